Background: an optimization exercise with open tools, aiming at small area. Do not read the settings as production practice. In this exercise RTL edits were held to simulation tests only and were not proved equivalent to the original. Runs are listed by start time; runs that overlapped did not see each other's results, and the first one shown may already differ from the original design. Not every run is shown, and edits may drop behaviour that the tests do not exercise. No activity file was given, so power comes from the tool's default toggle rates. The clock port is modelled as an ideal driver; clocking choices that lean on that would not hold on a real chip.

[design.v]
module axi4_straddle_convertor #
(
    parameter integer AXI_TUSER_L        = 161,
    parameter integer BUFFER_SIZE        = 4
)
(
    input wire                                  ACLK,
    input wire                                  ARESETN,
    input wire [AXI_TUSER_L-1:0]               S_AXIS_TUSER,
    input wire [511:0]                         S_AXIS_TDATA,
    input wire [15:0]                          S_AXIS_TKEEP,
    input wire                                 S_AXIS_TLAST,
    input wire                                 S_AXIS_TVALID,
    output wire                                S_AXIS_TREADY,
    output wire [AXI_TUSER_L-1:0]              M_AXIS_TUSER,
    output wire [511:0]                        M_AXIS_TDATA,
    output wire [15:0]                         M_AXIS_TKEEP,
    output wire                                M_AXIS_TLAST,
    output wire                                M_AXIS_TVALID,
    input wire                                 M_AXIS_TREADY,
    output reg [1:0]                                error_invalid_state
);
reg [511:0] data0_reg [0:BUFFER_SIZE-1];
reg [15:0]  keep0_reg [0:BUFFER_SIZE-1];
reg [511:0] data1_reg [0:BUFFER_SIZE-1];
reg [15:0]  keep1_reg [0:BUFFER_SIZE-1];
reg [$clog2(BUFFER_SIZE)-1:0] write_ptr0, read_ptr0;
reg [$clog2(BUFFER_SIZE)-1:0] write_ptr1, read_ptr1;
reg [1:0] buffer0_lanes_valid;
reg [1:0] buffer1_lanes_valid;
reg illegal_sop_encountered;
reg illegal_eop_encountered;
reg buffer1_full, buffer1_empty;
reg buffer0_full, buffer0_empty;
reg [1:0] tlp_active;
reg [1:0] tlp_active_next;
reg [1:0] tlp_active_current;
reg old_tlp;
reg old_tlp_current;
reg [BUFFER_SIZE-1:0] buffer0_eop;
reg [BUFFER_SIZE-1:0] buffer1_eop;
reg reading_from_buffer0;   
reg output_is_sop;   
reg [3:0] byte_lane_tracker;
reg [3:0] byte_lane_tracker_next;
reg [3:0] byte_lane_tracker_current;
reg [3:0] is_eop_delayed;
reg [15:0] keep0_masked;
reg [15:0] keep1_masked;
reg [15:0] mask0, mask1;
wire [3:0]  is_sop;
wire [3:0]  is_eop;
wire [1:0]  is_sop0_ptr, is_sop1_ptr;
wire [3:0]  is_eop0_ptr, is_eop1_ptr;
wire discontinue;
assign is_sop = (AXI_TUSER_L == 161) ? S_AXIS_TUSER[67:64] : 4'b0001;
assign is_eop = (AXI_TUSER_L == 161) ? S_AXIS_TUSER[79:76] : 4'b0001;
assign is_sop0_ptr = (AXI_TUSER_L == 161) ? S_AXIS_TUSER[69:68] : 2'b00;
assign is_sop1_ptr = (AXI_TUSER_L == 161) ? S_AXIS_TUSER[71:70] : 2'b00;
assign is_eop0_ptr = (AXI_TUSER_L == 161) ? S_AXIS_TUSER[83:80] : 2'b00;
assign is_eop1_ptr = (AXI_TUSER_L == 161) ? S_AXIS_TUSER[87:84] : 2'b00;
assign discontinue = (AXI_TUSER_L == 161) ? S_AXIS_TUSER[96] : 1'b0;
assign S_AXIS_TREADY = !buffer0_full && !buffer1_full;
wire [$clog2(BUFFER_SIZE)-1:0] next_write_ptr0 = (write_ptr0 == BUFFER_SIZE - 1) ? 0 : write_ptr0 + 1;
wire [$clog2(BUFFER_SIZE)-1:0] next_write_ptr1 = (write_ptr1 == BUFFER_SIZE - 1) ? 0 : write_ptr1 + 1;
wire [$clog2(BUFFER_SIZE)-1:0] next_next_write_ptr0 = (next_write_ptr0 == BUFFER_SIZE - 1) ? 0 : next_write_ptr0 + 1;
wire [$clog2(BUFFER_SIZE)-1:0] next_next_write_ptr1 = (next_write_ptr1 == BUFFER_SIZE - 1) ? 0 : next_write_ptr1 + 1;
wire buffer0_would_be_full = (next_write_ptr0 == read_ptr0);
wire buffer1_would_be_full = (next_write_ptr1 == read_ptr1);
wire buffer0_next_would_be_full = (next_next_write_ptr0 == read_ptr0);
wire buffer1_next_would_be_full = (next_next_write_ptr1 == read_ptr1);
reg buffer0_lane0_filled;
reg buffer1_lane0_filled;
wire buffer0_has_data = (write_ptr0 != read_ptr0);
wire buffer1_has_data = (write_ptr1 != read_ptr1);
wire actual_read_from_buffer0 = buffer0_has_data && (!buffer1_has_data || reading_from_buffer0);
assign M_AXIS_TVALID = buffer0_has_data || buffer1_has_data;
assign M_AXIS_TDATA = actual_read_from_buffer0 ? data0_reg[read_ptr0] : data1_reg[read_ptr1];
assign M_AXIS_TKEEP = actual_read_from_buffer0 ? keep0_reg[read_ptr0] : keep1_reg[read_ptr1];
assign M_AXIS_TLAST = actual_read_from_buffer0 ? buffer0_eop[read_ptr0] : buffer1_eop[read_ptr1];
reg [3:0] output_eop_ptr;
reg [AXI_TUSER_L-1:0] output_tuser;
always @(*) begin
    output_eop_ptr = 4'b0000;
    if (M_AXIS_TKEEP[15]) output_eop_ptr = 4'd15;
    else if (M_AXIS_TKEEP[14]) output_eop_ptr = 4'd14;
    else if (M_AXIS_TKEEP[13]) output_eop_ptr = 4'd13;
    else if (M_AXIS_TKEEP[12]) output_eop_ptr = 4'd12;
    else if (M_AXIS_TKEEP[11]) output_eop_ptr = 4'd11;
    else if (M_AXIS_TKEEP[10]) output_eop_ptr = 4'd10;
    else if (M_AXIS_TKEEP[9]) output_eop_ptr = 4'd9;
    else if (M_AXIS_TKEEP[8]) output_eop_ptr = 4'd8;
    else if (M_AXIS_TKEEP[7]) output_eop_ptr = 4'd7;
    else if (M_AXIS_TKEEP[6]) output_eop_ptr = 4'd6;
    else if (M_AXIS_TKEEP[5]) output_eop_ptr = 4'd5;
    else if (M_AXIS_TKEEP[4]) output_eop_ptr = 4'd4;
    else if (M_AXIS_TKEEP[3]) output_eop_ptr = 4'd3;
    else if (M_AXIS_TKEEP[2]) output_eop_ptr = 4'd2;
    else if (M_AXIS_TKEEP[1]) output_eop_ptr = 4'd1;
    else output_eop_ptr = 4'd0;
    if (AXI_TUSER_L == 161) begin
        output_tuser = {161{1'b0}};
        output_tuser[64] = output_is_sop;   
        output_tuser[76] = M_AXIS_TLAST;    
        output_tuser[83:80] = output_eop_ptr;   
    end else begin
        output_tuser = {AXI_TUSER_L{1'b0}};
    end
end
assign M_AXIS_TUSER = output_tuser&{AXI_TUSER_L{M_AXIS_TVALID}};
always @(*) begin
    keep0_masked = S_AXIS_TKEEP;
    keep1_masked = S_AXIS_TKEEP;
    mask0 = S_AXIS_TKEEP & ((16'h1 << (is_eop0_ptr + 1)) - 1);
    mask1 = S_AXIS_TKEEP & ((16'h1 << (is_eop1_ptr + 1)) - 1);
    if (S_AXIS_TVALID && S_AXIS_TREADY) begin
        if (tlp_active_current[0] && !tlp_active_next[0]) begin
            keep0_masked = (is_eop[0]&&(!old_tlp_current)) ? mask0 : mask1;
        end
        if (tlp_active_current[1] && !tlp_active_next[1]) begin
            keep1_masked = (is_eop[1]&&old_tlp_current) ? mask0 : mask1;
        end
    end
end
always @(*) begin
    tlp_active_next            = tlp_active;
    tlp_active_current         = tlp_active;
    byte_lane_tracker_current  = byte_lane_tracker;
    byte_lane_tracker_next     = byte_lane_tracker;
    old_tlp_current            = old_tlp;
    illegal_sop_encountered    = 1'b0;
    illegal_eop_encountered    = 1'b0;
    if (S_AXIS_TVALID && S_AXIS_TREADY) begin
        casez ({is_sop[1:0],tlp_active})
            4'b11??:begin
                tlp_active_current        = 2'b11;
                byte_lane_tracker_current = 4'b1001;
                old_tlp_current           = 1'b0;
            end
            4'b0100:begin
                tlp_active_current        = 2'b01;  
                byte_lane_tracker_current = (is_sop0_ptr == 2'b00) ? 4'b0011 : 4'b0010;
                old_tlp_current           = 1'b0;
            end
            4'b0101:begin
                tlp_active_current        = 2'b11;  
                byte_lane_tracker_current = (is_sop0_ptr == 2'b00) ? 4'b0110 : 4'b1001;
                old_tlp_current           = 1'b0;
            end
            4'b0110:begin
                tlp_active_current        = 2'b11;  
                byte_lane_tracker_current = (is_sop0_ptr == 2'b00) ? 4'b1001 : 4'b0110;
                old_tlp_current           = 1'b1;
            end
            4'b00??:begin
                tlp_active_current        = tlp_active;
                byte_lane_tracker_current = byte_lane_tracker;
                old_tlp_current           = old_tlp;
            end
            default:begin
                tlp_active_current        = tlp_active;
                byte_lane_tracker_current = byte_lane_tracker;
                old_tlp_current           = old_tlp;
                illegal_sop_encountered   = 1'b1;
            end
        endcase
        casez ({is_eop[1:0],tlp_active_current})
            4'b1111:begin
                tlp_active_next           = 2'b00;
                byte_lane_tracker_next    = 4'b0000;
            end
            4'b0111:begin
                tlp_active_next           = (!old_tlp_current)? 2'b10 : 2'b01;  
                byte_lane_tracker_next    = (!old_tlp_current)? 4'b1100 : 4'b0011;
            end
            4'b0101:begin
                tlp_active_next           = 2'b00;  
                byte_lane_tracker_next    = 4'b0000;  
            end
            4'b0110:begin
                tlp_active_next           = 2'b00;  
                byte_lane_tracker_next    = 4'b0000;
            end
            4'b00??:begin
                tlp_active_next           = tlp_active_current;
                byte_lane_tracker_next    = byte_lane_tracker_current;
            end
            default:begin
                tlp_active_next           = tlp_active_current;
                byte_lane_tracker_next    = byte_lane_tracker_current;
                illegal_eop_encountered   = 1'b1;
            end
        endcase 
    end
end
always @(posedge ACLK) begin
    if (!ARESETN) begin
        write_ptr0 <= 0;
        read_ptr0  <= 0;
        write_ptr1 <= 0;
        read_ptr1  <= 0;
        buffer0_lanes_valid <= 2'b00;
        buffer1_lanes_valid <= 2'b00;
        tlp_active        <= 2'b00;
        byte_lane_tracker <= 4'b0000;
        is_eop_delayed    <= 4'b0000;
        buffer0_full      <= 0;
        buffer0_empty     <= 1;
        buffer1_full      <= 0;
        buffer1_empty     <= 1;
        old_tlp           <= 0;
        buffer0_eop <= {BUFFER_SIZE{1'b0}};
        buffer1_eop <= {BUFFER_SIZE{1'b0}};
        buffer0_lane0_filled <= 0;
        buffer1_lane0_filled <= 0;
        reading_from_buffer0 <= 1;   
        output_is_sop <= 1;   
        error_invalid_state  <= 2'b00;
    end else begin
        is_eop_delayed <= (S_AXIS_TVALID)? is_eop : 4'b1111;
        old_tlp        <= old_tlp_current;
        tlp_active        <= S_AXIS_TREADY? tlp_active_next : tlp_active_current;
        byte_lane_tracker <= S_AXIS_TREADY? byte_lane_tracker_next : byte_lane_tracker_current;
        if (S_AXIS_TVALID && S_AXIS_TREADY) begin
            error_invalid_state <= error_invalid_state |{illegal_sop_encountered, illegal_eop_encountered};
        end
        if (S_AXIS_TVALID && S_AXIS_TREADY) begin
            if (tlp_active_current[0]) begin
                case (byte_lane_tracker_current[1:0])
                    2'b01: begin  
                        if (!buffer0_lane0_filled) begin
                            buffer0_lane0_filled <= 1;
                            data0_reg[write_ptr0][255:0] <= S_AXIS_TDATA[255:0];
                            keep0_reg[write_ptr0][7:0] <= keep0_masked[7:0];
                        keep0_reg[write_ptr0][15:8] <= 8'h00;
                        end else begin
                            buffer0_lane0_filled <= 0;
                            data0_reg[write_ptr0][511:256] <= S_AXIS_TDATA[255:0];
                            keep0_reg[write_ptr0][15:8] <= keep0_masked[7:0];
                        end
                    end
                    2'b10: begin  
                        if (!buffer0_lane0_filled) begin
                            buffer0_lane0_filled <= 1;
                            data0_reg[write_ptr0][255:0] <= S_AXIS_TDATA[511:256];
                            keep0_reg[write_ptr0][7:0] <= keep0_masked[15:8];
                        keep0_reg[write_ptr0][15:8] <= 8'h00;
                        end else begin
                            buffer0_lane0_filled <= 0;
                            data0_reg[write_ptr0][511:256] <= S_AXIS_TDATA[511:256];
                            keep0_reg[write_ptr0][15:8] <= keep0_masked[15:8];
                        end
                    end
                    2'b11: begin  
                        if (!buffer0_lane0_filled) begin
                            buffer0_lane0_filled <= 0;
                            data0_reg[write_ptr0][255:0] <= S_AXIS_TDATA[255:0];
                            data0_reg[write_ptr0][511:256] <= S_AXIS_TDATA[511:256];
                            keep0_reg[write_ptr0][7:0] <= keep0_masked[7:0];
                            keep0_reg[write_ptr0][15:8] <= keep0_masked[15:8];
                        end else begin
                            buffer0_lane0_filled <= 1;
                            data0_reg[write_ptr0][511:256] <= S_AXIS_TDATA[255:0];
                            data0_reg[next_write_ptr0][255:0] <= S_AXIS_TDATA[511:256];
                            keep0_reg[write_ptr0][15:8] <= keep0_masked[7:0];
                            keep0_reg[next_write_ptr0][7:0] <= keep0_masked[15:8];
                            keep0_reg[next_write_ptr0][15:8] <= 8'h00;
                        end
                    end
                    default: begin  
                        buffer0_lane0_filled <= buffer0_lane0_filled;
                    end
                endcase
                if (tlp_active_current[0] && !tlp_active_next[0]) begin
                    if (byte_lane_tracker_current[1] && buffer0_lane0_filled && byte_lane_tracker_current[0]) begin
                        buffer0_eop[next_write_ptr0] <= 1'b1;
                    end else begin
                        buffer0_eop[write_ptr0] <= 1'b1;
                    end
                end else begin
                    buffer0_eop[write_ptr0] <= 1'b0;
                end
                if (tlp_active_current[0] && !tlp_active_next[0]) begin
                    write_ptr0 <= next_write_ptr0;
                    buffer0_lane0_filled <= 0;
                end else begin
                    casez({buffer0_lane0_filled, byte_lane_tracker_current[1:0]})
                        3'b11?: write_ptr0 <= next_write_ptr0;
                        3'b1?1: write_ptr0 <= next_write_ptr0;
                        3'b?11: write_ptr0 <= next_write_ptr0;
                        default: write_ptr0 <= write_ptr0;
                    endcase
                end
            end
            if (tlp_active_current[1]) begin
                case (byte_lane_tracker_current[3:2])
                    2'b01: begin  
                        if (!buffer1_lane0_filled) begin
                            buffer1_lane0_filled <= 1;
                            data1_reg[write_ptr1][255:0] <= S_AXIS_TDATA[255:0];
                            keep1_reg[write_ptr1][7:0] <= keep1_masked[7:0];
                        keep1_reg[write_ptr1][15:8] <= 8'h00;
                        end else begin
                            buffer1_lane0_filled <= 0;
                            data1_reg[write_ptr1][511:256] <= S_AXIS_TDATA[255:0];
                            keep1_reg[write_ptr1][15:8] <= keep1_masked[7:0];
                        end
                    end
                    2'b10: begin  
                        if (!buffer1_lane0_filled) begin
                            buffer1_lane0_filled <= 1;
                            data1_reg[write_ptr1][255:0] <= S_AXIS_TDATA[511:256];
                            keep1_reg[write_ptr1][7:0] <= keep1_masked[15:8];
                        keep1_reg[write_ptr1][15:8] <= 8'h00;
                        end else begin
                            buffer1_lane0_filled <= 0;
                            data1_reg[write_ptr1][511:256] <= S_AXIS_TDATA[511:256];
                            keep1_reg[write_ptr1][15:8] <= keep1_masked[15:8];
                        end
                    end
                    2'b11: begin  
                        if (!buffer1_lane0_filled) begin
                            buffer1_lane0_filled <= 0;
                            data1_reg[write_ptr1][255:0] <= S_AXIS_TDATA[255:0];
                            data1_reg[write_ptr1][511:256] <= S_AXIS_TDATA[511:256];
                            keep1_reg[write_ptr1][7:0] <= keep1_masked[7:0];
                            keep1_reg[write_ptr1][15:8] <= keep1_masked[15:8];
                        end else begin
                            buffer1_lane0_filled <= 1;
                            data1_reg[write_ptr1][511:256] <= S_AXIS_TDATA[255:0];
                            data1_reg[next_write_ptr1][255:0] <= S_AXIS_TDATA[511:256];
                            keep1_reg[write_ptr1][15:8] <= keep1_masked[7:0];
                            keep1_reg[next_write_ptr1][7:0] <= keep1_masked[15:8];
                            keep1_reg[next_write_ptr1][15:8] <= 8'h00;
                        end
                    end
                    default: begin  
                        buffer1_lane0_filled <= buffer1_lane0_filled;
                    end
                endcase
                if (tlp_active_current[1] && !tlp_active_next[1]) begin
                    if (byte_lane_tracker_current[3] && buffer1_lane0_filled && byte_lane_tracker_current[2]) begin
                        buffer1_eop[next_write_ptr1] <= 1'b1;
                    end else begin
                        buffer1_eop[write_ptr1] <= 1'b1;
                    end
                end else begin
                    buffer1_eop[write_ptr1] <= 1'b0;
                end
                if (tlp_active_current[1] && !tlp_active_next[1]) begin
                    write_ptr1 <= next_write_ptr1;
                    buffer1_lane0_filled <= 0;
                end else begin
                    casez({buffer1_lane0_filled, byte_lane_tracker_current[3:2]})
                        3'b11?: write_ptr1 <= next_write_ptr1;
                        3'b1?1: write_ptr1 <= next_write_ptr1;
                        3'b?11: write_ptr1 <= next_write_ptr1;
                        default: write_ptr1 <= write_ptr1;
                    endcase
                end
            end
        end
        if (M_AXIS_TVALID && M_AXIS_TREADY) begin
            if (actual_read_from_buffer0) begin
                read_ptr0 <= read_ptr0 + 1;
                if (buffer0_eop[read_ptr0] && buffer1_has_data) begin
                    reading_from_buffer0 <= 0;
                end
                if (buffer0_eop[read_ptr0]) begin
                    output_is_sop <= 1;
                end else begin
                    output_is_sop <= 0;
                end
            end else begin
                read_ptr1 <= read_ptr1 + 1;
                if (buffer1_eop[read_ptr1] && buffer0_has_data) begin
                    reading_from_buffer0 <= 1;
                end
                if (buffer1_eop[read_ptr1]) begin
                    output_is_sop <= 1;
                end else begin
                    output_is_sop <= 0;
                end
            end
        end
        buffer0_empty <= (write_ptr0 == read_ptr0) && (buffer0_lanes_valid == 2'b00);
        buffer0_full  <= buffer0_would_be_full || (buffer0_lane0_filled && buffer0_next_would_be_full);
        buffer1_empty <= (write_ptr1 == read_ptr1) && (buffer1_lanes_valid == 2'b00);
        buffer1_full  <= buffer1_would_be_full || (buffer1_lane0_filled && buffer1_next_would_be_full);
    end
end
endmodule
[run.sh]
#!/bin/bash
# synth_recipe.tcl (not shown) runs the flow's synth.tcl, then flattens the netlist and writes it again
# the make line also repeats each setting of config.mk as NAME=value (left out here)
make -C /OpenROAD-flow-scripts/flow DESIGN_CONFIG=/design/flow/config.mk WORK_HOME=/design/flow/orfs CLKGATE_MAP_FILE= SYNTH_SCRIPT=/design/flow/synth_recipe.tcl finish
[config.mk]
export PLATFORM = sky130hd
export DESIGN_NAME = axi4_straddle_convertor
export DESIGN_NICKNAME = axi4_straddle_convertor
export VERILOG_FILES = /design/flow/design.v
export SDC_FILE = /design/flow/constraint.sdc
export NUM_CORES = 8
export LEC_CHECK = 0
export CAP_MARGIN = 20
export CORE_MARGIN = 2
export CORE_UTILIZATION = 40
export SLEW_MARGIN = 20
[constraint.sdc]
create_clock -name core_clock -period 6.0 [get_ports {ACLK}]
set_input_delay 1.2000 -clock core_clock [delete_from_list [all_inputs] [get_ports {ACLK}]]
set_output_delay 1.2000 -clock core_clock [all_outputs]
set_load 0.01 [all_outputs]
==> results of run 1 <==
-- power by group through the flow --
stage | combinational, µW | sequential (µW) | clock [µW]
2_1_floorplan | 14000 | 33900 | 0
3_3_place_gp | 27800 | 34100 | 0
3_5_place_dp | 27800 | 34100 | 0
4_1_cts | 27900 | 33400 | 28400
5_1_grt | 28900 | 33500 | 29500
6_report | 27600 | 33400 | 27900
-- cell type report --
class | instances | area, µm²
diodes | 39 | 97.59
clock buffers | 529 | 11630
clock inverters | 293 | 3012
fillers | 42530 | 263500
inverters | 21 | 78.83
multi-input cells | 6598 | 66430
flip-flops and latches | 4259 | 126900
well taps | 6655 | 8327
repair buffers | 1632 | 18040
-- routing by layer --
layer  up-vias  track usage (%)  part of all wire [%]
met1     59445            30.93                    41
li1      47710                -                     -
met3       881            3.506                   5.7
met2      3890            39.64                    50
met4        32            7.462                   3.4
met5         -                0                 0.030
-- critical path: cells and delay by family, from the launching register on --
| family | cells | cell delay (ps) |
|---|---|---|
| flip-flops | 1 | 560 |
| XOR/XNOR | 1 | 210 |
| buffers and inverters | 3 | 1200 |
| AND/OR/NAND/NOR | 4 | 1440 |
-- worst min path at each step --
| stage | slack, ps | endpoint |
|---|---|---|
| floorplan | 430 | output_is_sop$_SDFFE_PN1P_ |
| global placement | 450 | buffer1_eop[3]$_SDFFE_PN0P_ |
| detailed placement | 460 | buffer1_eop[2]$_SDFFE_PN0P_ |
| CTS | 470 | buffer1_eop[2]$_SDFFE_PN0P_ |
| global route | 490 | buffer1_eop[3]$_SDFFE_PN0P_ |
| finish | 480 | buffer1_eop[2]$_SDFFE_PN0P_ |
-- cells in the final DEF, fill, tap and decap left out, types with 93 or more instances in the layout --
cell,netlist,routed
mux2_2,1632,1632
buf_12,0,246
mux2_1,175,175
buf_4,410,302
clkinv_2,0,95
o21ai_0,93,93
clkbuf_16,0,453
conb_1,2,157
mux2_4,525,525
edfxtp_1,4160,4160
mux4_2,1058,1058
dfxtp_1,99,95
nand2_1,2396,2381
clkinv_1,0,103
clkdlybuf4s50_1,0,1084
-- cells by family after synthesis --
group,count (synthesis),share of synthesized area (%)
DFF,4259,63.40
and+or+nand+nor,2624,5.149
other,2,0.003752
muxes,3480,26.46
AOI/OAI and AO/OA,300,0.9633
buffers and inverters,1412,3.814
xor gates and xnor gates,13,0.05689
adders and majority gates,24,0.1500
-- through the flow --
stage / hold WS [ps] / util, % / instances
6_report: 476.7 / 47.09 / 20026
4_1_cts: 474.8 / 47.07 / 19987
2_1_floorplan: 431.6 / - / 12269
3_3_place_gp: 447.7 / 44.13 / 19165
5_1_grt: 494.8 / 47.08 / 20011
3_5_place_dp: 461.2 / 44.13 / 19165
==> reports/summary.txt, run 1 <==
Outcome - no timing/DRC/antenna violations
Worst-path fanout max - 38
Setup TNS - 0 ps
F_max - 174.1 MHz
Postcts setup bufs - 0
Post-synth EDFFs - 4160
Crit share post-route - 95.74%
CORE AREA - 498100 µm²
Hold-fix buffers at CTS - 0
Worst R2R Setup Slack - 1640 ps
Power density cells - 379.2 nW/µm²
Layout net count - 13680
IO buf count - 1084
Area Overhead vs Synth - 17.18%
Hold Fails Final Rpt - 0
Crit path arrival time - 4540 ps
Top cells by area, synth - edfxtp_1 (62%), mux4_2 (12%), mux2_2 (9.2%), nand2_1 (4.5%), mux2_4 (3.9%)
Die X - 711.4 µm
Hold Crit Class - reg -> reg
Synth Area per Inst - 16.52 µm²
CTS tree - done
Max Root-Sink Buffers - 4
Clk pwr share - 31.4%
Final instance area - 234500 µm²
Register area share after synthesis - 63.40%
RePlAce Congestion - 0.8344
RSZ-0062 raised after global routing - false
IO Pins - 1388
Top-area cell type share of the netlist area - 62.41%
Hold wc startpoint - buffer1_eop[2]$_SDFFE_PN0P_
Skew-Pair Late Insertion Delay - 1070 ps
Worst R2R Path Depth - 10
Syn. warnings - 1
CP Capture Point - M_AXIS_TDATA[335]
CTS root buffer - clkbuf_16
Slew HR - 24.26%
Comb power frac - 31.0%
Peak supply drop - 521.5 µV
Detailed Place HPWL - 401200 µm
Initial antenna violation count - 109
Power, Total - 88930 µW
Antenna Nets Post-Route - 0
Switching share of power - 31.48%
Overall die area - 506100 µm²
Flops & latches, synth - 4259
Synth area leader - edfxtp_1
Cell mode on critical path - nand2_1
Placed Area - 219800 µm²
Endpoints failing setup - 0
Fin worst setup slack - 255.4 ps
Resize count post-CTS - 0
Gr usage total - 23.36%
WS Path Type - reg -> out
Worst path cell trace - xor2_1 > nand2b_1 > and2_4 > buf_12 > buf_4 > nand2_1 > nand2_1 > clkdlybuf4s50_1
CP startpoint - write_ptr0[0]$_SDFFE_PN0P_
Largest net degree at the start of global routing - 115
Post-synth top flop - edfxtp_1
Sink Count - 4259
Psw - 28000 µW
Reg clk slew, reported paths - 60 ps
Site row count - 259
Initial drt markers - 9951
Die height - 711.4 µm
Setup WS pre-CTS - 417.6 ps
DR WL/cell - 30.20 µm
GRT Residual Overflow - 0
Worst R2R Start - tlp_active[0]$_SDFF_PN0_
DRC Markers - 0
Pleak - 0.07999 µW
Critical path's slowest cell - and2_4
Sequential share of power - 37.6%
Most frequent cell after synthesis - edfxtp_1
DRT Pass-1 Iters - 6
Final WL - 604800 µm
Worst flop-to-flop path endpoint - data0_reg[3][121]$_DFFE_PP_
Slew Limit Fails - 0
Final clock skew - 98.84 ps
Synth cell count leaders - edfxtp_1 (4160), nand2_1 (2396), mux2_2 (1632), mux4_2 (1058), clkbuf_1 (577)
Distinct cell type count after synthesis - 86
First-pass GRT wire length - 862100 µm
Worst-margin pin slew - 1133 ps
Slowest stage delay, CP - 730 ps
DR vias - 111958
WHS Path Cells - 2
Async set-reset flop share out of synthesis - 0%
CTS Buf Count - 450
Critical Path Sink Type - output pin
Ratio of cells with drive above 1 in the final layout - 33.54%
Post-Syn Area - 200200 µm²
Synthesized instance count - 12114
Post-layout minimum cycle time - 5745 ps
Initial core utilization - 40.19%
H-tree Lvls - 5
CP required - 4800 ps
Via density per instance - 5.591
Vias in the first global route - 113401
Max cap viols - 0
CP Launch Type - register
Cell internal pwr - 60930 µW
==> run 2: changes to the inputs <==
==> design.v (replaced) <==
module axi4_straddle_convertor #
(
    parameter integer AXI_TUSER_L        = 161,
    parameter integer BUFFER_SIZE        = 4
)
(
    input wire                                  ACLK,
    input wire                                  ARESETN,
    input wire [AXI_TUSER_L-1:0]               S_AXIS_TUSER,
    input wire [511:0]                         S_AXIS_TDATA,
    input wire [15:0]                          S_AXIS_TKEEP,
    input wire                                 S_AXIS_TLAST,
    input wire                                 S_AXIS_TVALID,
    output wire                                S_AXIS_TREADY,
    output wire [AXI_TUSER_L-1:0]              M_AXIS_TUSER,
    output wire [511:0]                        M_AXIS_TDATA,
    output wire [15:0]                         M_AXIS_TKEEP,
    output wire                                M_AXIS_TLAST,
    output wire                                M_AXIS_TVALID,
    input wire                                 M_AXIS_TREADY,
    output reg [1:0]                           error_invalid_state
);
wire [3:0] is_sop      = S_AXIS_TUSER[67:64];
wire [3:0] is_eop      = S_AXIS_TUSER[79:76];
wire [1:0] is_sop0_ptr = S_AXIS_TUSER[69:68];
wire [3:0] is_eop0_ptr = S_AXIS_TUSER[83:80];
wire [3:0] is_eop1_ptr = S_AXIS_TUSER[87:84];
reg [1:0] write_ptr0, read_ptr0;
reg [1:0] write_ptr1, read_ptr1;
reg       lane0_filled0, lane0_filled1;
reg       buffer0_full, buffer1_full;
reg [1:0] tlp_active;
reg [3:0] byte_lane_tracker;
reg       old_tlp;
reg [3:0] buffer0_eop, buffer1_eop;
reg       reading_from_buffer0;
reg       output_is_sop;
assign S_AXIS_TREADY = !buffer0_full && !buffer1_full;
wire s_fire = S_AXIS_TVALID && S_AXIS_TREADY;
reg [1:0] tlp_cur, tlp_nxt;
reg [3:0] blt_cur, blt_nxt;
reg       old_cur;
reg       illegal_sop, illegal_eop;
always @(*) begin
    tlp_cur = tlp_active;
    blt_cur = byte_lane_tracker;
    old_cur = old_tlp;
    illegal_sop = 1'b0;
    casez ({is_sop[1:0], tlp_active})
        4'b11??: begin tlp_cur = 2'b11; blt_cur = 4'b1001; old_cur = 1'b0; end
        4'b0100: begin tlp_cur = 2'b01; blt_cur = (is_sop0_ptr == 2'b00) ? 4'b0011 : 4'b0010; old_cur = 1'b0; end
        4'b0101: begin tlp_cur = 2'b11; blt_cur = (is_sop0_ptr == 2'b00) ? 4'b0110 : 4'b1001; old_cur = 1'b0; end
        4'b0110: begin tlp_cur = 2'b11; blt_cur = (is_sop0_ptr == 2'b00) ? 4'b1001 : 4'b0110; old_cur = 1'b1; end
        4'b00??: ;
        default: illegal_sop = 1'b1;
    endcase
    tlp_nxt = tlp_cur;
    blt_nxt = blt_cur;
    illegal_eop = 1'b0;
    casez ({is_eop[1:0], tlp_cur})
        4'b1111: begin tlp_nxt = 2'b00; blt_nxt = 4'b0000; end
        4'b0111: begin tlp_nxt = old_cur ? 2'b01 : 2'b10; blt_nxt = old_cur ? 4'b0011 : 4'b1100; end
        4'b0101: begin tlp_nxt = 2'b00; blt_nxt = 4'b0000; end
        4'b0110: begin tlp_nxt = 2'b00; blt_nxt = 4'b0000; end
        4'b00??: ;
        default: illegal_eop = 1'b1;
    endcase
end
wire [15:0] mask0 = S_AXIS_TKEEP & ((32'h1 << ({28'd0, is_eop0_ptr} + 32'd1)) - 32'd1);
wire [15:0] mask1 = S_AXIS_TKEEP & ((32'h1 << ({28'd0, is_eop1_ptr} + 32'd1)) - 32'd1);
wire end0 = tlp_cur[0] && !tlp_nxt[0];
wire end1 = tlp_cur[1] && !tlp_nxt[1];
wire [15:0] km0 = end0 ? ((is_eop[0] && !old_cur) ? mask0 : mask1) : S_AXIS_TKEEP;
wire [15:0] km1 = end1 ? ((is_eop[1] &&  old_cur) ? mask0 : mask1) : S_AXIS_TKEEP;
wire       act0 = s_fire && tlp_cur[0];
wire       act1 = s_fire && tlp_cur[1];
wire [1:0] l0 = blt_cur[1:0];
wire [1:0] l1 = blt_cur[3:2];
wire [1:0] nwp0 = write_ptr0 + 2'd1;
wire [1:0] nwp1 = write_ptr1 + 2'd1;
wire wlo0  = act0 && !lane0_filled0 && (l0 != 2'b00);
wire whi0  = act0 && ((l0 == 2'b11) || (lane0_filled0 && l0 != 2'b00));
wire wlon0 = act0 && lane0_filled0 && (l0 == 2'b11);
wire wlo1  = act1 && !lane0_filled1 && (l1 != 2'b00);
wire whi1  = act1 && ((l1 == 2'b11) || (lane0_filled1 && l1 != 2'b00));
wire wlon1 = act1 && lane0_filled1 && (l1 == 2'b11);
wire slo0 = (l0 == 2'b10) || (l0 == 2'b11 && lane0_filled0);
wire shi0 = (l0 == 2'b10) || (l0 == 2'b11 && !lane0_filled0);
wire slo1 = (l1 == 2'b10) || (l1 == 2'b11 && lane0_filled1);
wire shi1 = (l1 == 2'b10) || (l1 == 2'b11 && !lane0_filled1);
wire [255:0] din_lo0, din_hi0, din_lo1, din_hi1;
genvar b;
generate
for (b = 0; b < 256; b = b + 1) begin : g_din
    straddle_muxi u_lo0 (.s(slo0), .a(S_AXIS_TDATA[b]), .b(S_AXIS_TDATA[256+b]), .y(din_lo0[b]));
    straddle_muxi u_hi0 (.s(shi0), .a(S_AXIS_TDATA[b]), .b(S_AXIS_TDATA[256+b]), .y(din_hi0[b]));
    straddle_muxi u_lo1 (.s(slo1), .a(S_AXIS_TDATA[b]), .b(S_AXIS_TDATA[256+b]), .y(din_lo1[b]));
    straddle_muxi u_hi1 (.s(shi1), .a(S_AXIS_TDATA[b]), .b(S_AXIS_TDATA[256+b]), .y(din_hi1[b]));
end
endgenerate
wire [7:0]   kin_lo0 = slo0 ? km0[15:8] : km0[7:0];
wire [7:0]   kin_hi0 = shi0 ? km0[15:8] : km0[7:0];
wire [7:0]   kin_lo1 = slo1 ? km1[15:8] : km1[7:0];
wire [7:0]   kin_hi1 = shi1 ? km1[15:8] : km1[7:0];
reg [255:0] d0_lo [0:3];
reg [255:0] d0_hi [0:3];
reg [255:0] d1_lo [0:3];
reg [255:0] d1_hi [0:3];
reg [7:0]   k0_lo [0:3];
reg [7:0]   k0_hi [0:3];
reg [7:0]   k1_lo [0:3];
reg [7:0]   k1_hi [0:3];
genvar e;
generate
for (e = 0; e < 4; e = e + 1) begin : g_ent
    wire lo_we0 = (wlo0 && write_ptr0 == e) || (wlon0 && nwp0 == e);
    wire hi_we0 = whi0 && write_ptr0 == e;
    wire lo_we1 = (wlo1 && write_ptr1 == e) || (wlon1 && nwp1 == e);
    wire hi_we1 = whi1 && write_ptr1 == e;
    always @(posedge ACLK) begin
        if (lo_we0) begin d0_lo[e] <= din_lo0; k0_lo[e] <= kin_lo0; end
        if (hi_we0) d0_hi[e] <= din_hi0;
        if (lo_we0 || hi_we0) k0_hi[e] <= hi_we0 ? kin_hi0 : 8'h00;
        if (lo_we1) begin d1_lo[e] <= din_lo1; k1_lo[e] <= kin_lo1; end
        if (hi_we1) d1_hi[e] <= din_hi1;
        if (lo_we1 || hi_we1) k1_hi[e] <= hi_we1 ? kin_hi1 : 8'h00;
    end
end
endgenerate
wire has0 = (write_ptr0 != read_ptr0);
wire has1 = (write_ptr1 != read_ptr1);
wire rd0  = has0 && (!has1 || reading_from_buffer0);
assign M_AXIS_TVALID = has0 || has1;
wire [3:0] sel0 = {4{rd0}}  & (4'b0001 << read_ptr0);
wire [3:0] sel1 = {4{!rd0}} & (4'b0001 << read_ptr1);
wire [3:0] nsel0 = ~sel0;
wire [3:0] nsel1 = ~sel1;
wire [511:0] q0 [0:3];
wire [511:0] q1 [0:3];
genvar q;
generate
for (q = 0; q < 4; q = q + 1) begin : g_q
    assign q0[q] = {d0_hi[q], d0_lo[q]};
    assign q1[q] = {d1_hi[q], d1_lo[q]};
end
for (b = 0; b < 512; b = b + 1) begin : g_out
    straddle_out8 u_o (.ns({nsel1, nsel0}),
                       .q({q1[3][b], q1[2][b], q1[1][b], q1[0][b], q0[3][b], q0[2][b], q0[1][b], q0[0][b]}),
                       .y(M_AXIS_TDATA[b]));
end
endgenerate
reg [15:0]  tkeep;
integer i;
always @(*) begin
    tkeep = 16'd0;
    for (i = 0; i < 4; i = i + 1)
        tkeep = tkeep | ({16{sel0[i]}} & {k0_hi[i], k0_lo[i]})
                      | ({16{sel1[i]}} & {k1_hi[i], k1_lo[i]});
end
wire eop0_rd = buffer0_eop[read_ptr0];
wire eop1_rd = buffer1_eop[read_ptr1];
assign M_AXIS_TKEEP = tkeep;
assign M_AXIS_TLAST = rd0 ? eop0_rd : eop1_rd;
reg [3:0] out_eop_ptr;
integer j;
always @(*) begin
    out_eop_ptr = 4'd0;
    for (j = 1; j < 16; j = j + 1)
        if (tkeep[j]) out_eop_ptr = j[3:0];
end
assign M_AXIS_TUSER = {{(AXI_TUSER_L-84){1'b0}}, out_eop_ptr, 3'b000, M_AXIS_TLAST,
                       11'd0, output_is_sop, 64'd0};
wire m_fire = M_AXIS_TVALID && M_AXIS_TREADY;
always @(posedge ACLK) begin
    if (!ARESETN) begin
        write_ptr0 <= 2'd0;
        read_ptr0  <= 2'd0;
        write_ptr1 <= 2'd0;
        read_ptr1  <= 2'd0;
        tlp_active <= 2'b00;
        byte_lane_tracker <= 4'b0000;
        buffer0_full <= 1'b0;
        buffer1_full <= 1'b0;
        old_tlp <= 1'b0;
        buffer0_eop <= 4'b0000;
        buffer1_eop <= 4'b0000;
        lane0_filled0 <= 1'b0;
        lane0_filled1 <= 1'b0;
        reading_from_buffer0 <= 1'b1;
        output_is_sop <= 1'b1;
        error_invalid_state <= 2'b00;
    end else begin
        if (s_fire) begin
            tlp_active <= tlp_nxt;
            byte_lane_tracker <= blt_nxt;
            old_tlp <= old_cur;
            error_invalid_state <= error_invalid_state | {illegal_sop, illegal_eop};
        end
        if (act0) begin
            if (end0) begin
                if (wlon0) buffer0_eop[nwp0] <= 1'b1;
                else       buffer0_eop[write_ptr0] <= 1'b1;
            end else begin
                buffer0_eop[write_ptr0] <= 1'b0;
            end
            if (end0 || (lane0_filled0 && l0 != 2'b00) || l0 == 2'b11)
                write_ptr0 <= nwp0;
            if (end0)
                lane0_filled0 <= 1'b0;
            else if (l0 == 2'b01 || l0 == 2'b10)
                lane0_filled0 <= !lane0_filled0;
        end
        if (act1) begin
            if (end1) begin
                if (wlon1) buffer1_eop[nwp1] <= 1'b1;
                else       buffer1_eop[write_ptr1] <= 1'b1;
            end else begin
                buffer1_eop[write_ptr1] <= 1'b0;
            end
            if (end1 || (lane0_filled1 && l1 != 2'b00) || l1 == 2'b11)
                write_ptr1 <= nwp1;
            if (end1)
                lane0_filled1 <= 1'b0;
            else if (l1 == 2'b01 || l1 == 2'b10)
                lane0_filled1 <= !lane0_filled1;
        end
        if (m_fire) begin
            if (rd0) begin
                read_ptr0 <= read_ptr0 + 2'd1;
                if (eop0_rd && has1) reading_from_buffer0 <= 1'b0;
                output_is_sop <= eop0_rd;
            end else begin
                read_ptr1 <= read_ptr1 + 2'd1;
                if (eop1_rd && has0) reading_from_buffer0 <= 1'b1;
                output_is_sop <= eop1_rd;
            end
        end
        buffer0_full <= (nwp0 == read_ptr0) || (lane0_filled0 && (nwp0 + 2'd1 == read_ptr0));
        buffer1_full <= (nwp1 == read_ptr1) || (lane0_filled1 && (nwp1 + 2'd1 == read_ptr1));
    end
end
endmodule
module straddle_muxi (input wire s, input wire a, input wire b, output wire y);
assign y = ~(s ? b : a);
endmodule
module straddle_out8 (input wire [7:0] ns, input wire [7:0] q, output wire y);
assign y = ~&(ns | q);
endmodule
--- a/config.mk
+++ b/config.mk
@@ -11 +11,3 @@
 export SLEW_MARGIN = 20
+export SYNTH_HIERARCHICAL = 1
+export SYNTH_MINIMUM_KEEP_SIZE = 0
==> run 2 against run 1 <==
  * Still clean
  * Final cell count down 18%
  * Power down 4.5%
  * Non-clock buffer count up 23
  * Setup slack worse by 140 ps
  * Hold slack better by 6.9 ps
  * Count of clock-buffer cells in the layout down 7
  * Synthesized cell count down 28%
  * Sequential power up 4%
  * Sequential cell count down 4
==> reports/summary.txt, run 2 <==
Outcome - no timing/DRC/antenna violations
Peak supply drop - 452.4 µV
Final clock skew - 60.01 ps
H-tree Lvls - 5
Critical Path Sink Type - output pin
Setup TNS - 0 ps
Slew Limit Fails - 0
Syn. warnings - 15
Post-layout minimum cycle time - 5885 ps
Max cap viols - 0
Via density per instance - 6.146
Flops & latches, synth - 4255
Placed Area - 184100 µm²
Final instance area - 198000 µm²
IO Pins - 1388
F_max - 169.9 MHz
Crit path arrival time - 4690 ps
Top-area cell type share of the netlist area - 79.15%
CP required - 4800 ps
WS Path Type - reg -> out
DR vias - 100877
DRT Pass-1 Iters - 8
Synth Area per Inst - 18.38 µm²
Gr usage total - 26.82%
CTS Buf Count - 426
Most frequent cell after synthesis - edfxtp_1
Top cells by area, synth - edfxtp_1 (79%), o22ai_1 (8.0%), mux2i_1 (6.8%), or4_1 (2.4%), buf_4 (0.75%)
Final WL - 565100 µm
CP Launch Type - register
Hold Crit Class - reg -> reg
Reg clk slew, reported paths - 60 ps
Vias in the first global route - 99955
Initial drt markers - 10985
CP top delay family - buffers and inverters
CORE AREA - 399100 µm²
Die height - 637.0 µm
Post-synth EDFFs - 4224
Crit share post-route - 98.08%
Sink Count - 4255
Power density cells - 428.8 nW/µm²
Worst-margin pin slew - 1063 ps
Most common cell after layout, fill and taps aside - edfxtp_1
Post-Syn Area - 160300 µm²
Filler cells - 32432
Max Root-Sink Buffers - 4
Most frequent cells in the layout - edfxtp_1 (4224), o22ai_1 (2050), mux2i_1 (1081)
Site row count - 232
Distinct cell type count after synthesis - 82
Ratio of cells with drive above 1 in the final layout - 11.22%
Antenna Nets Post-Route - 0
Skew-Pair Late Insertion Delay - 1000 ps
IO buf count - 1084
Worst-path fanout max - 23
Endpoints failing setup - 0
GRT Residual Overflow - 0
Post-synth top flop - edfxtp_1
Synth area leader - edfxtp_1
Synthesized instance count - 8720
DRC Markers - 0
Slew HR - 28.66%
CTS tree - done
Initial antenna violation count - 127
Synth cell count leaders - edfxtp_1 (4224), o22ai_1 (2050), mux2i_1 (1081), or4_1 (512), buf_4 (160)
Worst path cell trace - xnor2_4 > nand2_1 > a21boi_4 > buf_12 > nand2_8 > buf_16 > buf_4 > o22ai_1 > or4_1 > clkdlybuf4s50_1
Worst R2R Setup Slack - 2050 ps
Critical path's slowest cell - or4_1
Crit path buf inv count - 4
CTS root buffer - clkbuf_16
Async set-reset flop share out of synthesis - 0%
Initial core utilization - 40.15%
Die X - 637.0 µm
Hold Fails Final Rpt - 0
RePlAce Congestion - 0.8446
Overall die area - 405700 µm²
Hold-fix buffers at CTS - 0
Register area share after synthesis - 79.54%
Largest net degree at the start of global routing - 95
Layout net count - 11482
First-pass GRT wire length - 779200 µm
DR WL/cell - 34.43 µm
Pleak - 0.06459 µW
Area Overhead vs Synth - 23.54%
Detailed Place HPWL - 352200 µm
RSZ-0062 raised after global routing - false
Slowest stage delay, CP - 670 ps
run 2: changes by cell type in the layout (fill, tap and decap cells not counted), sizes merged, moves of 36 or more:
| cell | change |
|---|---|
| nand2 | -2316 |
| mux2 | -2305 |
| o22ai | +2049 |
| mux4 | -1056 |
| mux2i | +992 |
| or4 | +512 |
| dfxtp | -68 |
| edfxtp | +64 |
| nor2 | +52 |
| a21oi | -43 |
| a22oi | +42 |
| o21ai | -36 |
run 2: tightest hold or removal path, stage by stage, from the launching register on:
cell     delay, ps
dfxtp_1        330
nor2_1          50
nor2_1          70
run 2: kinds of logic (layout without fill, tap and decap cells):
group,after synthesis,after routing,share of synthesized area [%]
XOR/XNOR,10,10,0.06402
AND/OR/NAND/NOR,786,790,3.194
AO/OA/AOI/OAI,2273,2274,8.975
buffers and inverters,251,2474,0.9900
flip-flops,4255,4255,79.54
multiplexers,1111,1111,6.988
adder cells (fa/ha/maj),32,32,0.2498
other,2,202,0.004686
run 2: power by group:
part           switching (µW)  internal, µW
clock                   11200         14500
combinational           15000          9370
sequential                212         34600
run 2: worst paths after layout:
kind | endpoint | depth (start not counted) | from
min reg2reg | error_invalid_state[1]$_SDFFE_PN0P_ | 2 | error_invalid_state[1]$_SDFFE_PN0P_
min | error_invalid_state[1]$_SDFFE_PN0P_ | 2 | error_invalid_state[1]$_SDFFE_PN0P_
max reg2reg | d1_hi[1][146]$_DFFE_PP_ | 9 | tlp_active[0]$_SDFFE_PN0P_
max | M_AXIS_TDATA[184] | 10 | read_ptr0[1]$_SDFFE_PN0P_
run 2: modules after synthesis, one instance, submodules excluded:
module | flip-flops and latches | cell area, µm² | cells inside
straddle_muxi | 0 | 10.01 | 1
straddle_out8 | 0 | 32.53 | 5
axi4_straddle_convertor | 4255 | 133400 | 5136
run 2: metal layers:
layer	part of all wire, %	up-vias	GRT usage (%)
met5	0.10	-	0
met4	5.3	88	12.94
met3	8.8	1146	5.231
met2	47	5882	43.02
met1	39	52222	35.12
li1	-	41539	-
run 2: final cells by class:
type	count	area, µm²	share of cell area, %
timing repair buffer	1655	18100	9.141
clock buffer	522	11130	5.620
sequential	4255	127500	64.38
tap	5265	6588	3.327
inverter	44	242.7	0.1226
clock inverter	253	2237	1.130
multi-input combinational	4374	32120	16.22
antenna	45	112.6	0.05688
run 2: timing repair:
| action | 4_1_cts | 5_1_grt |
|---|---|---|
| resized for setup | 15 | 7 |
| hold endpoints to repair | 0 | 0 |
| setup endpoints to repair | 402 | 56 |
| pin swaps | 3 | 1 |
| setup buffers | 16 | 7 |
| gates cloned | 4 | 1 |
run 2: through the flow:
step / cells / total power [µW] / hold slack (ps) / setup WS (ps) / util, %
floorplan: 8875 / 45030 / 446.3 / -1670 / -
global placement: 15565 / 59220 / 458.7 / 619.7 / 46.12
detailed placement: 15565 / 59340 / 477.0 / 685.6 / 46.12
CTS: 16360 / 85120 / 492.7 / -8.948 / 49.55
global route: 16403 / 87040 / 524.0 / 17.15 / 49.60
finish: 16413 / 84900 / 483.5 / 114.9 / 49.61
==> run 3: changes to the inputs <==
--- a/design.v
+++ b/design.v
@@ -68,4 +68,10 @@
 end
-wire [15:0] mask0 = S_AXIS_TKEEP & ((32'h1 << ({28'd0, is_eop0_ptr} + 32'd1)) - 32'd1);
-wire [15:0] mask1 = S_AXIS_TKEEP & ((32'h1 << ({28'd0, is_eop1_ptr} + 32'd1)) - 32'd1);
+reg [15:0] mask0, mask1;
+integer m;
+always @(*) begin
+    for (m = 0; m < 16; m = m + 1) begin
+        mask0[m] = S_AXIS_TKEEP[m] && (m <= is_eop0_ptr);
+        mask1[m] = S_AXIS_TKEEP[m] && (m <= is_eop1_ptr);
+    end
+end
 wire end0 = tlp_cur[0] && !tlp_nxt[0];
@@ -100,6 +106,6 @@
 endgenerate
-wire [7:0]   kin_lo0 = slo0 ? km0[15:8] : km0[7:0];
-wire [7:0]   kin_hi0 = shi0 ? km0[15:8] : km0[7:0];
-wire [7:0]   kin_lo1 = slo1 ? km1[15:8] : km1[7:0];
-wire [7:0]   kin_hi1 = shi1 ? km1[15:8] : km1[7:0];
+wire [7:0]   kin_lo0 = ~(slo0 ? km0[15:8] : km0[7:0]);
+wire [7:0]   kin_hi0 = ~(shi0 ? km0[15:8] : km0[7:0]);
+wire [7:0]   kin_lo1 = ~(slo1 ? km1[15:8] : km1[7:0]);
+wire [7:0]   kin_hi1 = ~(shi1 ? km1[15:8] : km1[7:0]);
 reg [255:0] d0_lo [0:3];
@@ -122,6 +128,6 @@
         if (hi_we0) d0_hi[e] <= din_hi0;
-        if (lo_we0 || hi_we0) k0_hi[e] <= hi_we0 ? kin_hi0 : 8'h00;
+        if (lo_we0 || hi_we0) k0_hi[e] <= hi_we0 ? kin_hi0 : 8'hff;
         if (lo_we1) begin d1_lo[e] <= din_lo1; k1_lo[e] <= kin_lo1; end
         if (hi_we1) d1_hi[e] <= din_hi1;
-        if (lo_we1 || hi_we1) k1_hi[e] <= hi_we1 ? kin_hi1 : 8'h00;
+        if (lo_we1 || hi_we1) k1_hi[e] <= hi_we1 ? kin_hi1 : 8'hff;
     end
@@ -133,6 +139,7 @@
 assign M_AXIS_TVALID = has0 || has1;
-wire [3:0] sel0 = {4{rd0}}  & (4'b0001 << read_ptr0);
-wire [3:0] sel1 = {4{!rd0}} & (4'b0001 << read_ptr1);
-wire [3:0] nsel0 = ~sel0;
-wire [3:0] nsel1 = ~sel1;
+reg  [7:0] nsel_q;
+wire [3:0] nsel0 = nsel_q[3:0];
+wire [3:0] nsel1 = nsel_q[7:4];
+wire [3:0] sel0  = ~nsel0;
+wire [3:0] sel1  = ~nsel1;
 wire [511:0] q0 [0:3];
@@ -151,14 +158,22 @@
 endgenerate
-reg [15:0]  tkeep;
-integer i;
-always @(*) begin
-    tkeep = 16'd0;
-    for (i = 0; i < 4; i = i + 1)
-        tkeep = tkeep | ({16{sel0[i]}} & {k0_hi[i], k0_lo[i]})
-                      | ({16{sel1[i]}} & {k1_hi[i], k1_lo[i]});
-end
-wire eop0_rd = buffer0_eop[read_ptr0];
-wire eop1_rd = buffer1_eop[read_ptr1];
+wire [15:0] tkeep;
+generate
+for (b = 0; b < 16; b = b + 1) begin : g_kout
+    if (b < 8) begin : g_l
+        straddle_out8 u_o (.ns({nsel1, nsel0}),
+                           .q({k1_lo[3][b], k1_lo[2][b], k1_lo[1][b], k1_lo[0][b],
+                               k0_lo[3][b], k0_lo[2][b], k0_lo[1][b], k0_lo[0][b]}),
+                           .y(tkeep[b]));
+    end else begin : g_h
+        straddle_out8 u_o (.ns({nsel1, nsel0}),
+                           .q({k1_hi[3][b-8], k1_hi[2][b-8], k1_hi[1][b-8], k1_hi[0][b-8],
+                               k0_hi[3][b-8], k0_hi[2][b-8], k0_hi[1][b-8], k0_hi[0][b-8]}),
+                           .y(tkeep[b]));
+    end
+end
+endgenerate
+wire tlast;
+straddle_out8 u_tlast (.ns({nsel1, nsel0}), .q(~{buffer1_eop, buffer0_eop}), .y(tlast));
 assign M_AXIS_TKEEP = tkeep;
-assign M_AXIS_TLAST = rd0 ? eop0_rd : eop1_rd;
+assign M_AXIS_TLAST = tlast;
 reg [3:0] out_eop_ptr;
@@ -173,2 +188,26 @@
 wire m_fire = M_AXIS_TVALID && M_AXIS_TREADY;
+wire eop0_rd = buffer0_eop[read_ptr0];
+wire eop1_rd = buffer1_eop[read_ptr1];
+wire adv0 = act0 && (end0 || (lane0_filled0 && l0 != 2'b00) || l0 == 2'b11);
+wire adv1 = act1 && (end1 || (lane0_filled1 && l1 != 2'b00) || l1 == 2'b11);
+wire [1:0] write_ptr0_n = adv0 ? nwp0 : write_ptr0;
+wire [1:0] write_ptr1_n = adv1 ? nwp1 : write_ptr1;
+wire [1:0] read_ptr0_n  = (m_fire &&  rd0) ? read_ptr0 + 2'd1 : read_ptr0;
+wire [1:0] read_ptr1_n  = (m_fire && !rd0) ? read_ptr1 + 2'd1 : read_ptr1;
+reg        rfb0_n;
+always @(*) begin
+    rfb0_n = reading_from_buffer0;
+    if (m_fire) begin
+        if (rd0) begin
+            if (eop0_rd && has1) rfb0_n = 1'b0;
+        end else begin
+            if (eop1_rd && has0) rfb0_n = 1'b1;
+        end
+    end
+end
+wire has0_n = (write_ptr0_n != read_ptr0_n);
+wire has1_n = (write_ptr1_n != read_ptr1_n);
+wire rd0_n  = has0_n && (!has1_n || rfb0_n);
+wire [7:0] nsel_n = ~{{4{!rd0_n}} & (4'b0001 << read_ptr1_n),
+                      {4{ rd0_n}} & (4'b0001 << read_ptr0_n)};
 always @(posedge ACLK) begin
@@ -191,2 +230,3 @@
         error_invalid_state <= 2'b00;
+        nsel_q <= 8'b1110_1111;
     end else begin
@@ -205,4 +245,2 @@
             end
-            if (end0 || (lane0_filled0 && l0 != 2'b00) || l0 == 2'b11)
-                write_ptr0 <= nwp0;
             if (end0)
@@ -219,4 +257,2 @@
             end
-            if (end1 || (lane0_filled1 && l1 != 2'b00) || l1 == 2'b11)
-                write_ptr1 <= nwp1;
             if (end1)
@@ -226,13 +262,10 @@
         end
-        if (m_fire) begin
-            if (rd0) begin
-                read_ptr0 <= read_ptr0 + 2'd1;
-                if (eop0_rd && has1) reading_from_buffer0 <= 1'b0;
-                output_is_sop <= eop0_rd;
-            end else begin
-                read_ptr1 <= read_ptr1 + 2'd1;
-                if (eop1_rd && has0) reading_from_buffer0 <= 1'b1;
-                output_is_sop <= eop1_rd;
-            end
-        end
+        write_ptr0 <= write_ptr0_n;
+        write_ptr1 <= write_ptr1_n;
+        read_ptr0  <= read_ptr0_n;
+        read_ptr1  <= read_ptr1_n;
+        reading_from_buffer0 <= rfb0_n;
+        nsel_q <= nsel_n;
+        if (m_fire)
+            output_is_sop <= rd0 ? eop0_rd : eop1_rd;
         buffer0_full <= (nwp0 == read_ptr0) || (lane0_filled0 && (nwp0 + 2'd1 == read_ptr0));
==> flow/run.sh (new file) <==
#!/bin/bash
# Standard synthesis and layout; the only change is the cell used to buffer the ports
# (buf_1 instead of the resizer's default pick).
set -euo pipefail
bash standard.sh synth > synth.log 2>&1
bash standard.sh "BUFFER_PORTS_ARGS=-buffer_cell sky130_fd_sc_hd__buf_1" finish > layout.log 2>&1
==> standard.sh (new file) <==
#!/bin/bash
# synth_recipe.tcl (not shown) runs the flow's synth.tcl, then flattens the netlist and writes it again
# the make line also repeats each setting of config.mk as NAME=value (left out here)
make -C /OpenROAD-flow-scripts/flow DESIGN_CONFIG=/design/flow/config.mk WORK_HOME=/design/flow/orfs CLKGATE_MAP_FILE= SYNTH_SCRIPT=/design/flow/synth_recipe.tcl "${@:-finish}"
--- a/config.mk
+++ b/config.mk
@@ -7,6 +7,9 @@
 export LEC_CHECK = 0
-export CAP_MARGIN = 20
+export CAP_MARGIN = 40
 export CORE_MARGIN = 2
-export CORE_UTILIZATION = 40
-export SLEW_MARGIN = 20
+export CORE_UTILIZATION = 70
+export CTS_BUF_LIST = sky130_fd_sc_hd__clkbuf_16
+export CTS_CLUSTER_DIAMETER = 60
+export CTS_CLUSTER_SIZE = 30
+export SLEW_MARGIN = 40
 export SYNTH_HIERARCHICAL = 1
removed: run.sh
==> run 3 against run 2 <==
  * Cell area down 10%
  * Via count fell by 0.82%
  * Critical path depth decreased by 5
  * First-iteration DRC count increased by 35%
  * Sequential cell count rose by 8
  * Largest cell class unchanged
  * Largest power group unchanged
  * Highest routed layer unchanged
==> reports/summary.txt, run 3 <==
Outcome - no timing/DRC/antenna violations
CP required - 4800 ps
Register area share after synthesis - 79.65%
Max cap viols - 0
Postcts setup bufs - 0
Top cells by area, synth - edfxtp_1 (79%), o22ai_1 (8.3%), mux2i_1 (6.6%), or4_1 (2.5%), buf_4 (0.75%)
RePlAce Congestion - 0.8662
Worst path cell trace - buf_12 > buf_4 > o22ai_1 > or4_1 > buf_1
Initial antenna violation count - 198
Worst R2R Path Depth - 11
Die X - 482.4 µm
Antenna Nets Post-Route - 0
Power density cells - 376.0 nW/µm²
Largest net degree at the start of global routing - 133
Skew-Pair Late Insertion Delay - 930 ps
Synth Area in Compound Gates - 9.105%
Filler cells - 12497
Overall die area - 232700 µm²
Resize count post-CTS - 0
First-pass GRT wire length - 689900 µm
Most frequent cells in the layout - edfxtp_1 (4224), o22ai_1 (2117), buf_1 (1084)
Endpoints failing setup - 0
Most frequent cell after synthesis - edfxtp_1
RSZ-0062 raised after global routing - false
CTS root buffer - clkbuf_16
Via density per instance - 7.412
DRT Pass-1 Iters - 6
Die height - 482.4 µm
Hold Crit Class - reg -> reg
F_max - 183.0 MHz
Largest family of logic cells by synthesized area - compound AO/OA/AOI/OAI gates
Post-Syn Area - 160200 µm²
IO buf count - 1084
DRC Markers - 0
Worst R2R Start - tlp_active[0]$_SDFFE_PN0P_
Synth area leader - edfxtp_1
Crit share post-route - 91.09%
Slew HR - 25.82%
Hold Fails Final Rpt - 0
Final WL - 491100 µm
FF/Latch Area - 127700 µm²
Finished Core Util - 78.33%
GRT Residual Overflow - 0
Detailed Place HPWL - 279200 µm
Pleak - 0.05617 µW
Top-area cell type share of the netlist area - 79.17%
IO Pins - 1388
Site row count - 175
CP Capture Point - M_AXIS_TDATA[405]
Post-synthesis xor/xnor area fraction - 0.1085%
Critical Path Sink Type - output pin
Initial drt markers - 14825
DR WL/cell - 36.38 µm
Initial core utilization - 70.43%
CTS Buf Count - 201
Hold-fix buffers at CTS - 0
Synth Area per Inst - 18.34 µm²
Simple-Gate Fraction of Synth Area - 3.328%
Post-layout minimum cycle time - 5465 ps
Flops & latches, synth - 4263
Post-Synth Adder-Cell Area - 0.1718%
Setup TNS - 0 ps
CP Launch Type - register
Final clock skew - 46.73 ps
Layout net count - 10905
Slowest stage delay, CP - 820 ps
Gr usage total - 41.62%
CP startpoint - nsel_q[7]$_SDFF_PN1_
Slew Limit Fails - 0
CP top delay family - buffers and inverters
Crit path arrival time - 4270 ps
Peak supply drop - 363.9 µV
Critical path's slowest cell - buf_4
Distinct cell type count after synthesis - 70
WS Path Type - reg -> out
Ratio of cells with drive above 1 in the final layout - 6.307%
Post-synth EDFFs - 4224
CTS tree - done
Reg clk slew, reported paths - 90 ps
Post-synth top flop - edfxtp_1
Synth cell count leaders - edfxtp_1 (4224), o22ai_1 (2117), mux2i_1 (1055), or4_1 (531), buf_4 (160)
Mux contribution to synthesized area - 6.696%
H-tree Lvls - 4
Vias in the first global route - 96250
Worst flop-to-flop path endpoint - k1_hi[0][1]$_SDFFCE_PN1P_
Area of the multi-input gates - 31940 µm²
CORE AREA - 227500 µm²
Worst-path fanout max - 94
Synthesized instance count - 8736
Async set-reset flop share out of synthesis - 0%
Max Root-Sink Buffers - 3
Crit path buf inv count - 3
Most common cell after layout, fill and taps aside - edfxtp_1
Worst-margin pin slew - 1113 ps
Syn. warnings - 15
Worst R2R Setup Slack - 1810 ps
Area Overhead vs Synth - 11.22%
Sink Count - 4263
DR vias - 100052
Crit path depth - 5
run 3: cell count changes after synthesis, moves of 12 or more:
cell / previous run / this run
o21a_1: 1 / 18
o22ai_1: 2050 / 2117
nor2_1: 117 / 65
o21ai_0: 54 / 34
a22oi_1: 53 / 0
nand2b_1: 6 / 20
or4_1: 512 / 531
nand2_1: 73 / 100
mux2_2: 23 / 11
mux2i_1: 1081 / 1055
run 3: worst min path at each step:
| stage | start | to | slack, ps | depth (start not counted) |
|---|---|---|---|---|
| 2_1_floorplan | byte_lane_tracker[3]$_SDFFE_PN0P_ | byte_lane_tracker[3]$_SDFFE_PN0P_ | 500 | 2 |
| 3_3_place_gp | error_invalid_state[0]$_SDFFE_PN0P_ | error_invalid_state[0]$_SDFFE_PN0P_ | 450 | 1 |
| 3_5_place_dp | error_invalid_state[0]$_SDFFE_PN0P_ | error_invalid_state[0]$_SDFFE_PN0P_ | 470 | 1 |
| 4_1_cts | error_invalid_state[0]$_SDFFE_PN0P_ | error_invalid_state[0]$_SDFFE_PN0P_ | 490 | 1 |
| 5_1_grt | error_invalid_state[0]$_SDFFE_PN0P_ | error_invalid_state[0]$_SDFFE_PN0P_ | 520 | 1 |
| 6_report | error_invalid_state[0]$_SDFFE_PN0P_ | error_invalid_state[0]$_SDFFE_PN0P_ | 500 | 1 |
run 3: power by group:
| part | internal [µW] | switching [µW] |
|---|---|---|
| logic | 4030 | 10600 |
| clock network | 7200 | 9750 |
| registers | 35000 | 401 |
run 3: logic make-up after synthesis:
| group | after synthesis |
|---|---|
| fa+ha+maj | 22 |
| compound gates | 2312 |
| xor+xnor | 19 |
| mux | 1068 |
| simple gates | 815 |
| other cells | 1 |
| buf+inv | 236 |
| flops | 4263 |
run 3: metrics by stage:
stage               total power [µW]  std cells  hold WS (ps)  worst slack (ps)  instance area [µm²]
floorplan                      44320       8890         504.7             -1711               161100
global placement               49840      12984         452.1              1118               170400
detailed placement             50190      12990         466.7             943.3               170600
CTS                            66510      13357         488.3             540.2               177700
global route                   68500      13462         519.7             452.8               178100
finish                         67000      13498         498.6             534.8               178200
run 3: modules after synthesis (local to each module, per instance):
module | cells inside | area, µm² | flops+latches
straddle_out8 | 5 | 32.53 | 0
axi4_straddle_convertor | 5067 | 132800 | 4263
straddle_muxi | 1 | 10.01 | 0
run 3: layout make-up:
type,instances,share of cell area [%]
antenna,136,0.1910
clock inverter,159,1.065
clock buffer,208,2.921
inverter,34,0.1039
sequential,4263,71.64
tap,3009,2.113
multi-input combinational,4391,17.92
timing repair buffer,1298,4.045
run 3: worst register-to-register path: stages, from the launching register on:
cell and delay [ps]:
dfxtp_1 690, nor2b_1 240, a22o_1 250, a21oi_1 190, a2bb2oi_2 220, inv_1 100, ha_2 290, a21oi_1 460
buf_4 310, mux2_2 350, a211oi_1 700, nand2_1 120
run 3: layer usage:
| layer | track usage, % | wire [µm] | part of all wire [%] |
|---|---|---|---|
| met1 | 54.74 | 163300 | 33 |
| met2 | 62.21 | 226100 | 46 |
| met3 | 13.07 | 70920 | 14 |
| met4 | 23.98 | 29920 | 6.1 |
| met5 | 0 | 789 | 0.16 |
==> run 4: changes to the inputs <==
--- a/design.v
+++ b/design.v
@@ -32,3 +32,3 @@
 reg [1:0] tlp_active;
-reg [3:0] byte_lane_tracker;
+reg       lane_x;
 reg       old_tlp;
@@ -40,8 +40,9 @@
 reg [1:0] tlp_cur, tlp_nxt;
-reg [3:0] blt_cur, blt_nxt;
+reg       x_cur, x_nxt;
 reg       old_cur;
 reg       illegal_sop, illegal_eop;
+wire      sp0z = (is_sop0_ptr == 2'b00);
 always @(*) begin
     tlp_cur = tlp_active;
-    blt_cur = byte_lane_tracker;
+    x_cur   = lane_x;
     old_cur = old_tlp;
@@ -49,6 +50,6 @@
     casez ({is_sop[1:0], tlp_active})
-        4'b11??: begin tlp_cur = 2'b11; blt_cur = 4'b1001; old_cur = 1'b0; end
-        4'b0100: begin tlp_cur = 2'b01; blt_cur = (is_sop0_ptr == 2'b00) ? 4'b0011 : 4'b0010; old_cur = 1'b0; end
-        4'b0101: begin tlp_cur = 2'b11; blt_cur = (is_sop0_ptr == 2'b00) ? 4'b0110 : 4'b1001; old_cur = 1'b0; end
-        4'b0110: begin tlp_cur = 2'b11; blt_cur = (is_sop0_ptr == 2'b00) ? 4'b1001 : 4'b0110; old_cur = 1'b1; end
+        4'b11??: begin tlp_cur = 2'b11; x_cur = 1'b0;  old_cur = 1'b0; end
+        4'b0100: begin tlp_cur = 2'b01; x_cur = !sp0z; old_cur = 1'b0; end
+        4'b0101: begin tlp_cur = 2'b11; x_cur = sp0z;  old_cur = 1'b0; end
+        4'b0110: begin tlp_cur = 2'b11; x_cur = !sp0z; old_cur = 1'b1; end
         4'b00??: ;
@@ -57,9 +58,9 @@
     tlp_nxt = tlp_cur;
-    blt_nxt = blt_cur;
+    x_nxt   = x_cur;
     illegal_eop = 1'b0;
     casez ({is_eop[1:0], tlp_cur})
-        4'b1111: begin tlp_nxt = 2'b00; blt_nxt = 4'b0000; end
-        4'b0111: begin tlp_nxt = old_cur ? 2'b01 : 2'b10; blt_nxt = old_cur ? 4'b0011 : 4'b1100; end
-        4'b0101: begin tlp_nxt = 2'b00; blt_nxt = 4'b0000; end
-        4'b0110: begin tlp_nxt = 2'b00; blt_nxt = 4'b0000; end
+        4'b1111: begin tlp_nxt = 2'b00; x_nxt = 1'b0; end
+        4'b0111: begin tlp_nxt = old_cur ? 2'b01 : 2'b10; x_nxt = 1'b0; end
+        4'b0101: begin tlp_nxt = 2'b00; x_nxt = 1'b0; end
+        4'b0110: begin tlp_nxt = 2'b00; x_nxt = 1'b0; end
         4'b00??: ;
@@ -82,4 +83,4 @@
 wire       act1 = s_fire && tlp_cur[1];
-wire [1:0] l0 = blt_cur[1:0];
-wire [1:0] l1 = blt_cur[3:2];
+wire [1:0] l0 = !tlp_cur[0] ? 2'b00 : x_cur ? 2'b10 : tlp_cur[1] ? 2'b01 : 2'b11;
+wire [1:0] l1 = !tlp_cur[1] ? 2'b00 : !tlp_cur[0] ? 2'b11 : x_cur ? 2'b01 : 2'b10;
 wire [1:0] nwp0 = write_ptr0 + 2'd1;
@@ -219,3 +220,3 @@
         tlp_active <= 2'b00;
-        byte_lane_tracker <= 4'b0000;
+        lane_x <= 1'b0;
         buffer0_full <= 1'b0;
@@ -234,3 +235,3 @@
             tlp_active <= tlp_nxt;
-            byte_lane_tracker <= blt_nxt;
+            lane_x <= x_nxt;
             old_tlp <= old_cur;
==> flow/run.sh (replaced) <==
#!/bin/bash
# Standard synthesis and layout, with two changes: the ports are buffered with buf_1
# (instead of the resizer's default pick), and the clock tree is built without dummy loads.
set -euo pipefail
CTS="-sink_clustering_enable -repair_clock_nets -buf_list sky130_fd_sc_hd__clkbuf_16"
CTS="$CTS -sink_clustering_size 30 -sink_clustering_max_diameter 60 -dont_use_dummy_load"
bash standard.sh synth > synth.log 2>&1
bash standard.sh "BUFFER_PORTS_ARGS=-buffer_cell sky130_fd_sc_hd__buf_1" "CTS_ARGS=$CTS" finish > layout.log 2>&1
==> run 4 against run 3 <==
  * Setup slack improved by 310 ps
  * Still clean on timing, DRC and antenna
  * Critical endpoint is now M_AXIS_TUSER[80]
  * Highest routed layer unchanged
  * Hold slack got worse by 18 ps
  * Combinational power fell by 31%
  * First-iteration DRC count fell by 1.9%
  * Critical path depth rose by 5
  * Synthesized cell count fell by 0.13%
  * Sequential share of layout area rose by 0.69 points
  * Sequential power fell by 3%
==> reports/summary.txt, run 4 <==
Initial antenna violation count - 177
Ratio of cells with drive above 1 in the final layout - 4.987%
DR vias - 99244
Critical path's slowest cell - dfxtp_4
F_max - 194.1 MHz
Hold Crit Class - reg -> reg
Most frequent cell after synthesis - edfxtp_1
GRT Residual Overflow - 0
Vias in the first global route - 96236
Crit share post-route - 85.88%
Flops & latches, synth - 4260
First-pass GRT wire length - 685400 µm
Switching share of power - 27.38%
Final clock skew - 114.5 ps
Postcts setup bufs - 0
Detailed Place HPWL - 284100 µm
Most frequent cells in the layout - edfxtp_1 (4224), o22ai_1 (2121), buf_1 (1084)
Worst R2R Path Depth - 9
Initial core utilization - 70.40%
Layout net count - 10900
CP required - 4800 ps
Top cells by area, synth - edfxtp_1 (79%), o22ai_1 (8.3%), mux2i_1 (6.6%), or4_1 (2.5%), buf_4 (0.75%)
IO buf count - 1084
Top-area cell type share of the netlist area - 79.20%
Grt met1 use - 54.90%
Reg clk slew, reported paths - 90 ps
Synth cell count leaders - edfxtp_1 (4224), o22ai_1 (2121), mux2i_1 (1053), or4_1 (529), buf_4 (160)
DRT Pass-1 Iters - 8
CP startpoint - nsel_q[4]$_SDFF_PN0_
Resize count post-CTS - 0
Post-synth EDFFs - 4224
Top Usage Layer GRT - met2
WS Path Type - reg -> out
Clk pwr share - 24.5%
Skew-Pair Late Insertion Delay - 930 ps
CORE AREA - 227500 µm²
Met3 Usage GRT - 12.34%
Overall die area - 232600 µm²
Power, Total - 58790 µW
H-tree Lvls - 4
Antenna Nets Post-Route - 0
Crit path arrival time - 3950 ps
Site row count - 175
Peak supply drop - 333.5 µV
CTS Buf Count - 202
Hold-fix buffers at CTS - 0
Distinct cell type count after synthesis - 80
Synth Area per Inst - 18.36 µm²
DRC Markers - 0
Register area share after synthesis - 79.65%
Max Root-Sink Buffers - 3
CP Capture Point - M_AXIS_TUSER[80]
Endpoints failing setup - 0
Psw - 16100 µW
CTS root buffer - clkbuf_16
Worst R2R Setup Slack - 1760 ps
Post-synth top flop - edfxtp_1
Worst flop-to-flop path endpoint - d0_hi[1][108]$_DFFE_PP_
Final WL - 488800 µm
Pleak - 0.05458 µW
Comb power frac - 17.2%
CTS tree - done
Via density per instance - 7.449
Worst-margin pin slew - 1001 ps
Async set-reset flop share out of synthesis - 0%
Die X - 482.3 µm
Slowest stage delay, CP - 850 ps
DR WL/cell - 36.69 µm
Initial drt markers - 14546
Largest net degree at the start of global routing - 116
Gr usage total - 41.41%
Power density cells - 333.2 nW/µm²
Synthesized instance count - 8725
Syn. warnings - 15
CP Launch Type - register
Slew Limit Fails - 0
IO Pins - 1388
Met2 GRT Util - 62.22%
Max cap viols - 0
Filler cells - 12768
RePlAce Congestion - 0.9089
Worst-path fanout max - 33
Post-layout minimum cycle time - 5153 ps
Cell internal pwr - 42690 µW
Worst path cell trace - buf_4 > o22ai_1 > or4_1 > a21oi_1 > o21bai_1 > a21oi_1 > o21bai_1 > a21oi_1 > o31ai_1 > buf_1
Slew HR - 33.28%
Sequential share of power - 58.3%
Synth area leader - edfxtp_1
Outcome - no timing/DRC/antenna violations
Setup TNS - 0 ps
Worst R2R Start - tlp_active[0]$_SDFFE_PN0P_
Post-Syn Area - 160200 µm²
WHS - 480.4 ps
Most common cell after layout, fill and taps aside - edfxtp_1
Sink Count - 4260
Cell mode on critical path - a21oi_1
Hold Fails Final Rpt - 0
RSZ-0062 raised after global routing - false
Critical Path Sink Type - output pin
Die height - 482.3 µm
Area Overhead vs Synth - 10.16%
[run 4: worst max-delay path, delay by kind of cell (launching register included)]
kind	cells	cell delay, ps
buf+inv	2	650
compound gates	7	890
simple gates	1	670
flops	1	850
[run 4: power by group through the flow]
stage	Combinational [µW]	Clock [µW]	Sequential, µW
final	10100	14400	34300
after global routing	10400	15400	34300
after CTS	9820	14400	34300
after detailed placement	9780	0	34900
after global placement	9590	0	34900
after floorplan	4750	0	35500
[run 4: area by class of cell]
cell class	instances	area, µm²	share of cell area (%)
Sequential cell	4260	127600	72.32
Multi-Input combinational cell	4381	31830	18.04
Antenna cell	128	320.3	0.1816
Timing Repair Buffer	1305	7645	4.333
Inverter	38	212.7	0.1206
Tap cell	3009	3765	2.134
Clock buffer	202	5055	2.865
[run 4: modules after synthesis, one instance, submodules excluded]
module	cell area (µm²)	cells inside	times used
axi4_straddle_convertor	132700	5056	1
straddle_out8	32.53	5	529
straddle_muxi	10.01	1	1024
[run 4: cell families after synthesis]
logic type / count (synthesis) / share of synthesized area, %
and+or+nand+nor: 820 / 3.333
DFF: 4260 / 79.65
muxes: 1068 / 6.745
adders and majority gates: 18 / 0.1406
xor gates and xnor gates: 17 / 0.09297
buffers and inverters: 238 / 0.9523
other: 1 / 0.002341
AOI/OAI and AO/OA: 2303 / 9.084
[run 4: metrics by stage]
| step | util (%) | area [µm²] | instances | setup slack (ps) |
|---|---|---|---|---|
| final | 77.55 | 176400 | 13323 | 847.2 |
| after global routing | 77.51 | 176300 | 13291 | 734.7 |
| after CTS | 77.41 | 176100 | 13195 | 850.6 |
| after detailed placement | 75.18 | 171000 | 12993 | 987.0 |
| after global placement | 75.05 | 170700 | 12981 | 1061 |
| after floorplan | - | 160900 | 8879 | -1531 |
[run 4: worst min-delay path by stage]
stage                                        startpoint                                   to  slack, ps  cells past startpoint
finish              error_invalid_state[1]$_SDFFE_PN0P_  error_invalid_state[1]$_SDFFE_PN0P_        480                      1
detailed placement  error_invalid_state[1]$_SDFFE_PN0P_  error_invalid_state[1]$_SDFFE_PN0P_        460                      1
global route        error_invalid_state[1]$_SDFFE_PN0P_  error_invalid_state[1]$_SDFFE_PN0P_        490                      1
CTS                 error_invalid_state[1]$_SDFFE_PN0P_  error_invalid_state[1]$_SDFFE_PN0P_        480                      1
floorplan                    output_is_sop$_SDFFE_PN1P_           output_is_sop$_SDFFE_PN1P_        450                      2
global placement    error_invalid_state[0]$_SDFFE_PN0P_  error_invalid_state[0]$_SDFFE_PN0P_        450                      1
[run 4: routing by layer]
| metal | vias to the layer above | routed length [µm] |
|---|---|---|
| met4 | 116 | 28760 |
| met2 | 7999 | 226700 |
| met1 | 49883 | 163600 |
| met3 | 1164 | 69040 |
| met5 | - | 737 |
| li1 | 40082 | - |
==> run 5: changes to the inputs <==
--- a/design.v
+++ b/design.v
@@ -69,14 +69,11 @@
 end
-reg [15:0] mask0, mask1;
-integer m;
-always @(*) begin
-    for (m = 0; m < 16; m = m + 1) begin
-        mask0[m] = S_AXIS_TKEEP[m] && (m <= is_eop0_ptr);
-        mask1[m] = S_AXIS_TKEEP[m] && (m <= is_eop1_ptr);
-    end
-end
 wire end0 = tlp_cur[0] && !tlp_nxt[0];
 wire end1 = tlp_cur[1] && !tlp_nxt[1];
-wire [15:0] km0 = end0 ? ((is_eop[0] && !old_cur) ? mask0 : mask1) : S_AXIS_TKEEP;
-wire [15:0] km1 = end1 ? ((is_eop[1] &&  old_cur) ? mask0 : mask1) : S_AXIS_TKEEP;
+wire [3:0] eptr0 = (is_eop[0] && !old_cur) ? is_eop0_ptr : is_eop1_ptr;
+wire [3:0] eptr1 = (is_eop[1] &&  old_cur) ? is_eop0_ptr : is_eop1_ptr;
+function [7:0] half_mask(input h, input [3:0] e);
+    integer k;
+    for (k = 0; k < 8; k = k + 1)
+        half_mask[k] = h ? (e[3] && k <= e[2:0]) : (e[3] || k <= e[2:0]);
+endfunction
 wire       act0 = s_fire && tlp_cur[0];
@@ -107,6 +104,10 @@
 endgenerate
-wire [7:0]   kin_lo0 = ~(slo0 ? km0[15:8] : km0[7:0]);
-wire [7:0]   kin_hi0 = ~(shi0 ? km0[15:8] : km0[7:0]);
-wire [7:0]   kin_lo1 = ~(slo1 ? km1[15:8] : km1[7:0]);
-wire [7:0]   kin_hi1 = ~(shi1 ? km1[15:8] : km1[7:0]);
+wire [7:0] klo0 = slo0 ? S_AXIS_TKEEP[15:8] : S_AXIS_TKEEP[7:0];
+wire [7:0] khi0 = shi0 ? S_AXIS_TKEEP[15:8] : S_AXIS_TKEEP[7:0];
+wire [7:0] klo1 = slo1 ? S_AXIS_TKEEP[15:8] : S_AXIS_TKEEP[7:0];
+wire [7:0] khi1 = shi1 ? S_AXIS_TKEEP[15:8] : S_AXIS_TKEEP[7:0];
+wire [7:0] kin_lo0 = ~(klo0 & (end0 ? half_mask(slo0, eptr0) : 8'hff));
+wire [7:0] kin_hi0 = ~(khi0 & (end0 ? half_mask(shi0, eptr0) : 8'hff));
+wire [7:0] kin_lo1 = ~(klo1 & (end1 ? half_mask(slo1, eptr1) : 8'hff));
+wire [7:0] kin_hi1 = ~(khi1 & (end1 ? half_mask(shi1, eptr1) : 8'hff));
 reg [255:0] d0_lo [0:3];
==> run 5 against run 4 <==
  * Still clean
  * Wire length is 0.47% higher
  * Die area shrank 0.26%
  * Count of clock-buffer cells in the layout rose by 1
  * Largest cell class unchanged
==> reports/summary.txt, run 5 <==
Skew-Pair Late Insertion Delay - 920 ps
CP required - 4800 ps
Async set-reset flop share out of synthesis - 0%
Slew Limit Fails - 0
Top-area cell type share of the netlist area - 79.41%
Synth Area per Inst - 18.46 µm²
GRT Residual Overflow - 0
Die height - 481.7 µm
Sequential share of power - 58.4%
Fin cells - 13276
Overall die area - 232000 µm²
Antenna Nets Post-Route - 0
Postcts setup bufs - 0
Most common cell after layout, fill and taps aside - edfxtp_1
Register area share after synthesis - 79.86%
Hold wc startpoint - error_invalid_state[0]$_SDFFE_PN0P_
Worst flop-to-flop path endpoint - d0_lo[2][129]$_DFFE_PP_
First-pass GRT wire length - 686100 µm
Ratio of cells with drive above 1 in the final layout - 4.979%
Slowest stage delay, CP - 740 ps
Final WL - 491100 µm
CORE AREA - 227100 µm²
Die X - 481.7 µm
Distinct cell type count after synthesis - 69
IO buf count - 1084
Finished Core Util - 77.41%
Layout net count - 10837
Worst R2R Setup Slack - 1800 ps
Final clock skew - 79.57 ps
Worst R2R Start - tlp_active[0]$_SDFFE_PN0P_
WHS - 459.0 ps
Post-synth top flop - edfxtp_1
Switching share of power - 27.16%
Critical path's slowest cell - or4_1
Synth area leader - edfxtp_1
Hold path endpoint - error_invalid_state[0]$_SDFFE_PN0P_
Gr usage total - 41.64%
Area Overhead vs Synth - 10.04%
Detailed Place HPWL - 276800 µm
WS Path Type - reg -> out
H-tree Lvls - 4
Synth cell count leaders - edfxtp_1 (4224), o22ai_1 (2116), mux2i_1 (1041), or4_1 (531), buf_4 (163)
Power density cells - 333.7 nW/µm²
Initial drt markers - 14813
RePlAce Congestion - 0.8704
Worst-path fanout max - 38
Site row count - 175
Resize count post-CTS - 0
Hold Crit Class - reg -> reg
DRT Pass-1 Iters - 7
Psw - 15930 µW
DRC Markers - 0
Largest net degree at the start of global routing - 131
CTS tree - done
Setup TNS - 0 ps
Vias in the first global route - 96157
Slew HR - 37.58%
Via density per instance - 7.479
Flops & latches, synth - 4260
WHS Path Cells - 2
CTS Buf Count - 203
Syn. warnings - 15
Filler cells - 12786
CP Launch Type - register
DR vias - 99286
Worst R2R Path Depth - 10
Most frequent cells in the layout - edfxtp_1 (4224), o22ai_1 (2116), buf_1 (1084)
Peak supply drop - 355.7 µV
Hold Fails Final Rpt - 0
Initial antenna violation count - 204
Crit path arrival time - 3940 ps
Post-layout minimum cycle time - 5135 ps
Initial core utilization - 70.35%
Post-synth EDFFs - 4224
Endpoints failing setup - 0
Top cells by area, synth - edfxtp_1 (79%), o22ai_1 (8.3%), mux2i_1 (6.5%), or4_1 (2.5%), buf_4 (0.77%)
Outcome - no timing/DRC/antenna violations
Critical Path Sink Type - output pin
RSZ-0062 raised after global routing - false
Dpl cells - 12926
Hold-fix buffers at CTS - 0
Power, Total - 58650 µW
Max Root-Sink Buffers - 3
Synthesized instance count - 8651
Crit share post-route - 85.59%
Cell internal pwr - 42720 µW
Comb power frac - 17.0%
Worst-margin pin slew - 936.3 ps
IO Pins - 1388
Clk pwr share - 24.6%
F_max - 194.7 MHz
Max cap viols - 0
CTS root buffer - clkbuf_16
DR WL/cell - 36.99 µm
Reg clk slew, reported paths - 70 ps
Most frequent cell after synthesis - edfxtp_1
Worst path cell trace - buf_4 > o22ai_1 > or4_1 > nor4_1 > nand2_1 > buf_1
Sink Count - 4260
Post-Syn Area - 159700 µm²
Pleak - 0.05435 µW
run 5: cell count changes after synthesis, moves of 10 or more:
| cell | change |
|---|---|
| inv_1 | +11 |
| buf_2 | -11 |
| o21a_1 | -12 |
| nand2_1 | -10 |
| maj3_1 | +24 |
| a221o_1 | +11 |
| mux2i_1 | -12 |
run 5: cells by family (layout without fill, tap and decap cells):
| family | after synthesis | after routing | share of synthesized area (%) |
|---|---|---|---|
| flip-flops | 4260 | 4260 | 79.86 |
| AO/OA/AOI/OAI | 2264 | 2264 | 8.942 |
| multiplexers | 1056 | 1056 | 6.643 |
| AND/OR/NAND/NOR | 773 | 773 | 3.177 |
| buffers and inverters | 234 | 1552 | 0.9533 |
| adder cells (fa/ha/maj) | 46 | 46 | 0.3196 |
| XOR/XNOR | 17 | 17 | 0.1018 |
| other | 1 | 299 | 0.002348 |
run 5: worst max path at each step:
stage                    startpoint                      to  slack (ps)  depth (start not counted)
2_1_floorplan      S_AXIS_TUSER[69]   d0_hi[2][0]$_DFFE_PP_       -3110                          7
3_3_place_gp       S_AXIS_TUSER[65]  d0_lo[1][28]$_DFFE_PP_         980                         11
3_5_place_dp       S_AXIS_TUSER[65]  d0_lo[1][59]$_DFFE_PP_         890                         11
4_1_cts        nsel_q[3]$_SDFF_PN1_        M_AXIS_TUSER[82]         920                          6
5_1_grt        nsel_q[3]$_SDFF_PN1_        M_AXIS_TUSER[82]         850                          6
6_report       nsel_q[3]$_SDFF_PN1_        M_AXIS_TUSER[82]         860                          6
run 5: area by class of cell:
type,instances,area (µm²),share of cell area (%)
antenna,144,360.3,0.2050
clock buffer,203,5080,2.890
inverter,48,195.2,0.1111
multi-input combinational,4311,31450,17.89
sequential,4260,127600,72.59
tap,3009,3765,2.142
timing repair buffer,1301,7320,4.164
run 5: routing by layer:
metal | up-vias | track usage (%) | share of wire, %
met2 | 8359 | 61.81 | 46
met3 | 1353 | 13.17 | 15
met5 | - | 0 | 0.16
met1 | 49548 | 54.61 | 33
li1 | 39896 | - | -
met4 | 130 | 25.12 | 6.3
run 5: per-stage QoR:
step           area (µm²)  setup slack [ps]
2_1_floorplan      160500             -3106
3_3_place_gp       169800             975.2
3_5_place_dp       170300             892.6
4_1_cts            175300             922.1
5_1_grt            175600             851.8
6_report           175800             864.7
run 5: per-module statistics from Yosys (local to each module, per instance):
| module | flops+latches | area (µm²) |
|---|---|---|
| straddle_muxi | 0 | 10.01 |
| axi4_straddle_convertor | 4260 | 132300 |
| straddle_out8 | 0 | 32.53 |
run 5: critical path: cells and delay by family (launching register included):
family	cells	cell delay, ps
AND/OR/NAND/NOR	3	1350
buffers and inverters	2	820
flip-flops	1	720
AO/OA/AOI/OAI	1	160
run 5: power groups by stage:
| stage | sequential [µW] | clock [µW] | combinational [µW] |
|---|---|---|---|
| 5_1_grt | 34300 | 15300 | 10300 |
| 3_5_place_dp | 34900 | 0 | 9630 |
| 2_1_floorplan | 35500 | 0 | 4990 |
| 3_3_place_gp | 35000 | 0 | 9330 |
| 4_1_cts | 34200 | 14400 | 9680 |
| 6_report | 34200 | 14400 | 9990 |
==> run 6: changes to the inputs <==
--- a/flow/run.sh
+++ b/flow/run.sh
@@ -5,3 +5,3 @@
 CTS="-sink_clustering_enable -repair_clock_nets -buf_list sky130_fd_sc_hd__clkbuf_16"
-CTS="$CTS -sink_clustering_size 30 -sink_clustering_max_diameter 60 -dont_use_dummy_load"
+CTS="$CTS -sink_clustering_size 30 -sink_clustering_max_diameter 80 -dont_use_dummy_load"
 bash standard.sh synth > synth.log 2>&1
==> run 6 against run 5 <==
  * Still clean on timing, DRC and antenna
  * Non-clock buffer count down 1
  * Power down 2.2%
  * Global-route usage down 0.093 points
  * Critical path depth unchanged
  * Hold slack better by 3.7 ps
  * Synthesized cell count unchanged
  * Wire length down 0.43%
  * First-iteration DRC count down 1.2%
  * Sequential share of layout area up 0.41 points
  * Count of clock-buffer cells in the layout down 38
  * Clock power down 9%
  * Clock skew up 19 ps
  * Largest cell class unchanged
  * Largest power group unchanged
==> reports/summary.txt, run 6 <==
Hold-fix buffers at CTS - 0
Flops & latches, synth - 4260
Largest net degree at the start of global routing - 131
Pleak - 0.05387 µW
Synth Area per Inst - 18.46 µm²
H-tree Lvls - 4
Endpoints failing setup - 0
Initial core utilization - 70.35%
Reg clk slew, reported paths - 100 ps
Top cells by area, synth - edfxtp_1 (79%), o22ai_1 (8.3%), mux2i_1 (6.5%), or4_1 (2.5%), buf_4 (0.77%)
Async set-reset flop share out of synthesis - 0%
Sink Count - 4260
DRC Markers - 0
Post-synth top flop - edfxtp_1
Hold Fails Final Rpt - 0
CP Launch Type - register
IO buf count - 1084
Synth area leader - edfxtp_1
Synth cell count leaders - edfxtp_1 (4224), o22ai_1 (2116), mux2i_1 (1041), or4_1 (531), buf_4 (163)
Post-synth EDFFs - 4224
Initial drt markers - 14631
CTS Buf Count - 165
Gr usage total - 41.55%
Layout net count - 10798
Final WL - 489000 µm
Dpl cells - 12926
Slew Limit Fails - 0
CTS tree - done
Crit share post-route - 85.25%
DR WL/cell - 36.95 µm
Crit path arrival time - 3920 ps
Site row count - 175
Register area share after synthesis - 79.86%
GRT Residual Overflow - 0
Vias in the first global route - 95986
Skew-Pair Late Insertion Delay - 910 ps
Fin cells - 13235
Slew HR - 36.02%
Max Root-Sink Buffers - 3
Power density cells - 328.1 nW/µm²
First-pass GRT wire length - 684700 µm
Fin worst setup slack - 884.9 ps
Critical Path Sink Type - output pin
Most frequent cell after synthesis - edfxtp_1
Hold Crit Class - reg -> reg
Most frequent cells in the layout - edfxtp_1 (4224), o22ai_1 (2116), buf_1 (1084)
Peak supply drop - 398.7 µV
WS Path Type - reg -> out
Antenna Nets Post-Route - 0
RSZ-0062 raised after global routing - false
Ratio of cells with drive above 1 in the final layout - 4.611%
Resize count post-CTS - 0
Detailed Place HPWL - 276800 µm
Top-area cell type share of the netlist area - 79.41%
Worst-margin pin slew - 959.7 ps
Distinct cell type count after synthesis - 69
Power, Total - 57350 µW
Final clock skew - 98.72 ps
Most common cell after layout, fill and taps aside - edfxtp_1
CORE AREA - 227100 µm²
Postcts setup bufs - 0
Die height - 481.7 µm
DRT Pass-1 Iters - 8
CP required - 4800 ps
Post-Syn Area - 159700 µm²
IO Pins - 1388
Setup TNS - 0 ps
Worst-path fanout max - 38
CTS root buffer - clkbuf_16
Area Overhead vs Synth - 9.424%
DR vias - 98711
Syn. warnings - 15
Outcome - no timing/DRC/antenna violations
WHS - 462.7 ps
Synthesized instance count - 8651
Post-layout minimum cycle time - 5115 ps
Die X - 481.7 µm
Setup WS pre-CTS - 892.6 ps
F_max - 195.5 MHz
Initial antenna violation count - 213
RePlAce Congestion - 0.8704
Overall die area - 232000 µm²
Max cap viols - 0
Via density per instance - 7.458
[run 6: cells by family (layout without fill, tap and decap cells)]
family | after synthesis | after routing | synth area share [%]
XOR/XNOR | 17 | 17 | 0.1018
multiplexers | 1056 | 1056 | 6.643
flip-flops | 4260 | 4260 | 79.86
AND/OR/NAND/NOR | 773 | 773 | 3.177
other | 1 | 297 | 0.002348
buffers and inverters | 234 | 1513 | 0.9533
adder cells (fa/ha/maj) | 46 | 46 | 0.3196
AO/OA/AOI/OAI | 2264 | 2264 | 8.942
[run 6: through the flow]
stage	cell area (µm²)	utilization (%)
global placement	169800	74.80
CTS	174400	76.80
global route	174700	76.93
detailed placement	170300	74.99
floorplan	160500	-
finish	174800	76.98
[run 6: where the power goes]
group	switching (µW)	internal, µW	leakage [µW]
clock	8170	4960	0.00203
combinational	7240	2740	0.0134
sequential	271	34000	0.0385
total	15700	41700	0.0539
[run 6: worst paths after layout]
path	start	endpoint	slack [ps]	depth (start not counted)
setup reg to reg	tlp_active[0]$_SDFFE_PN0P_	d0_lo[2][89]$_DFFE_PP_	1750	10
hold / removal	error_invalid_state[0]$_SDFFE_PN0P_	error_invalid_state[0]$_SDFFE_PN0P_	460	2
hold reg to reg	error_invalid_state[0]$_SDFFE_PN0P_	error_invalid_state[0]$_SDFFE_PN0P_	460	2
setup / recovery	nsel_q[3]$_SDFF_PN1_	M_AXIS_TUSER[82]	880	6
[run 6: Yosys stat by module (local to each module, per instance)]
| module | area, µm² | times used | flip-flops and latches | cells |
|---|---|---|---|---|
| straddle_muxi | 10.01 | 1024 | 0 | 1 |
| straddle_out8 | 32.53 | 529 | 0 | 5 |
| axi4_straddle_convertor | 132300 | 1 | 4260 | 4982 |
[run 6: critical path: stages (launching register included)]
cell	delay, ps
dfxtp_4	730
buf_4	660
o22ai_1	160
or4_1	770
nor4_1	470
nand2_1	120
buf_1	160
[run 6: layer usage]
metal	share of wire [%]	track usage [%]
met1	33	54.21
met2	46	61.67
met3	15	13.43
met4	6.1	25.21
met5	0.18	0
[run 6: final cells by class]
type	instances	area, µm²
sequential	4260	127600
fill	12931	52280
multi-input combinational	4311	31450
timing repair buffer	1300	7300
clock buffer	165	4129
tap	3009	3765
antenna	142	355.3
inverter	48	195.2
==> run 7: changes to the inputs <==
--- a/design.v
+++ b/design.v
@@ -120,3 +120,3 @@
 reg [7:0]   k1_hi [0:3];
-genvar e;
+genvar e, k;
 generate
@@ -127,9 +127,29 @@
     wire hi_we1 = whi1 && write_ptr1 == e;
+    wire kh_we0 = lo_we0 || hi_we0;
+    wire kh_we1 = lo_we1 || hi_we1;
+    wire [7:0] kh_d0 = hi_we0 ? kin_hi0 : 8'hff;
+    wire [7:0] kh_d1 = hi_we1 ? kin_hi1 : 8'hff;
+    wire [255:0] n_d0_lo, n_d0_hi, n_d1_lo, n_d1_hi;
+    wire [7:0]   n_k0_lo, n_k0_hi, n_k1_lo, n_k1_hi;
+    for (k = 0; k < 256; k = k + 1) begin : g_d
+        straddle_hold u_0l (.q(d0_lo[e][k]), .we(lo_we0), .nwe(!lo_we0), .d(din_lo0[k]), .y(n_d0_lo[k]));
+        straddle_hold u_0h (.q(d0_hi[e][k]), .we(hi_we0), .nwe(!hi_we0), .d(din_hi0[k]), .y(n_d0_hi[k]));
+        straddle_hold u_1l (.q(d1_lo[e][k]), .we(lo_we1), .nwe(!lo_we1), .d(din_lo1[k]), .y(n_d1_lo[k]));
+        straddle_hold u_1h (.q(d1_hi[e][k]), .we(hi_we1), .nwe(!hi_we1), .d(din_hi1[k]), .y(n_d1_hi[k]));
+    end
+    for (k = 0; k < 8; k = k + 1) begin : g_k
+        straddle_hold u_0l (.q(k0_lo[e][k]), .we(lo_we0), .nwe(!lo_we0), .d(kin_lo0[k]), .y(n_k0_lo[k]));
+        straddle_hold u_0h (.q(k0_hi[e][k]), .we(kh_we0), .nwe(!kh_we0), .d(kh_d0[k]),   .y(n_k0_hi[k]));
+        straddle_hold u_1l (.q(k1_lo[e][k]), .we(lo_we1), .nwe(!lo_we1), .d(kin_lo1[k]), .y(n_k1_lo[k]));
+        straddle_hold u_1h (.q(k1_hi[e][k]), .we(kh_we1), .nwe(!kh_we1), .d(kh_d1[k]),   .y(n_k1_hi[k]));
+    end
     always @(posedge ACLK) begin
-        if (lo_we0) begin d0_lo[e] <= din_lo0; k0_lo[e] <= kin_lo0; end
-        if (hi_we0) d0_hi[e] <= din_hi0;
-        if (lo_we0 || hi_we0) k0_hi[e] <= hi_we0 ? kin_hi0 : 8'hff;
-        if (lo_we1) begin d1_lo[e] <= din_lo1; k1_lo[e] <= kin_lo1; end
-        if (hi_we1) d1_hi[e] <= din_hi1;
-        if (lo_we1 || hi_we1) k1_hi[e] <= hi_we1 ? kin_hi1 : 8'hff;
+        d0_lo[e] <= n_d0_lo;
+        d0_hi[e] <= n_d0_hi;
+        d1_lo[e] <= n_d1_lo;
+        d1_hi[e] <= n_d1_hi;
+        k0_lo[e] <= n_k0_lo;
+        k0_hi[e] <= n_k0_hi;
+        k1_lo[e] <= n_k1_lo;
+        k1_hi[e] <= n_k1_hi;
     end
@@ -277,2 +297,5 @@
 endmodule
+module straddle_hold (input wire q, input wire we, input wire nwe, input wire d, output wire y);
+assign y = (q | we) & (d | nwe);
+endmodule
 module straddle_muxi (input wire s, input wire a, input wire b, output wire y);
--- a/flow/run.sh
+++ b/flow/run.sh
@@ -5,3 +5,3 @@
 CTS="-sink_clustering_enable -repair_clock_nets -buf_list sky130_fd_sc_hd__clkbuf_16"
-CTS="$CTS -sink_clustering_size 30 -sink_clustering_max_diameter 80 -dont_use_dummy_load"
+CTS="$CTS -sink_clustering_size 26 -sink_clustering_max_diameter 80 -dont_use_dummy_load"
 bash standard.sh synth > synth.log 2>&1
==> run 7 against run 6 <==
  * Clock power rose by 8%
  * Largest power group unchanged
  * Critical path depth unchanged
  * Sequential cell count is the same
  * Largest cell class unchanged
  * Die area fell by 3.3%
  * Global-route usage up 14 points
  * Register-to-register slack worse by 190 ps
  * Hold slack improved by 15 ps
  * Critical path type unchanged
==> reports/summary.txt, run 7 <==
Fin cells - 17400
Area Overhead vs Synth - 10.86%
Synthesized instance count - 12886
RSZ-0062 raised after global routing - false
Worst path cell trace - buf_12 > buf_12 > buf_12 > o22ai_1 > or4_1 > buf_1
Most frequent cell after synthesis - dfxtp_1
Post-synthesis xor/xnor area fraction - 0.09072%
Synth area leader - dfxtp_1
Max Root-Sink Buffers - 3
Power density cells - 523.0 nW/µm²
Worst-margin pin slew - 1081 ps
CTS Buf Count - 184
Setup WS pre-CTS - 1016 ps
Worst-path fanout max - 85
Post-synth top flop - dfxtp_1
Post-synth EDFFs - 0
Final WL - 655500 µm
Crit path arrival time - 3870 ps
Vias in the first global route - 142801
DRT Pass-1 Iters - 9
Initial core utilization - 70.37%
Resize count post-CTS - 0
Slew HR - 28.25%
Most frequent cells in the layout - dfxtp_1 (4252), o22a_1 (4224), o22ai_1 (2116)
Gr usage total - 55.82%
Post-Syn Area - 154500 µm²
Hold Fails Final Rpt - 0
F_max - 197.2 MHz
Outcome - no timing/DRC/antenna violations
Initial antenna violation count - 166
First-pass GRT wire length - 942600 µm
Endpoints failing setup - 0
Dpl cells - 17107
Die X - 473.8 µm
Worst R2R Setup Slack - 1560 ps
Peak supply drop - 439.9 µV
DRC Markers - 0
Overall die area - 224400 µm²
DR vias - 146130
Post-Synth Adder-Cell Area - 0.3305%
Top cells by area, synth - dfxtp_1 (55%), o22a_1 (24%), o22ai_1 (8.6%), mux2i_1 (6.8%), or4_1 (2.6%)
H-tree Lvls - 4
Most common cell after layout, fill and taps aside - dfxtp_1
Synth Area per Inst - 11.99 µm²
Async set-reset flop share out of synthesis - 0%
CORE AREA - 219500 µm²
Simple-Gate Fraction of Synth Area - 3.331%
Layout net count - 15137
Register area share after synthesis - 55.21%
Top-area cell type share of the netlist area - 55.21%
Fin worst setup slack - 927.9 ps
Setup TNS - 0 ps
CTS tree - done
Postcts setup bufs - 0
Skew-Pair Late Insertion Delay - 910 ps
RePlAce Congestion - 0.9508
CP Launch Type - register
Slowest stage delay, CP - 910 ps
Synth cell count leaders - dfxtp_1 (4260), o22a_1 (4224), o22ai_1 (2116), mux2i_1 (1048), or4_1 (529)
Antenna Nets Post-Route - 0
CTS root buffer - clkbuf_16
Critical Path Sink Type - output pin
Hold Crit Class - reg -> reg
WHS - 477.5 ps
Site row count - 172
Die height - 473.8 µm
Reg clk slew, reported paths - 90 ps
IO Pins - 1388
Via density per instance - 8.398
Largest net degree at the start of global routing - 119
WS Path Type - reg -> out
Max cap viols - 0
Final clock skew - 77.83 ps
Sink Count - 4260
Detailed Place HPWL - 373500 µm
Pleak - 0.06300 µW
GRT Residual Overflow - 0
Synth Area in Compound Gates - 33.16%
Distinct cell type count after synthesis - 73
DR WL/cell - 37.67 µm
Flops & latches, synth - 4260
Post-layout minimum cycle time - 5072 ps
Hold-fix buffers at CTS - 0
Crit share post-route - 84.53%
Slew Limit Fails - 0
Largest family of logic cells by synthesized area - compound AO/OA/AOI/OAI gates
Critical path's slowest cell - or4_1
Syn. warnings - 23
CP required - 4800 ps
Ratio of cells with drive above 1 in the final layout - 4.077%
Cell mode on critical path - buf_12
Mux contribution to synthesized area - 6.900%
IO buf count - 1084
Initial drt markers - 23504
run 7: changes by cell type in the layout (fill, tap and decap cells not counted), sizes merged, moves of 10 or more:
cell / previous run / this run
o21ai: 32 / 22
diode: 142 / 106
edfxtp: 4224 / 0
a22o: 0 / 10
clkbuf: 166 / 199
nand3: 20 / 10
o22a: 0 / 4224
buf: 1299 / 1370
dfxtp: 36 / 4260
a21oi: 59 / 39
run 7: report_power, final:
part | internal, µW | switching (µW)
combinational | 13100 | 18800
clock | 5490 | 8740
sequential | 38000 | 5440
run 7: kinds of logic (layout without fill, tap and decap cells):
logic type / Yosys count / in the layout
other cells: 1 / 261
xor+xnor: 16 / 16
compound gates: 6476 / 6476
mux: 1061 / 1061
simple gates: 784 / 784
fa+ha+maj: 46 / 46
buf+inv: 242 / 1625
flops: 4260 / 4260
run 7: routing by layer:
metal	global-route usage [%]	share of wire, %	wire length [µm]	vias up
met5	1.406	0.21	1392	-
met4	47.46	10	67070	146
met3	24.22	17	110800	4366
met2	79.49	40	265100	14054
met1	64.17	32	211200	70367
li1	-	-	-	57197
run 7: layout make-up:
| cell class | instances | area [µm²] |
|---|---|---|
| diodes | 106 | 265.3 |
| clock buffers | 184 | 4604 |
| fillers | 14360 | 48260 |
| inverters | 56 | 399.1 |
| multi-input cells | 8538 | 68530 |
| flip-flops and latches | 4260 | 85310 |
| well taps | 2871 | 3592 |
| repair buffers | 1385 | 8549 |
run 7: worst max-delay path: cells and delay by family, from the launching register on:
| kind | cells | cell delay (ps) |
|---|---|---|
| compound gates | 1 | 150 |
| buf+inv | 4 | 1320 |
| flops | 1 | 550 |
| simple gates | 1 | 910 |
run 7: path summary, 6_finish.rpt:
check | cells past startpoint | to | from
setup / recovery | 6 | M_AXIS_TDATA[400] | nsel_q[6]$_SDFF_PN1_
hold / removal | 1 | d1_lo[1][168]$_DFF_P_ | d1_lo[1][168]$_DFF_P_
setup reg to reg | 13 | d0_hi[0][71]$_DFF_P_ | tlp_active[0]$_SDFFE_PN0P_
hold reg to reg | 1 | d1_lo[1][168]$_DFF_P_ | d1_lo[1][168]$_DFF_P_
run 7: through the flow:
step | area [µm²] | util [%] | power [µW]
finish | 171200 | 78.01 | 89570
global route | 171200 | 77.97 | 91660
CTS | 170900 | 77.84 | 86670
detailed placement | 166300 | 75.74 | 73210
global placement | 165900 | 75.58 | 71400
floorplan | 155300 | - | 61440
run 7: Yosys stat by module, one instance, submodules excluded:
module                   cells  flops+latches  cell area [µm²]  copies in the design
straddle_out8                5              0            32.53                   529
straddle_muxi                1              0            10.01                  1024
straddle_hold                1              0            8.758                  4224
axi4_straddle_convertor   4993           4260            90010                     1
==> run 8: changes to the inputs <==
==> flow/run.sh (replaced) <==
#!/bin/bash
# Standard synthesis and layout, with three changes: the ports are buffered with buf_1
# (instead of the resizer's default pick), the clock tree is built without dummy loads,
# and the layout's repair does not use the largest buffers and inverters (the platform's
# own don't-use list is kept and extended).
set -euo pipefail
CTS="-sink_clustering_enable -repair_clock_nets -buf_list sky130_fd_sc_hd__clkbuf_16"
CTS="$CTS -sink_clustering_size 26 -sink_clustering_max_diameter 80 -dont_use_dummy_load"
DU="sky130_fd_sc_hd__probe_p_8 sky130_fd_sc_hd__probec_p_8 sky130_fd_sc_hd__lpflow_bleeder_1 sky130_fd_sc_hd__lpflow_clkbufkapwr_1 sky130_fd_sc_hd__lpflow_clkbufkapwr_16 sky130_fd_sc_hd__lpflow_clkbufkapwr_2 sky130_fd_sc_hd__lpflow_clkbufkapwr_4 sky130_fd_sc_hd__lpflow_clkbufkapwr_8 sky130_fd_sc_hd__lpflow_clkinvkapwr_1 sky130_fd_sc_hd__lpflow_clkinvkapwr_16 sky130_fd_sc_hd__lpflow_clkinvkapwr_2 sky130_fd_sc_hd__lpflow_clkinvkapwr_4 sky130_fd_sc_hd__lpflow_clkinvkapwr_8 sky130_fd_sc_hd__lpflow_decapkapwr_12 sky130_fd_sc_hd__lpflow_decapkapwr_3 sky130_fd_sc_hd__lpflow_decapkapwr_4 sky130_fd_sc_hd__lpflow_decapkapwr_6 sky130_fd_sc_hd__lpflow_decapkapwr_8 sky130_fd_sc_hd__lpflow_inputiso0n_1 sky130_fd_sc_hd__lpflow_inputiso0p_1 sky130_fd_sc_hd__lpflow_inputiso1n_1 sky130_fd_sc_hd__lpflow_inputiso1p_1 sky130_fd_sc_hd__lpflow_inputisolatch_1 sky130_fd_sc_hd__lpflow_isobufsrc_1 sky130_fd_sc_hd__lpflow_isobufsrc_16 sky130_fd_sc_hd__lpflow_isobufsrc_2 sky130_fd_sc_hd__lpflow_isobufsrc_4 sky130_fd_sc_hd__lpflow_isobufsrc_8 sky130_fd_sc_hd__lpflow_isobufsrckapwr_16 sky130_fd_sc_hd__lpflow_lsbuf_lh_hl_isowell_tap_1 sky130_fd_sc_hd__lpflow_lsbuf_lh_hl_isowell_tap_2 sky130_fd_sc_hd__lpflow_lsbuf_lh_hl_isowell_tap_4 sky130_fd_sc_hd__lpflow_lsbuf_lh_isowell_4 sky130_fd_sc_hd__lpflow_lsbuf_lh_isowell_tap_1 sky130_fd_sc_hd__lpflow_lsbuf_lh_isowell_tap_2 sky130_fd_sc_hd__lpflow_lsbuf_lh_isowell_tap_4"
DU="$DU sky130_fd_sc_hd__buf_8 sky130_fd_sc_hd__buf_12 sky130_fd_sc_hd__buf_16"
DU="$DU sky130_fd_sc_hd__bufbuf_8 sky130_fd_sc_hd__bufbuf_16 sky130_fd_sc_hd__bufinv_8 sky130_fd_sc_hd__bufinv_16"
DU="$DU sky130_fd_sc_hd__inv_12 sky130_fd_sc_hd__inv_16"
bash standard.sh synth > synth.log 2>&1
bash standard.sh "BUFFER_PORTS_ARGS=-buffer_cell sky130_fd_sc_hd__buf_1" "CTS_ARGS=$CTS" "DONT_USE_CELLS=$DU" finish > layout.log 2>&1
==> run 8 against run 7 <==
  * Power is 0.50% lower
  * Hold slack worse by 6.8 ps
  * Critical path depth stayed put
==> reports/summary.txt, run 8 <==
GRT Residual Overflow - 0
Worst R2R Path Depth - 11
Resize count post-CTS - 0
Via density per instance - 8.268
Max cap viols - 0
Fin worst setup slack - 645.4 ps
Pleak - 0.06332 µW
First-pass GRT wire length - 928100 µm
Critical Path Sink Type - output pin
Area Overhead vs Synth - 10.43%
Gr usage total - 54.85%
Power density cells - 522.5 nW/µm²
Post-Synth Adder-Cell Area - 0.3305%
Die height - 473.8 µm
Antenna Nets Post-Route - 0
Worst path cell trace - buf_6 > buf_4 > buf_4 > o22ai_1 > or4_1 > buf_1
Post-layout minimum cycle time - 5355 ps
Postcts setup bufs - 0
Endpoints failing setup - 0
Power, Total - 89130 µW
FF/Latch Area - 85310 µm²
Initial drt markers - 22034
Post-synth top flop - dfxtp_1
WS Path Type - reg -> out
Worst-path fanout max - 27
Sink Count - 4260
CP Launch Type - register
Max Root-Sink Buffers - 3
Hold wc startpoint - error_invalid_state[1]$_SDFFE_PN0P_
Hold path endpoint - error_invalid_state[1]$_SDFFE_PN0P_
Peak supply drop - 399.2 µV
DR vias - 146029
Cell mode on critical path - buf_4
Slew Limit Fails - 0
Site row count - 172
Simple-Gate Fraction of Synth Area - 3.331%
Setup TNS - 0 ps
Hold Fails Final Rpt - 0
Flops & latches, synth - 4260
Worst flop-to-flop path endpoint - d0_lo[3][231]$_DFF_P_
Switching share of power - 36.60%
Cell internal pwr - 56500 µW
Die X - 473.8 µm
Detailed Place HPWL - 406800 µm
CTS Buf Count - 184
Register area share after synthesis - 55.21%
Sequential share of power - 48.7%
Layout net count - 15427
Largest family of logic cells by synthesized area - compound AO/OA/AOI/OAI gates
CTS tree - done
Most frequent cell after synthesis - dfxtp_1
Largest net degree at the start of global routing - 95
Hold-fix buffers at CTS - 0
Clk pwr share - 15.9%
Slowest stage delay, CP - 760 ps
Setup WS pre-CTS - 791.0 ps
Crit share post-route - 89.24%
H-tree Lvls - 4
Overall die area - 224400 µm²
F_max - 186.8 MHz
Synthesized instance count - 12886
Final clock skew - 73.17 ps
Syn. warnings - 23
Top-area cell type share of the netlist area - 55.21%
Synth cell count leaders - dfxtp_1 (4260), o22a_1 (4224), o22ai_1 (2116), mux2i_1 (1048), or4_1 (529)
Synth Area in Compound Gates - 33.16%
Post-synth EDFFs - 0
Most common cell after layout, fill and taps aside - dfxtp_1
Distinct cell type count after synthesis - 73
Vias in the first global route - 142196
RePlAce Congestion - 0.9717
Skew-Pair Late Insertion Delay - 920 ps
WHS Path Cells - 1
Post-Syn Area - 154500 µm²
Post-synthesis xor/xnor area fraction - 0.09072%
DR WL/cell - 36.57 µm
Hold Crit Class - reg -> reg
Initial antenna violation count - 109
Synth Area per Inst - 11.99 µm²
Crit path buf inv count - 4
Psw - 32620 µW
Outcome - no timing/DRC/antenna violations
Filler cells - 14447
Initial core utilization - 70.37%
Crit path arrival time - 4150 ps
CORE AREA - 219500 µm²
Worst-margin pin slew - 1008 ps
CTS root buffer - clkbuf_16
IO buf count - 1084
DRC Markers - 0
Most frequent cells in the layout - dfxtp_1 (4252), o22a_1 (4224), o22ai_1 (2116)
Slew HR - 33.08%
RSZ-0062 raised after global routing - false
DRT Pass-1 Iters - 9
Final WL - 646000 µm
CP top delay family - buffers and inverters
CP required - 4800 ps
Area of the multi-input gates - 68520 µm²
Mux contribution to synthesized area - 6.900%
Top cells by area, synth - dfxtp_1 (55%), o22a_1 (24%), o22ai_1 (8.6%), mux2i_1 (6.8%), or4_1 (2.6%)
Comb power frac - 35.4%
IO Pins - 1388
Reg clk slew, reported paths - 90 ps
Worst R2R Start - tlp_active[0]$_SDFFE_PN0P_
Ratio of cells with drive above 1 in the final layout - 5.927%
Synth area leader - dfxtp_1
Critical path's slowest cell - dfxtp_4
Async set-reset flop share out of synthesis - 0%
Worst R2R Setup Slack - 1590 ps
==> run 8: power groups by stage <==
stage | Sequential (µW) | Clock (µW) | Combinational [µW]
after floorplan | 43100 | 0 | 18400
after global placement | 43300 | 0 | 28200
after detailed placement | 43800 | 0 | 29300
after CTS | 43200 | 14000 | 29500
after global routing | 44400 | 15000 | 32000
final | 43400 | 14200 | 31500
==> run 8: kinds of logic after synthesis <==
| kind of cell | after synthesis |
|---|---|
| AOI/OAI and AO/OA | 6476 |
| buffers and inverters | 242 |
| muxes | 1061 |
| and+or+nand+nor | 784 |
| DFF | 4260 |
| adders and majority gates | 46 |
| xor gates and xnor gates | 16 |
| other | 1 |
==> run 8: routing by layer <==
metal	part of all wire (%)	global-route usage, %	wire, µm	vias up
met5	0.11	0.6489	692	-
met4	10	48.52	67640	82
met3	17	22.38	107000	4021
met2	40	77.31	260600	13987
met1	33	63.98	210000	70188
li1	-	-	-	57751
==> run 8: cell type report <==
type | count | share of cell area, %
sequential | 4260 | 50.01
antenna | 79 | 0.1159
clock buffer | 184 | 2.699
tap | 2871 | 2.106
inverter | 56 | 0.2252
timing repair buffer | 1675 | 4.670
multi-input combinational | 8538 | 40.17
==> run 8: Yosys stat by module (local to each module, per instance) <==
module | cells inside | cell area [µm²]
axi4_straddle_convertor | 4993 | 90010
straddle_hold | 1 | 8.758
straddle_muxi | 1 | 10.01
straddle_out8 | 5 | 32.53
==> run 8: metrics by stage <==
step | cells | area (µm²) | hold WS [ps] | util [%]
floorplan | 13040 | 155300 | 448.2 | -
detailed placement | 17396 | 165600 | 460.0 | 75.46
CTS | 17580 | 170200 | 473.8 | 77.56
global route | 17630 | 170500 | 489.9 | 77.67
global placement | 17384 | 165500 | 446.9 | 75.37
finish | 17663 | 170600 | 470.8 | 77.71
==> run 8: worst reg2reg max path: stages (launching register included) <==
cell,delay (ps)
dfxtp_1,490
or4b_4,520
a21oi_4,190
a21oi_1,80
a21oi_1,200
ha_2,260
and2_1,380
nor2_2,210
inv_8,490
buf_2,850
mux2i_1,530
o22a_1,200
==> run 8: worst max-delay path by stage <==
stage | start | endpoint | cells past startpoint
2_1_floorplan | S_AXIS_TUSER[69] | k1_lo[0][1]$_DFF_P_ | 8
3_3_place_gp | S_AXIS_TUSER[69] | d0_lo[3][235]$_DFF_P_ | 12
3_5_place_dp | S_AXIS_TUSER[69] | d0_lo[0][245]$_DFF_P_ | 12
4_1_cts | nsel_q[6]$_SDFF_PN1_ | M_AXIS_TUSER[80] | 11
5_1_grt | nsel_q[6]$_SDFF_PN1_ | M_AXIS_TUSER[80] | 11
6_report | nsel_q[6]$_SDFF_PN1_ | M_AXIS_TDATA[482] | 6
==> run 9: changes to the inputs <==
--- a/flow/run.sh
+++ b/flow/run.sh
@@ -7,3 +7,3 @@
 CTS="-sink_clustering_enable -repair_clock_nets -buf_list sky130_fd_sc_hd__clkbuf_16"
-CTS="$CTS -sink_clustering_size 26 -sink_clustering_max_diameter 80 -dont_use_dummy_load"
+CTS="$CTS -sink_clustering_size 28 -sink_clustering_max_diameter 80 -dont_use_dummy_load"
 DU="sky130_fd_sc_hd__probe_p_8 sky130_fd_sc_hd__probec_p_8 sky130_fd_sc_hd__lpflow_bleeder_1 sky130_fd_sc_hd__lpflow_clkbufkapwr_1 sky130_fd_sc_hd__lpflow_clkbufkapwr_16 sky130_fd_sc_hd__lpflow_clkbufkapwr_2 sky130_fd_sc_hd__lpflow_clkbufkapwr_4 sky130_fd_sc_hd__lpflow_clkbufkapwr_8 sky130_fd_sc_hd__lpflow_clkinvkapwr_1 sky130_fd_sc_hd__lpflow_clkinvkapwr_16 sky130_fd_sc_hd__lpflow_clkinvkapwr_2 sky130_fd_sc_hd__lpflow_clkinvkapwr_4 sky130_fd_sc_hd__lpflow_clkinvkapwr_8 sky130_fd_sc_hd__lpflow_decapkapwr_12 sky130_fd_sc_hd__lpflow_decapkapwr_3 sky130_fd_sc_hd__lpflow_decapkapwr_4 sky130_fd_sc_hd__lpflow_decapkapwr_6 sky130_fd_sc_hd__lpflow_decapkapwr_8 sky130_fd_sc_hd__lpflow_inputiso0n_1 sky130_fd_sc_hd__lpflow_inputiso0p_1 sky130_fd_sc_hd__lpflow_inputiso1n_1 sky130_fd_sc_hd__lpflow_inputiso1p_1 sky130_fd_sc_hd__lpflow_inputisolatch_1 sky130_fd_sc_hd__lpflow_isobufsrc_1 sky130_fd_sc_hd__lpflow_isobufsrc_16 sky130_fd_sc_hd__lpflow_isobufsrc_2 sky130_fd_sc_hd__lpflow_isobufsrc_4 sky130_fd_sc_hd__lpflow_isobufsrc_8 sky130_fd_sc_hd__lpflow_isobufsrckapwr_16 sky130_fd_sc_hd__lpflow_lsbuf_lh_hl_isowell_tap_1 sky130_fd_sc_hd__lpflow_lsbuf_lh_hl_isowell_tap_2 sky130_fd_sc_hd__lpflow_lsbuf_lh_hl_isowell_tap_4 sky130_fd_sc_hd__lpflow_lsbuf_lh_isowell_4 sky130_fd_sc_hd__lpflow_lsbuf_lh_isowell_tap_1 sky130_fd_sc_hd__lpflow_lsbuf_lh_isowell_tap_2 sky130_fd_sc_hd__lpflow_lsbuf_lh_isowell_tap_4"
==> run 9 against run 8 <==
  * Count of clock-buffer cells in the layout shrank 11
  * Sequential power is essentially flat
  * Critical endpoint is now M_AXIS_TDATA[251]
  * Largest power group unchanged
  * Clock power shrank 3%
  * Still clean on timing, DRC and antenna
  * Via count shrank 0.35%
  * Non-clock buffer count shrank 2
==> reports/summary.txt, run 9 <==
Top cells by area, synth - dfxtp_1 (55%), o22a_1 (24%), o22ai_1 (8.6%), mux2i_1 (6.8%), or4_1 (2.6%)
Final clock skew - 52.74 ps
Largest net degree at the start of global routing - 95
Post-synth top flop - dfxtp_1
Die X - 473.8 µm
Final WL - 645700 µm
Layout net count - 15414
H-tree Lvls - 4
Distinct cell type count after synthesis - 73
IO buf count - 1084
Crit path arrival time - 4150 ps
Post-layout minimum cycle time - 5353 ps
Initial drt markers - 21742
Synth area leader - dfxtp_1
Worst R2R Setup Slack - 1580 ps
DR WL/cell - 36.60 µm
Hold-fix buffers at CTS - 0
CP Capture Point - M_AXIS_TDATA[251]
RSZ-0062 raised after global routing - false
Worst-path fanout max - 27
RePlAce Congestion - 0.9717
WHS - 475.2 ps
Via density per instance - 8.247
Worst R2R Path Depth - 11
Antenna Nets Post-Route - 0
CP startpoint - nsel_q[6]$_SDFF_PN1_
Outcome - no timing/DRC/antenna violations
Post-synth EDFFs - 0
Max Root-Sink Buffers - 3
Most frequent cell after synthesis - dfxtp_1
Register area share after synthesis - 55.21%
Flops & latches, synth - 4260
Hold Crit Class - reg -> reg
Worst-margin pin slew - 978.5 ps
CP Launch Type - register
Skew-Pair Late Insertion Delay - 900 ps
Top-area cell type share of the netlist area - 55.21%
FF/Latch Area - 85310 µm²
Hold Fails Final Rpt - 0
Synth cell count leaders - dfxtp_1 (4260), o22a_1 (4224), o22ai_1 (2116), mux2i_1 (1048), or4_1 (529)
Synth Area per Inst - 11.99 µm²
Endpoints failing setup - 0
Gr usage total - 54.75%
Fin worst setup slack - 646.7 ps
Die height - 473.8 µm
GRT Residual Overflow - 0
Pleak - 0.06316 µW
DR vias - 145522
Overall die area - 224400 µm²
Setup WS pre-CTS - 791.0 ps
DRC Markers - 0
Most common cell after layout, fill and taps aside - dfxtp_1
Resize count post-CTS - 0
Crit share post-route - 89.22%
Slew HR - 34.77%
First-pass GRT wire length - 926600 µm
Area of the multi-input gates - 68520 µm²
Async set-reset flop share out of synthesis - 0%
Synthesized instance count - 12886
Worst flop-to-flop path endpoint - d0_lo[3][34]$_DFF_P_
Post-Syn Area - 154500 µm²
Area Overhead vs Synth - 10.21%
WS Path Type - reg -> out
IO Pins - 1388
Worst R2R Start - tlp_active[0]$_SDFFE_PN0P_
Power density cells - 520.9 nW/µm²
CP required - 4800 ps
Peak supply drop - 383.5 µV
Detailed Place HPWL - 406800 µm
Finished Core Util - 77.56%
Initial core utilization - 70.37%
Initial antenna violation count - 111
Vias in the first global route - 141735
CORE AREA - 219500 µm²
Max cap viols - 0
Reg clk slew, reported paths - 80 ps
CTS root buffer - clkbuf_16
F_max - 186.8 MHz
CTS Buf Count - 173
Filler cells - 14420
Critical Path Sink Type - output pin
Postcts setup bufs - 0
Slew Limit Fails - 0
CTS tree - done
Syn. warnings - 23
Sink Count - 4260
Site row count - 172
Most frequent cells in the layout - dfxtp_1 (4252), o22a_1 (4224), o22ai_1 (2116)
Ratio of cells with drive above 1 in the final layout - 5.844%
DRT Pass-1 Iters - 20
run 9: cell count changes in the layout (fill, tap and decap cells not counted):
cell       before  now
clkbuf_16     188  175
diode_2        79   74
buf_4         272  271
buf_6          27   28
run 9: area by class of cell:
| class | count | share of cell area, % |
|---|---|---|
| Tap cell | 2871 | 2.110 |
| Inverter | 56 | 0.2256 |
| Clock buffer | 173 | 2.543 |
| Multi-Input combinational cell | 8538 | 40.25 |
| Timing Repair Buffer | 1673 | 4.652 |
| Antenna cell | 74 | 0.1088 |
| Sequential cell | 4260 | 50.11 |
run 9: per-module statistics from Yosys (local to each module, per instance):
module | area [µm²] | flip-flops and latches | copies in the design
axi4_straddle_convertor | 90010 | 4260 | 1
straddle_out8 | 32.53 | 0 | 529
straddle_muxi | 10.01 | 0 | 1024
straddle_hold | 8.758 | 0 | 4224
run 9: worst max-delay path: stages (launching register included):
cell and delay (ps):
dfxtp_4 740, buf_6 420, buf_4 420, buf_4 450, o22ai_1 130, or4_1 820
buf_1 220
run 9: layer usage:
layer / track usage [%] / vias up / wire, µm
met5: 0.3894 / - / 564
met4: 48.16 / 86 / 67880
met3: 22.03 / 3975 / 107000
met2: 77.37 / 13850 / 260500
met1: 64.02 / 69864 / 209800
li1: - / 57747 / -
run 9: how the worst min path moves through the flow:
| stage | startpoint | endpoint | slack (ps) | cells past startpoint |
|---|---|---|---|---|
| 6_report | error_invalid_state[1]$_SDFFE_PN0P_ | error_invalid_state[1]$_SDFFE_PN0P_ | 480 | 1 |
| 5_1_grt | d1_lo[3][50]$_DFF_P_ | d1_lo[3][50]$_DFF_P_ | 490 | 1 |
| 4_1_cts | error_invalid_state[1]$_SDFFE_PN0P_ | error_invalid_state[1]$_SDFFE_PN0P_ | 480 | 1 |
| 3_5_place_dp | error_invalid_state[1]$_SDFFE_PN0P_ | error_invalid_state[1]$_SDFFE_PN0P_ | 460 | 1 |
| 3_3_place_gp | error_invalid_state[0]$_SDFFE_PN0P_ | error_invalid_state[0]$_SDFFE_PN0P_ | 450 | 1 |
| 2_1_floorplan | k1_hi[1][1]$_DFF_P_ | k1_hi[1][1]$_DFF_P_ | 450 | 1 |
run 9: logic make-up after synthesis:
group	synth area share (%)
buf+inv	0.9785
other cells	0.002428
compound gates	33.16
fa+ha+maj	0.3305
mux	6.900
flops	55.21
xor+xnor	0.09072
simple gates	3.331
run 9: metrics by stage:
stage | cell area (µm²) | total power, µW | setup TNS [ps] | cells
floorplan | 155300 | 61440 | -7804280 | 13040
global placement | 165500 | 71510 | 0 | 17384
detailed placement | 165600 | 73140 | 0 | 17396
CTS | 170000 | 86270 | 0 | 17569
global route | 170200 | 90880 | 0 | 17619
finish | 170200 | 88690 | 0 | 17645
run 9: power breakdown:
part	leakage, µW	internal, µW	switching, µW
Sequential	0.0352	38000	5420
Clock	0.00213	5190	8640
Combinational	0.0258	13000	18500
==> run 10: changes to the inputs <==
--- a/design.v
+++ b/design.v
@@ -94,2 +94,3 @@
 wire shi1 = (l1 == 2'b10) || (l1 == 2'b11 && !lane0_filled1);
+wire nslo0 = !slo0, nshi0 = !shi0, nslo1 = !slo1, nshi1 = !shi1;
 wire [255:0] din_lo0, din_hi0, din_lo1, din_hi1;
@@ -98,6 +99,6 @@
 for (b = 0; b < 256; b = b + 1) begin : g_din
-    straddle_muxi u_lo0 (.s(slo0), .a(S_AXIS_TDATA[b]), .b(S_AXIS_TDATA[256+b]), .y(din_lo0[b]));
-    straddle_muxi u_hi0 (.s(shi0), .a(S_AXIS_TDATA[b]), .b(S_AXIS_TDATA[256+b]), .y(din_hi0[b]));
-    straddle_muxi u_lo1 (.s(slo1), .a(S_AXIS_TDATA[b]), .b(S_AXIS_TDATA[256+b]), .y(din_lo1[b]));
-    straddle_muxi u_hi1 (.s(shi1), .a(S_AXIS_TDATA[b]), .b(S_AXIS_TDATA[256+b]), .y(din_hi1[b]));
+    straddle_aoi22 u_lo0 (.a0(slo0), .b0(S_AXIS_TDATA[256+b]), .a1(nslo0), .b1(S_AXIS_TDATA[b]), .y(din_lo0[b]));
+    straddle_aoi22 u_hi0 (.a0(shi0), .b0(S_AXIS_TDATA[256+b]), .a1(nshi0), .b1(S_AXIS_TDATA[b]), .y(din_hi0[b]));
+    straddle_aoi22 u_lo1 (.a0(slo1), .b0(S_AXIS_TDATA[256+b]), .a1(nslo1), .b1(S_AXIS_TDATA[b]), .y(din_lo1[b]));
+    straddle_aoi22 u_hi1 (.a0(shi1), .b0(S_AXIS_TDATA[256+b]), .a1(nshi1), .b1(S_AXIS_TDATA[b]), .y(din_hi1[b]));
 end
@@ -300,4 +301,4 @@
 endmodule
-module straddle_muxi (input wire s, input wire a, input wire b, output wire y);
-assign y = ~(s ? b : a);
+module straddle_aoi22 (input wire a0, input wire b0, input wire a1, input wire b1, output wire y);
+assign y = ~((a0 & b0) | (a1 & b1));
 endmodule
--- a/flow/run.sh
+++ b/flow/run.sh
@@ -1,6 +1,7 @@
 #!/bin/bash
-# Standard synthesis and layout, with three changes: the ports are buffered with buf_1
+# Standard synthesis and layout, with four changes: the ports are buffered with buf_1
 # (instead of the resizer's default pick), the clock tree is built without dummy loads,
-# and the layout's repair does not use the largest buffers and inverters (the platform's
-# own don't-use list is kept and extended).
+# the layout's repair does not use the largest buffers and inverters (the platform's
+# own don't-use list is kept and extended), and flow/downsize.tcl sets the data-input
+# select gates back to their smallest size before floorplanning.
 set -euo pipefail
@@ -13,2 +14,3 @@
 bash standard.sh synth > synth.log 2>&1
-bash standard.sh "BUFFER_PORTS_ARGS=-buffer_cell sky130_fd_sc_hd__buf_1" "CTS_ARGS=$CTS" "DONT_USE_CELLS=$DU" finish > layout.log 2>&1
+bash standard.sh "BUFFER_PORTS_ARGS=-buffer_cell sky130_fd_sc_hd__buf_1" "CTS_ARGS=$CTS" "DONT_USE_CELLS=$DU" \
+  "PRE_FLOORPLAN_TCL=$PWD/flow/downsize.tcl" finish > layout.log 2>&1
==> flow/downsize.tcl (new file) <==
# Synthesis sizes the data-input select gates (a22oi) up to _2 for the large load it
# assumes at every module output; each drives only four gates here, so start them at _1.
# The flow's timing and design repair resize them again wherever that is needed.
set n 0
foreach inst [get_cells *] {
  if {[get_property $inst ref_name] eq "sky130_fd_sc_hd__a22oi_2"} {
    replace_cell $inst sky130_fd_sc_hd__a22oi_1
    incr n
  }
}
puts "downsize.tcl: $n a22oi_2 cells replaced by a22oi_1"
==> run 10 against run 9 <==
  * Sequential power grew 6.2%
  * Combinational power increased by 26%
  * Clock power barely moved
  * Clock skew up 16 ps
  * Register-to-register slack lost 290 ps
  * Sequential cell count did not move
  * Synthesized cell count is 0.44% higher
  * Utilization increased by 0.23 points
  * Wire length grew 4.8%
  * First-iteration DRC count up 24%
  * Critical path depth did not move
  * Critical path type unchanged
==> reports/summary.txt, run 10 <==
Outcome - no timing/DRC/antenna violations
Setup TNS - 0 ps
Critical path's slowest cell - or4_1
DR WL/cell - 37.99 µm
Max Root-Sink Buffers - 3
Detailed Place HPWL - 422700 µm
WHS - 476.5 ps
Switching share of power - 39.26%
Max cap viols - 0
Pleak - 0.06266 µW
Crit path buf inv count - 4
Ratio of cells with drive above 1 in the final layout - 6.529%
F_max - 179.6 MHz
Reg clk slew, reported paths - 80 ps
RSZ-0062 raised after global routing - false
Die X - 470.0 µm
IO Pins - 1388
Crit path arrival time - 4370 ps
Slew HR - 33.10%
Endpoints failing setup - 0
DRT Pass-1 Iters - 8
Cell internal pwr - 60400 µW
Slew Limit Fails - 0
Initial antenna violation count - 128
CP Launch Type - register
Placed Area - 163700 µm²
Synthesized instance count - 12943
Resize count post-CTS - 0
GRT Residual Overflow - 0
Most frequent cells in the layout - dfxtp_1 (4252), o22a_1 (4224), o22ai_1 (2117)
DRC Markers - 0
H-tree Lvls - 4
CORE AREA - 216500 µm²
Die height - 470.0 µm
Sink Count - 4260
Largest net degree at the start of global routing - 73
Comb power frac - 39.7%
Syn. warnings - 23
Post-layout minimum cycle time - 5569 ps
CP required - 4800 ps
WS Path Type - reg -> out
Gr usage total - 58.30%
Sequential share of power - 46.4%
CTS root buffer - clkbuf_16
IO buf count - 1084
Site row count - 171
Worst-margin pin slew - 1003 ps
Hold Crit Class - reg -> reg
Slowest stage delay, CP - 930 ps
Finished Core Util - 77.79%
CTS tree - done
Hold Fails Final Rpt - 0
Hold-fix buffers at CTS - 0
Antenna Nets Post-Route - 0
Worst path cell trace - buf_6 > buf_4 > buf_2 > o22ai_1 > or4_1 > buf_1
RePlAce Congestion - 1.013
Most common cell after layout, fill and taps aside - dfxtp_1
Crit share post-route - 92.82%
Layout net count - 15570
Critical Path Sink Type - output pin
Final WL - 676500 µm
Overall die area - 220900 µm²
Power density cells - 590.4 nW/µm²
Initial drt markers - 26916
Final instance area - 168400 µm²
Skew-Pair Late Insertion Delay - 930 ps
Clk pwr share - 13.9%
Via density per instance - 8.594
Final clock skew - 68.82 ps
Vias in the first global route - 147995
First-pass GRT wire length - 972900 µm
CP top delay family - buffers and inverters
Postcts setup bufs - 0
Initial core utilization - 70.21%
Peak supply drop - 594.4 µV
Worst-path fanout max - 26
CTS Buf Count - 173
Psw - 39040 µW
DR vias - 153009
run 10: worst register-to-register path, cell delays in order, from the launching register on:
cell     delay, ps
dfxtp_1        530
inv_1          260
nand3_1        120
o21ai_0        100
a22oi_1        350
nand2_1        140
inv_1          100
ha_2           360
or2_2          200
and3_1         710
nand2_8        310
inv_8          540
buf_4          490
nand3_1        180
o22a_1         230
run 10: through the flow:
step                power (µW)  setup slack (ps)  std cells
floorplan                68620             -9583      13097
global placement         80560             894.8      17519
detailed placement       82620             711.0      17530
CTS                      95750             834.3      17703
global route            101600             481.5      17772
finish                   99440             431.1      17804
run 10: path summary, 6_finish.rpt:
kind                                             from                                  end  slack (ps)  cells past startpoint
setup / recovery                 nsel_q[4]$_SDFF_PN0_                    M_AXIS_TDATA[355]         430                      6
hold / removal    error_invalid_state[0]$_SDFFE_PN0P_  error_invalid_state[0]$_SDFFE_PN0P_         480                      2
setup reg to reg           tlp_active[1]$_SDFFE_PN0P_                  k0_hi[0][5]$_DFF_P_        1290                     14
hold reg to reg   error_invalid_state[0]$_SDFFE_PN0P_  error_invalid_state[0]$_SDFFE_PN0P_         480                      2
run 10: power groups by stage:
stage	sequential (µW)	combinational [µW]	clock [µW]
after detailed placement	46400	36200	0
final	46100	39500	13800
after CTS	45800	36300	13600
after floorplan	45400	23200	0
after global routing	47200	39800	14500
after global placement	45700	34800	0
run 10: layout make-up:
cell class,count,area [µm²]
Fill cell,14381,48080
Sequential cell,4260,85310
Clock buffer,173,4329
Tap cell,2854,3571
Inverter,56,362.8
Multi-Input combinational cell,8588,66040
Timing Repair Buffer,1779,8586
Antenna cell,94,235.2
run 10: metal layers:
layer	part of all wire (%)	vias up	wire [µm]	global-route usage (%)
met2	39	16023	266100	80.68
met1	31	72510	208200	66.33
met3	18	5139	123100	27.36
met4	12	100	78180	53.21
met5	0.13	-	883	1.363
li1	-	59237	-	-
==> run 11: changes to the inputs <==
--- a/design.v
+++ b/design.v
@@ -99,6 +99,6 @@
 for (b = 0; b < 256; b = b + 1) begin : g_din
-    straddle_aoi22 u_lo0 (.a0(slo0), .b0(S_AXIS_TDATA[256+b]), .a1(nslo0), .b1(S_AXIS_TDATA[b]), .y(din_lo0[b]));
-    straddle_aoi22 u_hi0 (.a0(shi0), .b0(S_AXIS_TDATA[256+b]), .a1(nshi0), .b1(S_AXIS_TDATA[b]), .y(din_hi0[b]));
-    straddle_aoi22 u_lo1 (.a0(slo1), .b0(S_AXIS_TDATA[256+b]), .a1(nslo1), .b1(S_AXIS_TDATA[b]), .y(din_lo1[b]));
-    straddle_aoi22 u_hi1 (.a0(shi1), .b0(S_AXIS_TDATA[256+b]), .a1(nshi1), .b1(S_AXIS_TDATA[b]), .y(din_hi1[b]));
+    straddle_oai22 u_lo0 (.a0(nslo0), .b0(S_AXIS_TDATA[256+b]), .a1(slo0), .b1(S_AXIS_TDATA[b]), .y(din_lo0[b]));
+    straddle_oai22 u_hi0 (.a0(nshi0), .b0(S_AXIS_TDATA[256+b]), .a1(shi0), .b1(S_AXIS_TDATA[b]), .y(din_hi0[b]));
+    straddle_oai22 u_lo1 (.a0(nslo1), .b0(S_AXIS_TDATA[256+b]), .a1(slo1), .b1(S_AXIS_TDATA[b]), .y(din_lo1[b]));
+    straddle_oai22 u_hi1 (.a0(nshi1), .b0(S_AXIS_TDATA[256+b]), .a1(shi1), .b1(S_AXIS_TDATA[b]), .y(din_hi1[b]));
 end
@@ -301,4 +301,4 @@
 endmodule
-module straddle_aoi22 (input wire a0, input wire b0, input wire a1, input wire b1, output wire y);
-assign y = ~((a0 & b0) | (a1 & b1));
+module straddle_oai22 (input wire a0, input wire b0, input wire a1, input wire b1, output wire y);
+assign y = ~((a0 | b0) & (a1 | b1));
 endmodule
--- a/flow/run.sh
+++ b/flow/run.sh
@@ -1,7 +1,6 @@
 #!/bin/bash
-# Standard synthesis and layout, with four changes: the ports are buffered with buf_1
+# Standard synthesis and layout, with three changes: the ports are buffered with buf_1
 # (instead of the resizer's default pick), the clock tree is built without dummy loads,
-# the layout's repair does not use the largest buffers and inverters (the platform's
-# own don't-use list is kept and extended), and flow/downsize.tcl sets the data-input
-# select gates back to their smallest size before floorplanning.
+# and the layout's repair does not use the largest buffers and inverters (the platform's
+# own don't-use list is kept and extended).
 set -euo pipefail
@@ -14,3 +13,2 @@
 bash standard.sh synth > synth.log 2>&1
-bash standard.sh "BUFFER_PORTS_ARGS=-buffer_cell sky130_fd_sc_hd__buf_1" "CTS_ARGS=$CTS" "DONT_USE_CELLS=$DU" \
-  "PRE_FLOORPLAN_TCL=$PWD/flow/downsize.tcl" finish > layout.log 2>&1
+bash standard.sh "BUFFER_PORTS_ARGS=-buffer_cell sky130_fd_sc_hd__buf_1" "CTS_ARGS=$CTS" "DONT_USE_CELLS=$DU" finish > layout.log 2>&1
removed: flow/downsize.tcl
==> run 11 against run 10 <==
  * Maximum frequency up 2.9%
  * Global-route usage up 1.3 points
  * Sequential share of layout area up 0.33 points
  * Wire length up 1.3%
  * Largest power group unchanged
==> reports/summary.txt, run 11 <==
Post-Syn Area - 150700 µm²
Finished Core Util - 78.05%
Skew-Pair Late Insertion Delay - 910 ps
Hold Crit Class - reg -> reg
RePlAce Congestion - 1.011
Flops & latches, synth - 4260
Most frequent cell after synthesis - dfxtp_1
CP Launch Type - register
Post-synth top flop - dfxtp_1
First-pass GRT wire length - 979700 µm
Layout net count - 15603
DRT Pass-1 Iters - 13
Initial drt markers - 27599
Ratio of cells with drive above 1 in the final layout - 6.710%
Resize count post-CTS - 0
Placed Area - 162600 µm²
WS Path Type - reg -> out
Peak supply drop - 495.3 µV
Max cap viols - 0
Crit share post-route - 90.16%
CP required - 4800 ps
Setup TNS - 0 ps
Pleak - 0.06108 µW
DRC Markers - 0
Crit path arrival time - 4210 ps
Critical Path Sink Type - output pin
DR WL/cell - 38.45 µm
Hold Fails Final Rpt - 0
H-tree Lvls - 4
CTS tree - done
Synth cell count leaders - dfxtp_1 (4260), o22a_1 (4224), o22ai_1 (3141), or4_1 (530), buf_4 (157)
Worst path cell trace - buf_6 > buf_4 > o22ai_1 > or4_1 > buf_1
Die X - 468.1 µm
Synth Area per Inst - 11.65 µm²
Most frequent cells in the layout - dfxtp_1 (4252), o22a_1 (4224), o22ai_1 (3141)
Setup WS pre-CTS - 811.1 ps
Sink Count - 4260
Area Overhead vs Synth - 11.00%
Gr usage total - 59.59%
CTS Buf Count - 173
CORE AREA - 214400 µm²
Outcome - no timing/DRC/antenna violations
Reg clk slew, reported paths - 80 ps
Distinct cell type count after synthesis - 71
Register area share after synthesis - 56.57%
IO Pins - 1388
Endpoints failing setup - 0
Synth area leader - dfxtp_1
Postcts setup bufs - 0
Final WL - 685600 µm
Vias in the first global route - 147649
Die height - 468.1 µm
Post-layout minimum cycle time - 5410 ps
Critical path's slowest cell - or4_1
Initial antenna violation count - 118
Synthesized instance count - 12943
Antenna Nets Post-Route - 0
Fin worst setup slack - 590.1 ps
DR vias - 154438
Overall die area - 219100 µm²
Hold-fix buffers at CTS - 0
Site row count - 170
F_max - 184.8 MHz
Top cells by area, synth - dfxtp_1 (57%), o22a_1 (25%), o22ai_1 (13%), or4_1 (2.6%), buf_4 (0.78%)
Initial core utilization - 70.31%
Worst-path fanout max - 51
Post-synth EDFFs - 0
Detailed Place HPWL - 429600 µm
Via density per instance - 8.662
Max Root-Sink Buffers - 3
Syn. warnings - 23
Async set-reset flop share out of synthesis - 0%
Final clock skew - 82.73 ps
GRT Residual Overflow - 0
Slew HR - 32.22%
Slowest stage delay, CP - 910 ps
CTS root buffer - clkbuf_16
IO buf count - 1084
Final instance area - 167300 µm²
RSZ-0062 raised after global routing - false
Top-area cell type share of the netlist area - 56.57%
Most common cell after layout, fill and taps aside - dfxtp_1
Power density cells - 599.9 nW/µm²
Worst-margin pin slew - 1021 ps
Power, Total - 100400 µW
Slew Limit Fails - 0
Largest net degree at the start of global routing - 78
[run 11: final timing paths]
check                                       from                             endpoint  slack, ps  cells past startpoint
max                         nsel_q[2]$_SDFF_PN1_                    M_AXIS_TDATA[187]        590                      5
min          error_invalid_state[1]$_SDFFE_PN0P_  error_invalid_state[1]$_SDFFE_PN0P_        480                      1
max reg2reg           tlp_active[1]$_SDFFE_PN0P_                d0_hi[2][229]$_DFF_P_       1400                     13
min reg2reg  error_invalid_state[1]$_SDFFE_PN0P_  error_invalid_state[1]$_SDFFE_PN0P_        480                      1
[run 11: report_power, final]
group / switching (µW) / leakage, µW / internal (µW)
registers: 6520 / 0.0353 / 39900
clock network: 8720 / 0.00213 / 5200
logic: 24300 / 0.0236 / 15700
[run 11: area by class of cell]
| type | count | area [µm²] |
|---|---|---|
| Sequential cell | 4260 | 85310 |
| Multi-Input combinational cell | 8588 | 64760 |
| Fill cell | 14323 | 47070 |
| Timing Repair Buffer | 1812 | 8755 |
| Clock buffer | 173 | 4329 |
| Tap cell | 2838 | 3551 |
| Inverter | 56 | 372.9 |
| Antenna cell | 102 | 255.2 |
[run 11: cell families after synthesis]
| family | after synthesis | synth area share [%] |
|---|---|---|
| XOR/XNOR | 18 | 0.1046 |
| other | 1 | 0.002488 |
| buffers and inverters | 249 | 1.018 |
| AND/OR/NAND/NOR | 819 | 3.528 |
| adder cells (fa/ha/maj) | 31 | 0.2357 |
| AO/OA/AOI/OAI | 7542 | 38.36 |
| flip-flops | 4260 | 56.57 |
| multiplexers | 23 | 0.1768 |
[run 11: Yosys stat by module, one instance, submodules excluded]
module | cells | times used
axi4_straddle_convertor | 5050 | 1
straddle_oai22 | 1 | 1024
straddle_hold | 1 | 4224
straddle_out8 | 5 | 529
[run 11: worst max-delay path: cells and delay by family, from the launching register on]
| family | cells | cell delay, ps |
|---|---|---|
| AND/OR/NAND/NOR | 1 | 910 |
| buffers and inverters | 3 | 1520 |
| AO/OA/AOI/OAI | 1 | 150 |
| flip-flops | 1 | 650 |
[run 11: per-layer routing]
layer | up-vias | track usage (%) | share of wire [%]
li1 | 59357 | - | -
met1 | 72661 | 68.53 | 31
met2 | 16916 | 80.80 | 39
met3 | 5406 | 28.83 | 18
met4 | 98 | 54.41 | 12
met5 | - | 2.020 | 0.15
[run 11: through the flow]
stage | hold WS [ps] | instances
2_1_floorplan | 448.2 | 13097
3_3_place_gp | 449.3 | 17535
3_5_place_dp | 458.0 | 17549
4_1_cts | 474.0 | 17722
5_1_grt | 492.9 | 17778
6_report | 475.1 | 17829

-- static timing again, ports no longer ideal --
In the flow no input, the clock included, has a driving cell. The finished layouts below were timed again as built, in two steps. Step 1, drivers: a clkbuf_16 drives ACLK and a buf_2 each remaining input, both assumed. Step 2, shift: input delay + t, output delay - t, t = (earliest + latest rising clock arrival at the registers) / 2. This alone moves slack from input paths to output paths. a / b / c = no drivers / after step 1 / after step 2; a / b = the first two.
run | t (ns) | setup WS [ns] | latest minus earliest clock arrival (ns)
run 1 | 1.128 | 0.255 / 0.130 / 0.298 | 0.124 / 0.124
run 2 | 1.069 | 0.115 / 0.014 / 0.662 | 0.063 / 0.063
run 3 | 1.014 | 0.535 / 0.423 / 0.704 | 0.057 / 0.057
run 4 | 0.969 | 0.847 / 0.743 / 0.762 | 0.124 / 0.124
run 5 | 0.975 | 0.865 / 0.767 / 0.838 | 0.081 / 0.082
run 6 | 0.964 | 0.885 / 0.778 / 0.812 | 0.099 / 0.099
run 7 | 0.972 | 0.928 / 0.818 / 0.592 | 0.099 / 0.100
run 8 | 0.986 | 0.645 / 0.540 / 0.731 | 0.073 / 0.074
run 9 | 0.976 | 0.647 / 0.541 / 0.709 | 0.053 / 0.053
run 10 | 1.008 | 0.431 / 0.318 / 0.466 | 0.070 / 0.070
run 11 | 0.975 | 0.590 / 0.484 / 0.620 | 0.083 / 0.083
After both steps every run listed still meets setup and hold. The setup slack of run 7, which loses most, moves by -0.110 ns with the drivers and by -0.336 ns with both steps.
